This is an optimization exercise on Yosys and OpenROAD, whose aim is small area and a short achievable clock period, not a production implementation.
Where RTL was checked, it was by simulation tests only, not by an equivalence proof against the original.
Runs are listed by start time; runs that overlapped did not see each other's results, and the first one shown may already differ from the original design.
Not every run is shown, and edits may drop behaviour that the tests do not exercise.
No functional check of the RTL was part of run 5.
Power is estimated from default activity; no workload was simulated.

===== flow/config.mk =====
export PLATFORM = sky130hd
export DESIGN_NAME = sync_fifo
export DESIGN_NICKNAME = sync_fifo
export VERILOG_FILES = /design/flow/design.v
export SDC_FILE = /design/flow/constraint.sdc
export NUM_CORES = 4
export LEC_CHECK = 0
export CAP_MARGIN = 20
export CORE_MARGIN = 2
export CORE_UTILIZATION = 40
export SLEW_MARGIN = 20

===== flow/constraint.sdc =====
create_clock -name core_clock -period 5.0 [get_ports {i_clk}]
set_input_delay 1.0000 -clock core_clock [delete_from_list [all_inputs] [get_ports {i_clk}]]
set_output_delay 1.0000 -clock core_clock [all_outputs]
set_load 0.01 [all_outputs]

===== flow/design.v =====
module sync_fifo #(
  parameter integer ENTRIES      = 20,
  parameter integer ENTRIES_LOG2 = $clog2(ENTRIES), 
  parameter integer DATA_WIDTH   = 64
) (
  input  wire                   i_clk,
  input  wire                   i_rstn,
  input  wire                   i_wren,
  input  wire                   i_rden,
  input  wire [DATA_WIDTH-1:0]  i_data,
  output wire                   o_data_vld,
  output wire [DATA_WIDTH-1:0]  o_data,
  output wire                   o_overflow,
  output wire                   o_underflow
);
reg [DATA_WIDTH-1:0] mem_blk [0:ENTRIES-1];
reg [ENTRIES_LOG2-1:0]                  size;
reg [ENTRIES_LOG2-1:0] wr_ptr;
reg [ENTRIES_LOG2-1:0] rd_ptr;
wire int_overflow;
wire int_underflow;
reg [DATA_WIDTH-1:0] int_o_data;
reg                  int_data_vld;
integer i;
always @(posedge i_clk) begin
  if(!i_rstn) begin
    for (i = 0; i < ENTRIES; i = i + 1)
      mem_blk[i] <= {DATA_WIDTH{1'b0}};
    size                      <= {ENTRIES_LOG2{1'b0}};
    wr_ptr                    <= {ENTRIES_LOG2{1'b0}};
    rd_ptr                    <= {ENTRIES_LOG2{1'b0}};
    int_o_data                <= {DATA_WIDTH{1'b0}};
    int_data_vld              <= 1'b0;
  end else if(~int_overflow & i_wren & ~i_rden) begin
    size <= size + 1'b1;
    mem_blk[wr_ptr] <= i_data;
    wr_ptr <= (wr_ptr + 1'b1) % ENTRIES;
    int_data_vld <= 1'b0;
  end else if(~int_underflow & ~i_wren & i_rden) begin
    size <= size - 1'b1;
    int_o_data <= mem_blk[rd_ptr];
    rd_ptr <= (rd_ptr + 1'b1) % ENTRIES;
    int_data_vld <= 1'b1;
  end else if(i_wren & i_rden & ~|size) begin
    int_o_data <= i_data;
    int_data_vld <= 1'b1;
  end else if(i_wren & i_rden & |size) begin
    mem_blk[wr_ptr] <= i_data;
    int_o_data <= mem_blk[rd_ptr];
    int_data_vld <= 1'b1;
    wr_ptr <= (wr_ptr + 1'b1) % ENTRIES;
    rd_ptr <= (rd_ptr + 1'b1) % ENTRIES;
  end else begin
    int_data_vld <= 1'b0;
  end
end
assign int_overflow  = (rd_ptr == wr_ptr) & |size;
assign int_underflow = (rd_ptr == wr_ptr) & ~|size;
assign o_overflow   = int_overflow;
assign o_underflow  = int_underflow;
assign o_data       = int_o_data;
assign o_data_vld   = int_data_vld;
endmodule

===== flow/run.sh =====
#!/bin/bash
# synth_recipe.tcl (not shown) runs the flow's synth.tcl, then flattens the netlist and writes it again
# the make line also repeats each setting of config.mk as NAME=value (left out here)
make -C /OpenROAD-flow-scripts/flow DESIGN_CONFIG=/design/flow/config.mk WORK_HOME=/design/flow/orfs CLKGATE_MAP_FILE= SYNTH_SCRIPT=/design/flow/synth_recipe.tcl finish

==> key figures, run 1 <==
Floorplanning
  • Die Area: approximately 230000 µm²
  • Cell row count: roughly 180
  • Core box area: 227000 µm²
  • Top Ports: between 100 and 150
  • Initial Util: 0.401
  • Die height: about 480 µm
  • Die X: 481 µm

Clock network
  • Post-CTS Setup Inserts: 0
  • TritonCTS clock tree: yes
  • CTS Buffer Depth: 3
  • CTS Root Cell: clkbuf_16
  • PostCTS Resize Cnt: 0
  • Clk latency of the worst-skew pair: 0.84 ns
  • CTS buffer count: 210
  • Worst-path clk slew: 0.06 ns
  • Clk sinks: 2133
  • CTS Hold Bufs: 0
  • Number of H-tree levels: 4

Layout
  • NumNets Final: 5433
  • Finished Cell Area: ~100000 µm²
  • Area Overhead vs Synth: 13.8%
  • Multi-input logic area: 26400 µm²
  • Share of layout cells above drive strength 1: 0.220
  • Reg area: 63200 µm²
  • Fillers: between 15000 and 20000
  • Fin cells: 8550

STA
  • Setup Skew: 0.0246 ns
  • Final period utilization: 0.776
  • Setup-failing EPs final: 0
  • Final Hold Vio Count: 0
  • Slew headroom: 0.256
  • F_max: 258 MHz
  • Fin crit period: 3.88 ns
  • Worst hold slack: 0.475 ns
  • Final setup margin: ~1.1 ns
  • RSZ-0062 raised after global routing: no
  • Worst-Margin Slew: 1.12 ns
  • Final-report max-slew violation count: 0

Global routing
  • First-pass GRT wire length: around 330000 µm
  • Antenna violations before repair: 3
  • Grt ovf: 0
  • Vias in the first global route: 48800
  • Pin count of the biggest net entering global routing: between 80 and 90
  • Gr usage total: 0.192

Pwr
  • Power per cell area: 461 nW/µm²
  • Power, Total: roughly 48 mW
  • P_leak: 34.6 nW
  • Worst IR drop on VDD: 0.341 mV

Outcome
  • Outcome: timing/DRC/antenna clean

Drt
  • Detail-routed via count per cell: 5.42
  • Initial DRC Count: about 4200
  • Detailed-route DRC error count: 0
  • ANT nets after route: 0
  • Drt pass-1 iters: 5
  • Routed vias: approximately 46000
  • Drt wl/cell: 25.8 µm
  • Detailed Route WL: 221000 µm

Synthesis
  • Largest family of logic cells by synthesized area: multiplexers
  • Netlist Area Pre-Place: a little over 90000 µm²
  • Synth Warn #: 1
  • Avg Inst Size Synth: 17.1 µm²
  • Number of synthesized flops with an enable pin: 2048
  • Post-synth top area share: 0.675
  • Synth async-reset ratio: 0
  • Post-Synth Adder-Cell Area: 0.00201
  • Post-synth top flop: edfxtp_1
  • XOR/XNOR share of the synthesized area: 0.00135
  • Synthesized instance count: 5310
  • Yosys reg bits: between 2000 and 2500
  • Cell taking the most area after synthesis: edfxtp_1
  • Sequential-to-total area share from yosys stat: 0.694
  • Simple-gate share of the synthesized area: 0.107
  • Synth top area cells: edfxtp_1 68%, mux4_2 13%, and2_1 8.8%, dfxtp_1 1.9%, mux2_2 1.6%
  • Mux contribution to synthesized area: 0.151
  • Synth Area in Compound Gates: 0.0241
  • Yosys cell types: 52
  • Syn nets: ~5400

Place
  • Placed insts: 8146
  • # port buffers: about 130
  • Placed cell area: 96800 µm²
  • Hpwl dp: 120000 µm
  • Final Wtd Congestion: 0.729
  • Post-place setup slack: 0.792 ns

Setup path
  • Crit Path Class: register to output pin
  • Worst Path Required: around 4.0 ns
  • Capturing point of the worst reg2reg path: mem_blk[8][52]
  • End of the critical path: o_underflow
  • Reg2reg path depth: 9
  • Crit-path max FO: 16
  • Setup crit start: wr_ptr[4]
  • Crit start category: register
  • Critical Path AT: 2.88 ns
  • Endpoint class of the critical path: output pin
  • Worst R2R Start: size[1]
  • Register-to-register setup slack: 1.49 ns

Run
  • MaxCap Viol Count: 0

Hold path
  • Worst hold path type: register to register
[critical path, stage by stage, from the launching register on]
cell and delay [ns]:
dfxtp_1 0.65, xor2_1 0.15, nor3_2 0.43, nand3_1 0.17, inv_1 0.11, clkdlybuf4s50_1 0.54
[where the power goes]
| group | switching (mW) | internal, mW |
|---|---|---|
| combinational | 5.58 | 5.08 |
| sequential | 0.742 | 20.5 |
| clock | 6.79 | 9.04 |
[per-stage QoR]
step            util  setup TNS [ns]
2_1_floorplan      -         -102.64
4_1_cts        0.457               0
5_1_grt        0.457               0
6_report       0.457               0
3_3_place_gp   0.427               0
3_5_place_dp   0.427               0
[logic make-up (layout without fill, tap and decap cells)]
| kind of cell | after synthesis | in the layout |
|---|---|---|
| fa+ha+maj | 14 | 14 |
| buf+inv | 483 | 709 |
| other cells | 0 | 5 |
| compound gates | 311 | 311 |
| flops | 2133 | 2133 |
| mux | 714 | 714 |
| simple gates | 1641 | 1641 |
| xor+xnor | 14 | 14 |
[Yosys cell counts (all sizes together), types with 68 or more instances]
master  count
edfxtp   2048
and2     1282
mux4      512
clkbuf    363
nand2     140
mux2      129
nor2      116
buf       108
o21ai      90
dfxtp      85
mux2i      73
nor2b      68
[how the worst min path moves through the flow]
stage                         startpoint             end  slack (ns)  cells past startpoint
final                     int_o_data[16]  int_o_data[16]        0.47                      1
after global routing      int_o_data[16]  int_o_data[16]        0.49                      1
after CTS                 int_o_data[16]  int_o_data[16]        0.48                      1
after detailed placement  int_o_data[16]  int_o_data[16]        0.46                      1
after global placement     int_o_data[9]   int_o_data[9]        0.46                      1
after floorplan                  size[4]         size[4]        0.48                      2
[cells in the final DEF (no fill, tap or decap), types with 9 or more instances in the layout]
cell / netlist / layout
nor2_4: 11 / 33
inv_1: 12 / 12
nand2_1: 140 / 140
nor2_1: 105 / 83
a211oi_1: 66 / 66
buf_12: 0 / 68
buf_2: 80 / 25
mux4_2: 512 / 512
nand3_1: 10 / 9
ha_1: 13 / 13
edfxtp_1: 2048 / 2048
clkbuf_16: 0 / 214
and2_1: 1281 / 1280
o22ai_1: 64 / 64
clkdlybuf4s50_1: 0 / 109
o21ai_4: 0 / 20
mux2i_1: 73 / 73
clkinv_1: 0 / 26
buf_4: 1 / 96
bufinv_16: 0 / 15
mux2_2: 129 / 129
clkbuf_1: 363 / 50
dfxtp_1: 85 / 81
clkbuf_8: 0 / 28
a32o_1: 64 / 64
o21ai_0: 90 / 70
nor2b_1: 68 / 68
clkinv_2: 0 / 45
[routing by layer]
metal | wire length (µm) | global-route usage | part of all wire | up-vias
met4 | 4980 | 0.0509 | 0.023 | 0
met3 | 11400 | 0.0248 | 0.052 | 304
met5 | 0 | 0 | 0 | -
met1 | 94800 | 0.262 | 0.43 | 24400
met2 | 110000 | 0.325 | 0.50 | 1261
li1 | - | - | - | 20300
[registers in the layout, indices dropped and copies added (netlist names), named ones only]
| register | count |
|---|---|
| rd_ptr | 5 |
| wr_ptr | 5 |
| size | 5 |
| int_o_data | 64 |
| mem_blk | 2048 |
| int_data_vld | 1 |
[layout make-up]
cell class | count | share of cell area
sequential | 2133 | 0.610
multi-input combinational | 2694 | 0.254
clock buffer | 292 | 0.0572
tap | 3009 | 0.0363
timing repair buffer | 300 | 0.0321
clock inverter | 105 | 0.00935
inverter | 12 | 0.000435
antenna | 5 | 0.000121
==> run 2: changes to the inputs <==
==> flow/design.v (replaced) <==
module sync_fifo #(
  parameter integer ENTRIES      = 20,
  parameter integer ENTRIES_LOG2 = $clog2(ENTRIES),
  parameter integer DATA_WIDTH   = 64
) (
  input  wire                   i_clk,
  input  wire                   i_rstn,
  input  wire                   i_wren,
  input  wire                   i_rden,
  input  wire [DATA_WIDTH-1:0]  i_data,
  output wire                   o_data_vld,
  output wire [DATA_WIDTH-1:0]  o_data,
  output wire                   o_overflow,
  output wire                   o_underflow
);
localparam integer CW = $clog2(ENTRIES + 1);
reg  [DATA_WIDTH-1:0] mem [0:ENTRIES-1];
reg  [ENTRIES-1:0]    wr_oh;
reg  [ENTRIES-1:0]    rd_oh;
reg  [CW-1:0]         cnt;
reg                   full;
reg                   empty;
reg                   hio;
reg                   vld;
reg  [DATA_WIDTH-1:0] dout;
wire pop  = i_rden & (~empty | i_wren);
wire push = i_wren & (~full  | i_rden);
integer k;
always @(posedge i_clk) begin
  for (k = 0; k < ENTRIES; k = k + 1)
    if (wr_oh[k])
      mem[k] <= i_data;
end
reg [DATA_WIDTH-1:0] rdata;
always @(*) begin
  rdata = {DATA_WIDTH{1'b0}};
  for (k = 0; k < ENTRIES; k = k + 1)
    rdata = rdata | (mem[k] & {DATA_WIDTH{rd_oh[k] & ~empty}});
  rdata = rdata | (i_data & {DATA_WIDTH{empty}});
end
always @(posedge i_clk) begin
  if (!hio)
    dout <= rdata;
end
always @(posedge i_clk) begin
  if (!i_rstn) begin
    wr_oh <= {{(ENTRIES-1){1'b0}}, 1'b1};
    rd_oh <= {{(ENTRIES-1){1'b0}}, 1'b1};
    cnt   <= {CW{1'b0}};
    full  <= 1'b0;
    empty <= 1'b1;
    hio   <= 1'b0;
    vld   <= 1'b0;
  end else begin
    if (push) wr_oh <= {wr_oh[ENTRIES-2:0], wr_oh[ENTRIES-1]};
    if (pop)  rd_oh <= {rd_oh[ENTRIES-2:0], rd_oh[ENTRIES-1]};
    if (push & ~pop) begin
      cnt   <= cnt + 1'b1;
      empty <= 1'b0;
      full  <= (cnt == ENTRIES - 1);
    end else if (pop & ~push) begin
      cnt   <= cnt - 1'b1;
      full  <= 1'b0;
      empty <= (cnt == 1);
    end
    hio <= full & ~pop;
    vld <= pop;
  end
end
assign o_data      = dout;
assign o_data_vld  = vld;
assign o_overflow  = full;
assign o_underflow = empty;
endmodule
==> run 2 against run 1 <==
  * Critical path depth fell by 4
  * Combinational power fell by 91%
  * Critical path type unchanged
  * Count of clock-buffer cells in the layout fell by 110
  * Die area fell by 45%
  * Core utilization rose by 0.96 points
  * First-iteration DRC count rose by 7.6%
==> key figures, run 2 <==
Drt
  • Detailed-route DRC error count: 0
  • Top sig layer: met5
  • Detail-routed via count per cell: 6.27
  • Wire length on met1: 58700 µm
  • Initial DRC Count: 4476
  • Met3 wire len: 17700 µm
  • ANT nets after route: 0
  • Drt wl/cell: between 30 and 40 µm
  • Routed vias: 28800
  • Drt pass-1 iters: 5
  • Met2 WL: about 73000 µm
  • Detailed Route WL: 154000 µm

Place
  • Placed insts: between 4000 and 5000
  • Final Wtd Congestion: 0.773
  • Hpwl dp: 75200 µm
  • # port buffers: 134
  • Placed cell area: 53300 µm²

Clock network
  • CTS Buffer Depth: 3
  • Post-CTS Setup Inserts: 0
  • PostCTS Resize Cnt: 0
  • Number of H-tree levels: 4
  • Clk sinks: 1393
  • Worst-path clk slew: 0.06 ns
  • TritonCTS clock tree: yes
  • CTS buffer count: 140
  • Clk latency of the worst-skew pair: between 0.7 and 0.8 ns
  • CTS Root Cell: clkbuf_16
  • CTS Hold Bufs: 0

Pwr
  • Int Pwr: 19.3 mW
  • Worst IR drop on VDD: 0.335 mV
  • Psw: 5.08 mW
  • P_leak: approximately 18 nW
  • Sequential share of power: 0.542
  • Sw Share: 0.208
  • Power per cell area: 422 nW/µm²
  • Clk pwr share: 0.417
  • Logic pwr share: 0.041

Floorplanning
  • Initial Util: 0.404
  • Die X: 357 µm
  • Top Ports: 135
  • Die Area: 128000 µm²
  • Die height: 357 µm
  • Core box area: 124000 µm²
  • Cell row count: around 130

Setup path
  • Capturing point of the worst reg2reg path: cnt[3]
  • Worst R2R Start: empty
  • Crit Path Class: register to output pin
  • Reg2reg path depth: 9
  • CP max stage delay: 0.80 ns
  • Register-to-register setup slack: 2.15 ns
  • Crit path max-delay family: flip-flops
  • Worst Path Required: 4.00 ns
  • Crit-path max FO: 32
  • Critical Path AT: ~2.2 ns
  • Slowest-stage cell, CP: dfxtp_4
  • CP Cell Sequence: clkdlybuf4s50_1
  • Endpoint class of the critical path: output pin
  • WP buf/inv: 1
  • Crit start category: register

Synthesis
  • Avg Inst Size Synth: 18.7 µm²
  • Top-count cell post-synth: edfxtp_1
  • Number of synthesized flops with an enable pin: 1344
  • Post-synth top area share: 0.808
  • Synth async-reset ratio: 0
  • Netlist Area Pre-Place: 50000 µm²
  • Mux contribution to synthesized area: 0.000200
  • Yosys cell types: 39
  • Post-Synth Adder-Cell Area: 0.00100
  • Synth top area cells: edfxtp_1 81%, a22o_1 4.2%, a221oi_1 3.3%, a22oi_1 2.0%, dfxtp_1 2.0%
  • XOR/XNOR share of the synthesized area: 0.000701
  • Commonest cells in the synthesized netlist: 1344 x edfxtp_1, 237 x a22o_1, 188 x a221oi_1
  • Syn nets: 2750
  • Post-synth top flop: edfxtp_1
  • Yosys reg bits: 1393
  • Synthesized instance count: approximately 2700
  • Synth Area in Compound Gates: 0.127
  • Cell taking the most area after synthesis: edfxtp_1
  • Largest family of logic cells by synthesized area: compound AO/OA/AOI/OAI gates
  • Synth Warn #: 2
  • Simple-gate share of the synthesized area: 0.0283
  • Sequential-to-total area share from yosys stat: 0.827

Run
  • MaxCap Viol Count: 0

Global routing
  • Vias in the first global route: between 20000 and 30000
  • Gr usage total: 0.239
  • First-pass GRT wire length: 213000 µm
  • Antenna violations before repair: 12
  • Grt ovf: 0
  • Pin count of the biggest net entering global routing: 65

Layout
  • Commonest non-fill, non-tap cells in the layout: 1344 x edfxtp_1, 237 x a22o_1, 188 x a221oi_1
  • Finished Cell Area: 57700 µm²
  • Commonest non-fill, non-tap cell in the layout: edfxtp_1
  • Share of layout cells above drive strength 1: 0.103
  • Max FFs per register: 1280
  • Fin cells: 4599
  • Fillers: around 10000
  • Core Util, Final: 0.466
  • Area Overhead vs Synth: 15.6%
  • Largest Register: mem
  • Biggest regs: mem (1280), dout (64)
  • NumNets Final: 2918

STA
  • Final Hold Vio Count: 0
  • Fin Setup TNS: 0 ns
  • Slew headroom: 0.178
  • Worst-Margin Slew: 1.23 ns
  • RSZ-0062 raised after global routing: no
  • Worst hold slack: 0.538 ns
  • Final-report max-slew violation count: 0
  • Fin crit period: approximately 3.2 ns
  • Setup Skew: between 0.02 and 0.03 ns
  • Setup-failing EPs final: 0
  • Final period utilization: 0.641
  • F_max: 312 MHz

Hold path
  • Worst hold start: full
  • Hold path cells: 1
  • Worst Hold Path EP: hio
  • Worst hold path type: register to register

Outcome
  • Outcome: timing/DRC/antenna clean
==> run 2: cell types whose count changed in the layout (fill, tap and decap cells not counted), moves of 72 or more <==
cell      delta
mux4_2     -512
and2_1    -1274
dfxtp_1     -73
edfxtp_1   -704
a22o_1     +237
mux2_2     -129
a21oi_1    +112
a221oi_1   +188
a22oi_1    +135
mux2i_1     -72
==> run 2: power groups by stage <==
| stage | registers, mW | clock network [mW] | logic, mW |
|---|---|---|---|
| floorplan | 13.4 | 0 | 0.414 |
| global placement | 13.5 | 0 | 0.964 |
| detailed placement | 13.5 | 0 | 0.996 |
| CTS | 13.2 | 10.3 | 1.00 |
| global route | 13.2 | 10.7 | 1.08 |
| finish | 13.2 | 10.2 | 0.999 |
==> run 2: how the worst max path moves through the flow <==
stage	from	end	cells after the start
2_1_floorplan	i_rden	cnt[4]	9
3_3_place_gp	i_rden	cnt[4]	9
3_5_place_dp	i_rden	cnt[4]	9
4_1_cts	empty	o_underflow	1
5_1_grt	empty	o_underflow	1
6_report	empty	o_underflow	1
==> run 2: routing by layer <==
metal	up-vias	track usage
li1	11600	-
met1	15100	0.324
met2	1851	0.379
met3	305	0.0573
met4	18	0.0785
met5	-	0
==> run 2: logic make-up after synthesis <==
logic type / Yosys count
AO/OA/AOI/OAI: 804
XOR/XNOR: 4
adder cells (fa/ha/maj): 4
buffers and inverters: 180
flip-flops: 1393
multiplexers: 1
AND/OR/NAND/NOR: 292
==> run 2: area by class of cell <==
type	instances	area, µm²	share of cell area
diodes	4	10.0	0.000173
clock buffers	182	3840	0.0665
clock inverters	72	607	0.0105
inverters	7	30.0	0.000520
multi-input cells	1105	7870	0.136
flip-flops and latches	1393	41500	0.718
well taps	1637	2050	0.0355
repair buffers	199	1850	0.0321
==> run 2: through the flow <==
stage / setup WS (ns) / power, mW
3_3_place_gp: 1.38 / 14.4
5_1_grt: 1.75 / 25.0
3_5_place_dp: 1.45 / 14.5
2_1_floorplan: 2.20 / 13.8
6_report: 1.79 / 24.4
4_1_cts: 1.76 / 24.5
==> run 3: changes to the inputs <==
--- a/flow/config.mk
+++ b/flow/config.mk
@@ -8,4 +8,5 @@
 export CAP_MARGIN = 20
 export CORE_MARGIN = 2
-export CORE_UTILIZATION = 40
+export CORE_UTILIZATION = 65
+export SETUP_SLACK_MARGIN = 2.5
 export SLEW_MARGIN = 20
==> run 3 against run 2 <==
  * Still clean
  * Total power fell by 1.9%
  * Register-to-register slack improved by 0.34 ns
  * Global-route usage rose by 13 points
  * Non-clock buffer count did not move
  * Critical endpoint is now dout[18]
==> key figures, run 3 <==
Synthesis
  • Yosys cell types: 39
  • Synth async-reset ratio: 0
  • Post-synth top flop: edfxtp_1
  • Yosys reg bits: 1393
  • Synthesized instance count: about 2700
  • Synth Warn #: 2
  • Commonest cells in the synthesized netlist: 1344 x edfxtp_1, 237 x a22o_1, 188 x a221oi_1
  • Netlist Area Pre-Place: 50000 µm²
  • Syn nets: ~2800
  • Top-count cell post-synth: edfxtp_1
  • Sequential-to-total area share from yosys stat: 0.827
  • Synth top area cells: edfxtp_1 81%, a22o_1 4.2%, a221oi_1 3.3%, a22oi_1 2.0%, dfxtp_1 2.0%
  • Post-synth top area share: 0.808
  • Avg Inst Size Synth: between 15 and 20 µm²
  • Number of synthesized flops with an enable pin: 1344
  • Cell taking the most area after synthesis: edfxtp_1

Clock network
  • CTS buffer count: ~140
  • Number of H-tree levels: 4
  • CTS Root Cell: clkbuf_16
  • TritonCTS clock tree: yes
  • CTS Buffer Depth: 3
  • Clk latency of the worst-skew pair: 0.73 ns
  • Clk sinks: between 1000 and 1500
  • Worst-path clk slew: 0.06 ns

STA
  • Slew headroom: 0.174
  • Final period utilization: 0.502
  • Setup Skew: 0.0277 ns
  • RSZ-0062 raised after global routing: no
  • Final Hold Vio Count: 0
  • Setup-failing EPs final: 0
  • Final-report max-slew violation count: 0
  • Fin crit period: 2.51 ns
  • Fin Setup TNS: 0 ns
  • F_max: roughly 400 MHz
  • Worst-Margin Slew: roughly 1.2 ns

Drt
  • Detailed-route DRC error count: 0
  • Drt wl/cell: 36.5 µm
  • Initial DRC Count: 4464
  • Detailed Route WL: ~150000 µm
  • ANT nets after route: 0
  • Routed vias: just under 30000
  • Detail-routed via count per cell: 7.29
  • Drt pass-1 iters: 5

Floorplanning
  • Cell row count: just over 100
  • Top Ports: 135
  • Die Area: 79100 µm²
  • Core box area: 76100 µm²
  • Die height: 281 µm
  • Die X: roughly 280 µm
  • Initial Util: 0.657

Setup path
  • Crit-path max FO: 37
  • Worst Path Required: 5.53 ns
  • Crit Path Class: register to register
  • Endpoint class of the critical path: register
  • Crit start category: register
  • Critical Path AT: 3.04 ns

Layout
  • Max FFs per register: 1280
  • Fin cells: 3985
  • Commonest non-fill, non-tap cell in the layout: edfxtp_1
  • Finished Cell Area: approximately 57000 µm²
  • Share of layout cells above drive strength 1: 0.104
  • Biggest regs: mem (1280), dout (64)
  • Fillers: around 4500
  • NumNets Final: 2919
  • Multi-input logic area: 7920 µm²
  • Commonest non-fill, non-tap cells in the layout: 1344 x edfxtp_1, 237 x a22o_1, 188 x a221oi_1
  • Reg area: ~41000 µm²
  • Largest Register: mem
  • Area Overhead vs Synth: 13.6%

Global routing
  • Gr usage total: 0.373
  • First-pass GRT wire length: 203000 µm
  • Antenna violations before repair: 5
  • Grt ovf: 0
  • Vias in the first global route: 27800
  • Pin count of the biggest net entering global routing: 54

Pwr
  • Worst IR drop on VDD: 0.384 mV
  • Clk pwr share: 0.408
  • Power per cell area: 421 nW/µm²
  • Psw: 4.97 mW
  • P_leak: 17.9 nW
  • Int Pwr: 18.9 mW
  • Logic pwr share: 0.040
  • Sw Share: 0.208
  • Sequential share of power: 0.551

Place
  • # port buffers: 134
  • Final Wtd Congestion: 0.779
  • Placed cell area: 52500 µm²
  • Placed insts: 3725
  • Hpwl dp: around 66000 µm

Run
  • MaxCap Viol Count: 0

Hold path
  • Worst hold path type: register to register

Outcome
  • Outcome: timing/DRC/antenna clean
[run 3: cell count changes in the layout (fill, tap and decap cells not counted), sizes merged]
cell | previous run | this run
buf | 65 | 66
bufinv | 9 | 5
clkbuf | 182 | 186
clkdlybuf4s15 | 0 | 14
clkdlybuf4s50 | 134 | 64
clkinv | 53 | 52
clkinvlp | 6 | 2
diode | 4 | 1
dlygate4sd2 | 0 | 54
dlymetal6s2s | 0 | 1
inv | 11 | 10
o21a | 5 | 6
o21ai | 4 | 5
[run 3: power by group through the flow]
stage / registers [mW] / logic [mW] / clock network, mW
after global routing: 13.2 / 1.04 / 10.3
final: 13.2 / 0.967 / 9.76
after global placement: 13.4 / 0.925 / 0
after CTS: 13.2 / 0.956 / 9.83
after floorplan: 13.4 / 0.419 / 0
after detailed placement: 13.5 / 0.946 / 0
[run 3: cell type report]
type	count	share of cell area
Sequential cell	1393	0.731
Multi-Input combinational cell	1107	0.139
Clock buffer	186	0.0666
Timing Repair Buffer	199	0.0323
Tap cell	1030	0.0227
Clock inverter	62	0.00789
Inverter	7	0.000507
Antenna cell	1	0.0000441
[run 3: repair_timing]
item	4_1_cts	5_1_grt
cloned	2	0
hold buffers	0	0
setup buffers	6	3
gates resized for setup	88	3
pin swaps	1	0
endpoints found under the hold margin	0	0
setup endpoints to repair	112	8
[run 3: layer usage]
metal,wire [µm],vias to the layer above,share of wire,GRT usage
li1,-,11600,-,-
met1,53200,15000,0.37,0.534
met2,69400,2205,0.48,0.589
met3,18800,300,0.13,0.0809
met4,3980,8,0.027,0.108
met5,57,-,0.00039,0
[run 3: cell families (layout without fill, tap and decap cells)]
logic type,Yosys count,in the layout,synth area share
compound gates,804,806,0.127
xor+xnor,4,4,0.000701
fa+ha+maj,4,4,0.00100
buf+inv,180,454,0.0157
flops,1393,1393,0.827
mux,1,1,0.000200
other cells,0,1,0
simple gates,292,292,0.0283
[run 3: path summary, 6_finish.rpt]
path	startpoint	endpoint	slack, ns	depth (start not counted)
setup / recovery	empty	dout[18]	2.49	6
hold / removal	full	hio	0.57	1
setup reg to reg	empty	dout[18]	2.49	6
hold reg to reg	full	hio	0.57	1
[run 3: critical path, cell delays in order, from the launching register on]
cell,delay [ns]
dfxtp_4,0.36
buf_4,0.18
clkinv_2,0.10
buf_4,0.50
buf_4,0.74
nor2_1,0.11
a21oi_1,0.27
[run 3: metrics by stage]
stage                     utilization  hold WS, ns  setup WS [ns]  total power, mW
after floorplan                     -        0.506           2.42             13.8
after global placement          0.690        0.535           1.16             14.4
after detailed placement        0.690        0.560           1.16             14.4
after CTS                       0.746        0.574           2.28             24.0
after global routing            0.746        0.591           2.50             24.5
final                           0.746        0.575           2.49             23.9
==> run 4: changes to the inputs <==
--- a/flow/config.mk
+++ b/flow/config.mk
@@ -9,4 +9,4 @@
 export CORE_MARGIN = 2
 export CORE_UTILIZATION = 65
-export SETUP_SLACK_MARGIN = 2.5
+export CTS_BUF_LIST = sky130_fd_sc_hd__clkbuf_4 sky130_fd_sc_hd__clkbuf_8
 export SLEW_MARGIN = 20
==> run 4 against run 3 <==
  * Maximum frequency fell by 34%
  * Register-to-register slack got worse by 0.99 ns
  * Sequential cell count did not move
  * Design area fell by 0.59%
  * Routed wire length fell by 0.24%
  * Sequential power barely moved
  * Count of clock-buffer cells in the layout rose by 106
==> key figures, run 4 <==
Layout
  • Commonest non-fill, non-tap cell in the layout: edfxtp_1
  • Finished Cell Area: 56400 µm²
  • Max FFs per register: 1280
  • Fillers: 4588
  • Reg area: 41500 µm²
  • NumNets Final: slightly below 3000
  • Share of layout cells above drive strength 1: 0.140
  • Largest Register: mem
  • Area Overhead vs Synth: 13.0%
  • Commonest non-fill, non-tap cells in the layout: 1344 x edfxtp_1, 237 x a22o_1, 211 x clkbuf_8
  • Biggest regs: mem (1280), dout (64)
  • Multi-input logic area: ~7900 µm²

Clock network
  • CTS Root Cell: clkbuf_8
  • Post-CTS Setup Inserts: 0
  • TritonCTS clock tree: yes
  • PostCTS Resize Cnt: 0
  • Clk latency of the worst-skew pair: 0.87 ns
  • CTS buffer count: 206
  • Number of H-tree levels: 4
  • Worst-path clk slew: 0.06 ns
  • CTS Buffer Depth: 3
  • Clk sinks: 1393
  • CTS Hold Bufs: 0

STA
  • Worst-Margin Slew: 1.21 ns
  • Slew headroom: 0.192
  • Setup-failing EPs final: 0
  • Fin Setup TNS: 0 ns
  • Final Hold Vio Count: 0
  • RSZ-0062 raised after global routing: no
  • Fin crit period: 3.79 ns
  • Final-report max-slew violation count: 0
  • F_max: 264 MHz
  • Final period utilization: 0.757
  • Setup Skew: roughly 0.025 ns

Global routing
  • Antenna violations before repair: 6
  • Vias in the first global route: about 28000
  • Gr usage total: 0.371
  • Pin count of the biggest net entering global routing: 52
  • Grt ovf: 0
  • First-pass GRT wire length: a little over 200000 µm

Synthesis
  • Post-synth top flop: edfxtp_1
  • Cell taking the most area after synthesis: edfxtp_1
  • Number of synthesized flops with an enable pin: around 1300
  • Avg Inst Size Synth: 18.7 µm²
  • Sequential-to-total area share from yosys stat: 0.827
  • Post-synth top area share: 0.808
  • Top-count cell post-synth: edfxtp_1
  • Synth top area cells: edfxtp_1 81%, a22o_1 4.2%, a221oi_1 3.3%, a22oi_1 2.0%, dfxtp_1 2.0%
  • Yosys reg bits: about 1400
  • Syn nets: about 2800
  • Synth Warn #: 2
  • Netlist Area Pre-Place: 50000 µm²
  • Synthesized instance count: 2678
  • Commonest cells in the synthesized netlist: 1344 x edfxtp_1, 237 x a22o_1, 188 x a221oi_1
  • Yosys cell types: 39
  • Synth async-reset ratio: 0

Place
  • Final Wtd Congestion: 0.772
  • Placed cell area: 52400 µm²
  • # port buffers: 134
  • Hpwl dp: 66800 µm

Floorplanning
  • Top Ports: roughly 140
  • Die height: 281 µm
  • Core box area: between 70000 and 80000 µm²
  • Die Area: 79100 µm²
  • Initial Util: 0.657
  • Cell row count: 101
  • Die X: roughly 280 µm

Drt
  • Initial DRC Count: 4383
  • Detail-routed via count per cell: 7.11
  • ANT nets after route: 0
  • Drt wl/cell: 35.4 µm
  • Detailed-route DRC error count: 0
  • Routed vias: 29200
  • Detailed Route WL: 145000 µm
  • Drt pass-1 iters: 7

Setup path
  • Crit Path Class: register to output pin
  • Critical Path AT: 2.79 ns
  • Crit path max-delay family: buffers and inverters
  • CP Cell Sequence: buf_4, clkdlybuf4s50_1
  • Worst Path Required: 4.00 ns
  • Endpoint class of the critical path: output pin
  • Slowest-stage cell, CP: dfxtp_4
  • Crit start category: register
  • Crit-path max FO: 26
  • CP max stage delay: 0.71 ns
  • WP buf/inv: 2

Hold path
  • Worst hold path type: register to register

Pwr
  • Worst IR drop on VDD: 0.316 mV
  • Power per cell area: approximately 410 nW/µm²
  • Power, Total: 23.0 mW
  • P_leak: 17.8 nW

Outcome
  • Outcome: timing/DRC/antenna clean

Run
  • MaxCap Viol Count: 0
-- run 4: cell counts after synthesis --
No cell type changed its count.
-- run 4: logic make-up after synthesis --
group,count (synthesis),synth area share
buffers and inverters,180,0.0157
XOR/XNOR,4,0.000701
multiplexers,1,0.000200
AND/OR/NAND/NOR,292,0.0283
flip-flops,1393,0.827
adder cells (fa/ha/maj),4,0.00100
AO/OA/AOI/OAI,804,0.127
-- run 4: metal layers --
| metal | track usage | wire length [µm] | up-vias |
|---|---|---|---|
| met5 | 0 | 51 | - |
| met4 | 0.121 | 4340 | 8 |
| met3 | 0.0781 | 18800 | 298 |
| met2 | 0.584 | 68500 | 2216 |
| met1 | 0.529 | 53400 | 14900 |
| li1 | - | - | 11700 |
-- run 4: path summary, 6_finish.rpt --
check	depth (start not counted)	slack, ns	to	start
worst max-delay path	2	1.21	o_underflow	empty
worst min-delay path	1	0.55	hio	full
worst max register to register	9	1.50	cnt[4]	empty
worst min register to register	1	0.55	hio	full
-- run 4: area by class of cell --
type	count	share of cell area
Clock inverter	83	0.00807
Tap cell	1030	0.0228
Antenna cell	2	0.0000887
Clock buffer	292	0.0622
Timing Repair Buffer	192	0.0321
Inverter	7	0.000510
Multi-Input combinational cell	1105	0.139
Sequential cell	1393	0.735
-- run 4: metrics by stage --
stage	utilization	hold WS, ns	instances	worst slack (ns)
6_report	0.742	0.552	4104	1.21
5_1_grt	0.742	0.565	4104	1.20
4_1_cts	0.741	0.548	4100	1.18
3_5_place_dp	0.689	0.541	3725	1.32
3_3_place_gp	0.689	0.532	3725	1.37
2_1_floorplan	-	0.506	2678	2.20
-- run 4: power breakdown --
part	switching [mW]	internal (mW)
clock	4.20	4.59
combinational	0.555	0.421
sequential	0.205	13.0
total	4.96	18.0
==> run 5: changes to the inputs <==
==> flow/design.v (replaced) <==
module sync_fifo #(
  parameter integer ENTRIES      = 20,
  parameter integer ENTRIES_LOG2 = $clog2(ENTRIES),
  parameter integer DATA_WIDTH   = 64
) (
  input  wire                   i_clk,
  input  wire                   i_rstn,
  input  wire                   i_wren,
  input  wire                   i_rden,
  input  wire [DATA_WIDTH-1:0]  i_data,
  output wire                   o_data_vld,
  output wire [DATA_WIDTH-1:0]  o_data,
  output wire                   o_overflow,
  output wire                   o_underflow
);
localparam integer CW = $clog2(ENTRIES + 1);
localparam integer JW = ENTRIES / 2;    
reg  [DATA_WIDTH-1:0] mem [0:ENTRIES-1];
reg  [JW-1:0]         wr_j;
reg  [ENTRIES-1:0]    rsel;
reg                   byp;
reg                   full_i;
reg  [CW-1:0]         cnt;
reg                   full_q;
reg                   empty_q;
reg                   vld_q;
reg  [DATA_WIDTH-1:0] dout;
wire [ENTRIES-1:0]    wr_oh;
genvar g;
generate
  for (g = 0; g < ENTRIES; g = g + 1) begin : dec
    if (g == 0) begin : d0
      assign wr_oh[g] = ~wr_j[0] & ~wr_j[JW-1];
    end else if (g < JW) begin : dlo
      assign wr_oh[g] = wr_j[g-1] & ~wr_j[g];
    end else if (g == JW) begin : dmid
      assign wr_oh[g] = wr_j[JW-1] & wr_j[0];
    end else begin : dhi
      assign wr_oh[g] = ~wr_j[g-JW-1] & wr_j[g-JW];
    end
  end
endgenerate
wire pop  = i_rden & (~byp  | i_wren);
wire push = i_wren & (~full_i | i_rden);
integer k;
always @(posedge i_clk) begin
  for (k = 0; k < ENTRIES; k = k + 1)
    if (push & wr_oh[k])
      mem[k] <= i_data;
end
localparam integer NT = ENTRIES + 1;
localparam integer NG = (NT + 2) / 3;
wire [DATA_WIDTH-1:0] tdat [0:3*NG-1];
wire [3*NG-1:0]       tsel;
generate
  for (g = 0; g < 3*NG; g = g + 1) begin : term
    if (g < ENTRIES) begin : m
      assign tdat[g] = mem[g];
      assign tsel[g] = rsel[g];
    end else if (g == ENTRIES) begin : d
      assign tdat[g] = i_data;
      assign tsel[g] = byp;
    end else begin : z
      assign tdat[g] = {DATA_WIDTH{1'b0}};
      assign tsel[g] = 1'b0;
    end
  end
endgenerate
wire [DATA_WIDTH-1:0] grp_n [0:NG-1];
generate
  for (g = 0; g < NG; g = g + 1) begin : grp
    sync_fifo_aoi3 #(.W(DATA_WIDTH)) u_aoi (
      .d0(tdat[3*g]), .d1(tdat[3*g+1]), .d2(tdat[3*g+2]),
      .s(tsel[3*g+2:3*g]),
      .y_n(grp_n[g])
    );
  end
endgenerate
reg [DATA_WIDTH-1:0] rdata_n;
always @(*) begin
  rdata_n = {DATA_WIDTH{1'b1}};
  for (k = 0; k < NG; k = k + 1)
    rdata_n = rdata_n & grp_n[k];
end
always @(posedge i_clk)
  dout <= ~rdata_n;
wire [CW-1:0] cnt_nx = (push & ~pop) ? cnt + 1'b1 :
                       (pop & ~push) ? cnt - 1'b1 : cnt;
wire empty_nx = byp    ? ~(push & ~pop) : ((cnt == 1) & pop & ~push);
wire full_nx  = full_i ? ~(pop & ~push) : ((cnt == ENTRIES - 1) & push & ~pop);
wire [ENTRIES-1:0] rsel_rot = {rsel[ENTRIES-2:0], rsel[ENTRIES-1]};
wire [ENTRIES-1:0] rsel_nx  = empty_nx ? {ENTRIES{1'b0}} :
                              byp      ? wr_oh :
                              pop      ? rsel_rot : rsel;
always @(posedge i_clk) begin
  if (!i_rstn) begin
    wr_j    <= {JW{1'b0}};
    rsel    <= {ENTRIES{1'b0}};
    byp     <= 1'b1;
    full_i  <= 1'b0;
    cnt     <= {CW{1'b0}};
    full_q  <= 1'b0;
    empty_q <= 1'b1;
    vld_q   <= 1'b0;
  end else begin
    if (push) wr_j <= {wr_j[JW-2:0], ~wr_j[JW-1]};
    rsel    <= rsel_nx;
    byp     <= empty_nx;
    full_i  <= full_nx;
    cnt     <= cnt_nx;
    full_q  <= (cnt_nx == ENTRIES);
    empty_q <= (cnt_nx == 0);
    vld_q   <= pop;
  end
end
assign o_data      = dout;
assign o_data_vld  = vld_q;
assign o_overflow  = full_q;
assign o_underflow = empty_q;
endmodule
module sync_fifo_aoi3 #(
  parameter integer W = 64
) (
  input  wire [W-1:0] d0,
  input  wire [W-1:0] d1,
  input  wire [W-1:0] d2,
  input  wire [2:0]   s,
  output wire [W-1:0] y_n
);
assign y_n = ~((d0 & {W{s[0]}}) | (d1 & {W{s[1]}}) | (d2 & {W{s[2]}}));
endmodule
==> flow/flow/run.sh (new file) <==
#!/bin/bash
cp standard.sh standard_sh_copy.log
export BUFFER_PORTS_ARGS="-buffer_cell sky130_fd_sc_hd__buf_2"
bash standard.sh > standard.log 2>&1
==> flow/standard.sh (new file) <==
#!/bin/bash
# synth_recipe.tcl (not shown) runs the flow's synth.tcl, then flattens the netlist and writes it again
# the make line also repeats each setting of config.mk as NAME=value (left out here)
make -C /OpenROAD-flow-scripts/flow DESIGN_CONFIG=/design/flow/config.mk WORK_HOME=/design/flow/orfs CLKGATE_MAP_FILE= SYNTH_SCRIPT=/design/flow/synth_recipe.tcl "${@:-finish}"
--- a/flow/config.mk
+++ b/flow/config.mk
@@ -9,4 +9,6 @@
 export CORE_MARGIN = 2
 export CORE_UTILIZATION = 65
-export CTS_BUF_LIST = sky130_fd_sc_hd__clkbuf_4 sky130_fd_sc_hd__clkbuf_8
+export SETUP_SLACK_MARGIN = 2.5
 export SLEW_MARGIN = 20
+export SYNTH_HIERARCHICAL = 1
+export SYNTH_MINIMUM_KEEP_SIZE = 0
removed: flow/run.sh
==> run 5 against run 4 <==
  * Still clean
  * Die area decreased by 2.9%
  * Final cell count shrank 14%
  * Design area is 4.6% lower
  * Routed wire length shrank 20%
  * Worst hold slack worse by 0.079 ns
  * Combinational power fell by 34%
  * Non-clock buffer count decreased by 20
  * First-iteration DRC count up 11%
  * Global-route usage decreased by 7.0 points
  * Clock skew fell by 0.0016 ns
  * Sequential cell count fell by 9
  * Critical path type is now input port to register
  * Critical endpoint is now mem[4][46]
==> key figures, run 5 <==
STA
  • Final setup margin: 2.57 ns
  • RSZ-0062 raised after global routing: no
  • Fin crit period: 2.43 ns
  • F_max: 411 MHz
  • Final period utilization: 0.487
  • Setup-failing EPs final: 0
  • Final-report max-slew violation count: 0
  • Setup Skew: 0.0233 ns
  • Worst-Margin Slew: between 1 and 1.5 ns
  • Fin Setup TNS: 0 ns
  • Slew headroom: 0.194
  • Final Hold Vio Count: 0

Outcome
  • Outcome: timing/DRC/antenna clean

Setup path
  • Endpoint class of the critical path: register
  • Crit-path max FO: 33
  • Worst Path Required: 5.34 ns
  • Critical Path AT: 2.77 ns
  • Crit start category: input port
  • Crit Path Class: input port to register

Floorplanning
  • Initial Util: 0.654
  • Die height: 277 µm
  • Cell row count: 100
  • Die Area: 76800 µm²
  • Core box area: 74200 µm²
  • Top Ports: about 140
  • Die X: 277 µm

Pwr
  • Power per cell area: 428 nW/µm²
  • P_leak: roughly 17 nW
  • Worst IR drop on VDD: 0.316 mV

Layout
  • Multi-input logic area: 6710 µm²
  • Commonest non-fill, non-tap cell in the layout: edfxtp_1
  • Max FFs per register: 1280
  • Fillers: about 4400
  • Share of layout cells above drive strength 1: 0.161
  • Biggest regs: mem (1280), dout (64), rsel (20)
  • Largest Register: mem
  • NumNets Final: between 2000 and 3000
  • Commonest non-fill, non-tap cells in the layout: 1280 x edfxtp_1, 448 x a222oi_1, 136 x clkbuf_16
  • Reg area: 40600 µm²
  • Area Overhead vs Synth: 11.1%

Place
  • Final Wtd Congestion: 0.782
  • Post-place setup slack: 1.16 ns
  • Hpwl dp: about 54000 µm
  • # port buffers: 134

Clock network
  • CTS Buffer Depth: 3
  • CTS Root Cell: clkbuf_16
  • Worst-path clk slew: around 0.060 ns
  • Number of H-tree levels: 4
  • CTS buffer count: around 140
  • Clk sinks: 1384
  • TritonCTS clock tree: yes
  • Clk latency of the worst-skew pair: 0.72 ns
  • CTS Hold Bufs: 0

Synthesis
  • Post-Synth Adder-Cell Area: 0.000774
  • Cell taking the most area after synthesis: edfxtp_1
  • Post-synth top area share: 0.792
  • Synth Area in Compound Gates: 0.0990
  • Largest family of logic cells by synthesized area: compound AO/OA/AOI/OAI gates
  • Yosys reg bits: 1384
  • Netlist Area Pre-Place: 48500 µm²
  • Sequential-to-total area share from yosys stat: 0.835
  • Syn nets: approximately 2400
  • Post-synth top flop: edfxtp_1
  • Synthesized instance count: 2312
  • Number of synthesized flops with an enable pin: 1280
  • Avg Inst Size Synth: 21.0 µm²
  • Top-count cell post-synth: edfxtp_1
  • Synth top area cells: edfxtp_1 79%, a222oi_1 9.2%, dfxtp_1 4.3%, buf_6 2.3%, and4_1 1.2%
  • Mux contribution to synthesized area: 0.00392
  • Yosys cell types: 39
  • XOR/XNOR share of the synthesized area: 0.000542
  • Synth async-reset ratio: 0
  • Simple-gate share of the synthesized area: 0.0299
  • Commonest cells in the synthesized netlist: 1280 x edfxtp_1, 448 x a222oi_1, 104 x dfxtp_1
  • Synth Warn #: 9

Drt
  • Routed vias: roughly 26000
  • Detail-routed via count per cell: just over 7
  • Drt wl/cell: 32.6 µm
  • Detailed Route WL: 115000 µm
  • Initial DRC Count: 4847
  • Detailed-route DRC error count: 0
  • Drt pass-1 iters: 10
  • ANT nets after route: 0

Run
  • MaxCap Viol Count: 0

Global routing
  • Gr usage total: 0.302
  • Pin count of the biggest net entering global routing: 67
  • Antenna violations before repair: 6
  • First-pass GRT wire length: 168000 µm
  • Grt ovf: 0
  • Vias in the first global route: 25800

Hold path
  • Worst hold path type: register to register
-- run 5: repair_timing --
action,in CTS,in global routing
setup buffers,5,1
gates cloned,1,0
pin swaps,4,1
resized for setup,4,4
endpoints found under the setup margin,1135,695
-- run 5: through the flow --
| step | area, µm² | hold slack (ns) | instances | utilization | total power, mW |
|---|---|---|---|---|---|
| after floorplan | 48700 | 0.443 | 2312 | - | 13.4 |
| after global placement | 49600 | 0.451 | 3286 | 0.669 | 13.8 |
| after detailed placement | 49600 | 0.463 | 3286 | 0.669 | 13.8 |
| after CTS | 53800 | 0.476 | 3536 | 0.726 | 23.2 |
| after global routing | 53900 | 0.495 | 3537 | 0.726 | 23.7 |
| final | 53900 | 0.473 | 3540 | 0.726 | 23.1 |
-- run 5: where the power goes --
part	switching, mW	internal (mW)	total (mW)
Clock	4.07	5.43	9.50
Sequential	0.118	12.8	12.9
Combinational	0.437	0.207	0.644
Total	4.62	18.4	23.1
-- run 5: area by class of cell --
type	instances	area share
diodes	3	0.000139
flip-flops and latches	1384	0.754
well taps	969	0.0225
clock inverters	66	0.00978
repair buffers	172	0.0212
clock buffers	178	0.0672
inverters	16	0.00111
multi-input cells	752	0.124
-- run 5: critical path, cell delays in order --
cell,delay (ns)
buf_4,0.38
inv_1,0.17
a21oi_4,0.30
nand2_1,0.22
nor2_4,0.18
buf_4,0.49
-- run 5: worst paths after layout --
check	startpoint	endpoint	slack, ns	depth (start not counted)
setup reg to reg	byp	rsel[17]	2.71	4
setup / recovery	i_rden	mem[4][46]	2.57	6
hold reg to reg	mem[5][0]	dout[0]	0.47	2
hold / removal	mem[5][0]	dout[0]	0.47	2
-- run 5: kinds of logic (layout without fill, tap and decap cells) --
logic type                 Yosys count  after routing
adders and majority gates            3              3
other                                0              3
buffers and inverters              177            432
DFF                               1384           1384
and+or+nand+nor                    233            234
AOI/OAI and AO/OA                  493            493
xor gates and xnor gates             3              3
muxes                               19             19
-- run 5: routing by layer --
metal  global-route usage  wire length, µm  part of all wire  vias to the layer above
met5                    0               32           0.00028                        -
met4               0.0888             2610             0.023                        6
met3               0.0635            13400              0.12                      163
met2                0.464            54300              0.47                     1587
met1                0.445            45100              0.39                    13200
li1                     -                -                 -                    10700
==> run 6: changes to the inputs <==
--- a/flow/design.v
+++ b/flow/design.v
@@ -43,8 +43,12 @@
 wire pop  = i_rden & (~byp  | i_wren);
 wire push = i_wren & (~full_i | i_rden);
+wire [ENTRIES-1:0] wen;
+sync_fifo_wen #(.N(ENTRIES)) u_wen (
+  .sel(wr_oh), .full(full_i), .rden(i_rden), .wen(wen)
+);
 integer k;
 always @(posedge i_clk) begin
   for (k = 0; k < ENTRIES; k = k + 1)
-    if (push & wr_oh[k])
+    if (wen[k])
       mem[k] <= i_data;
 end
@@ -130,2 +134,12 @@
 assign y_n = ~((d0 & {W{s[0]}}) | (d1 & {W{s[1]}}) | (d2 & {W{s[2]}}));
 endmodule
+module sync_fifo_wen #(
+  parameter integer N = 20
+) (
+  input  wire [N-1:0] sel,
+  input  wire         full,
+  input  wire         rden,
+  output wire [N-1:0] wen
+);
+assign wen = sel & {N{~full | rden}};
+endmodule
--- a/flow/config.mk
+++ b/flow/config.mk
@@ -9,5 +9,7 @@
 export CORE_MARGIN = 2
 export CORE_UTILIZATION = 65
-export SETUP_SLACK_MARGIN = 2.5
+export CTS_CLUSTER_DIAMETER = 100
+export CTS_CLUSTER_SIZE = 30
+export SETUP_SLACK_MARGIN = 3.0
 export SLEW_MARGIN = 20
 export SYNTH_HIERARCHICAL = 1
==> run 6 against run 5 <==
  * Sequential cell count stayed put
  * Non-clock buffer count is 17 higher
  * Worst hold slack better by 0.012 ns
  * Critical endpoint is now o_data[48]
==> key figures, run 6 <==
Setup path
  • Capturing point of the worst reg2reg path: dout[39]
  • Crit start category: register
  • Register-to-register setup slack: 2.95 ns
  • Crit-path max FO: 1
  • CP max stage delay: about 0.38 ns
  • Reg2reg path depth: 3
  • Endpoint class of the critical path: output pin
  • Worst Path Required: 4.00 ns
  • Crit Path Class: register to output pin
  • WP buf/inv: 1
  • Slowest-stage cell, CP: dfxtp_2
  • CP Cell Sequence: buf_6
  • Critical Path AT: 1.17 ns
  • Worst R2R Start: rsel[4]
  • Crit path max-delay family: flip-flops

STA
  • Setup-failing EPs final: 0
  • F_max: 461 MHz
  • Slew headroom: 0.248
  • Worst-Margin Slew: 1.13 ns
  • Final-report max-slew violation count: 0
  • Fin Setup TNS: 0 ns
  • Final period utilization: 0.434
  • Final setup margin: 2.83 ns
  • Final Hold Vio Count: 0
  • Setup Skew: 0.0326 ns
  • RSZ-0062 raised after global routing: yes
  • Fin crit period: 2.17 ns

Layout
  • Max FFs per register: 1280
  • Commonest non-fill, non-tap cell in the layout: edfxtp_1
  • Area Overhead vs Synth: 7.66%
  • Finished Cell Area: approximately 52000 µm²
  • Commonest non-fill, non-tap cells in the layout: 1280 x edfxtp_1, 448 x a222oi_1, 91 x buf_2
  • Biggest regs: mem (1280), dout (64), rsel (20)
  • Core Util, Final: 0.705
  • Share of layout cells above drive strength 1: 0.164
  • Largest Register: mem
  • NumNets Final: 2499

Pwr
  • Worst IR drop on VDD: 0.307 mV
  • P_leak: 16.2 nW
  • Power per cell area: 370 nW/µm²

Synthesis
  • Avg Inst Size Synth: roughly 21 µm²
  • Sequential-to-total area share from yosys stat: 0.833
  • Post-synth top area share: 0.790
  • Number of synthesized flops with an enable pin: 1280
  • Top-count cell post-synth: edfxtp_1
  • Yosys reg bits: 1384
  • Yosys cell types: 38
  • Synth async-reset ratio: 0
  • Commonest cells in the synthesized netlist: 1280 x edfxtp_1, 448 x a222oi_1, 104 x dfxtp_1
  • Post-synth top flop: edfxtp_1
  • Syn nets: 2367
  • Cell taking the most area after synthesis: edfxtp_1
  • Synthesized instance count: 2296
  • Netlist Area Pre-Place: 48600 µm²
  • Synth Warn #: 9
  • Synth top area cells: edfxtp_1 79%, a222oi_1 9.2%, dfxtp_1 4.3%, buf_6 2.3%, and4_1 1.2%

Global routing
  • Gr usage total: 0.333
  • First-pass GRT wire length: between 150000 and 200000 µm
  • Pin count of the biggest net entering global routing: 67
  • Vias in the first global route: between 20000 and 25000
  • Antenna violations before repair: 13
  • Grt ovf: 0

Place
  • Final Wtd Congestion: 0.784
  • # port buffers: around 130
  • Placed cell area: 49400 µm²
  • Post-place setup slack: 1.38 ns
  • Hpwl dp: 60300 µm

Clock network
  • Worst-path clk slew: 0.11 ns
  • CTS Buffer Depth: 3
  • Number of H-tree levels: 2
  • Clk sinks: 1384
  • CTS Hold Bufs: 0
  • TritonCTS clock tree: yes
  • CTS Root Cell: clkbuf_16
  • CTS buffer count: 52
  • Clk latency of the worst-skew pair: 0.66 ns

Outcome
  • Outcome: timing/DRC/antenna clean

Hold path
  • Worst Hold Path EP: dout[38]
  • Hold path cells: 2
  • Worst hold start: mem[5][38]
  • Worst hold path type: register to register

Floorplanning
  • Core box area: 74300 µm²
  • Cell row count: 100
  • Die height: between 200 and 300 µm
  • Top Ports: 135
  • Die X: about 280 µm
  • Die Area: 77000 µm²
  • Initial Util: 0.655

Drt
  • Drt wl/cell: around 38 µm
  • Initial DRC Count: 5907
  • Routed vias: 26400
  • ANT nets after route: 0
  • Detailed-route DRC error count: 0
  • Detail-routed via count per cell: 7.66
  • Detailed Route WL: 132000 µm
  • Drt pass-1 iters: 10

Run
  • MaxCap Viol Count: 0
-- run 6: cell families after synthesis --
family / after synthesis / synth area share
AOI/OAI and AO/OA: 482 / 0.0972
DFF: 1384 / 0.833
and+or+nand+nor: 229 / 0.0330
adders and majority gates: 3 / 0.000772
buffers and inverters: 167 / 0.0298
muxes: 29 / 0.00597
xor gates and xnor gates: 2 / 0.000360
-- run 6: cell type report --
type	instances	area (µm²)
Tap cell	969	1210
Timing Repair Buffer	189	1730
Antenna cell	4	10.0
Inverter	6	22.5
Clock inverter	3	47.5
Fill cell	4594	21900
Clock buffer	95	1490
Sequential cell	1384	40700
Multi-Input combinational cell	795	7200
-- run 6: routing by layer --
layer	share of wire	track usage
met1	0.36	0.489
met2	0.46	0.512
met3	0.15	0.0803
met4	0.030	0.0852
met5	0.00072	0
-- run 6: per-stage QoR --
step	total power, mW	hold slack (ns)	instances
detailed placement	14.2	0.461	3262
global route	19.9	0.507	3442
finish	19.4	0.485	3445
floorplan	13.7	0.443	2296
CTS	19.4	0.489	3429
global placement	14.1	0.457	3259
-- run 6: worst max-delay path by stage --
stage,startpoint,to,depth (start not counted)
finish,dout[48],o_data[48],1
global route,dout[61],o_data[61],1
CTS,dout[61],o_data[61],1
detailed placement,i_rden,mem[4][3],4
global placement,i_rden,mem[4][4],4
floorplan,i_rden,mem[0][0],3
-- run 6: what timing repair did --
| item | CTS | global route |
|---|---|---|
| setup buffers | 19 | 12 |
| pin swaps | 30 | 6 |
| endpoints found under the hold margin | 0 | 0 |
| resized for setup | 118 | 47 |
| cloned | 50 | 0 |
| endpoints found under the setup margin | 1395 | 424 |
-- run 6: power breakdown --
part / internal, mW / total (mW) / switching (mW)
sequential: 12.9 / 13.0 / 0.171
clock: 2.07 / 5.33 / 3.26
combinational: 0.374 / 1.02 / 0.649
==> run 7: changes to the inputs <==
--- a/flow/config.mk
+++ b/flow/config.mk
@@ -8,8 +8,8 @@
 export CAP_MARGIN = 20
 export CORE_MARGIN = 2
-export CORE_UTILIZATION = 65
-export CTS_CLUSTER_DIAMETER = 100
-export CTS_CLUSTER_SIZE = 30
-export SETUP_SLACK_MARGIN = 3.0
+export CORE_UTILIZATION = 70
+export CTS_CLUSTER_DIAMETER = 80
+export CTS_CLUSTER_SIZE = 25
+export SETUP_SLACK_MARGIN = 2.8
 export SLEW_MARGIN = 20
 export SYNTH_HIERARCHICAL = 1
==> run 7 against run 6 <==
  * Still clean on timing, DRC and antenna
  * Synthesized cell count unchanged
  * Final cell count fell by 1.7%
  * Die area fell by 7.0%
  * Design area shrank 1.3%
  * Total power rose by 0.85%
  * Core utilization increased by 4.8 points
  * Register-to-register slack worse by 0.23 ns
  * Routed wire length is 14% lower
  * Combinational power fell by 18%
  * Critical endpoint is now mem[15][57]
  * Highest routed layer unchanged
==> key figures, run 7 <==
Outcome
  • Outcome: timing/DRC/antenna clean

Pwr
  • P_leak: 16.0 nW
  • Power per cell area: 378 nW/µm²
  • Worst IR drop on VDD: around 0.30 mV

Hold path
  • Worst hold path type: register to register

Setup path
  • Crit start category: register
  • CP max stage delay: 0.58 ns
  • WP buf/inv: 1
  • Crit path max-delay family: simple AND/OR/NAND/NOR gates
  • Critical Path AT: about 2.7 ns
  • CP Cell Sequence: nor2b_1, and2_4, buf_4
  • Crit Path Class: register to register
  • Endpoint class of the critical path: register
  • Crit-path max FO: 21
  • Worst Path Required: 5.38 ns
  • Slowest-stage cell, CP: nor2b_1

Global routing
  • GR Util met2: 0.507
  • Grt ovf: 0
  • Pin count of the biggest net entering global routing: 67
  • Vias in the first global route: ~25000
  • First-pass GRT wire length: 162000 µm
  • GR Layer Usage met1: 0.463
  • Met3 Use GR: 0.0488
  • Busiest grt layer: met2
  • Antenna violations before repair: 4
  • Gr usage total: 0.317

Clock network
  • CTS Buffer Depth: 3
  • Clk sinks: 1384
  • CTS buffer count: 61
  • Number of H-tree levels: 2
  • CTS Hold Bufs: 0
  • Worst-path clk slew: 0.10 ns
  • CTS Root Cell: clkbuf_16
  • TritonCTS clock tree: yes
  • Clk latency of the worst-skew pair: 0.69 ns

Synthesis
  • Top-count cell post-synth: edfxtp_1
  • Cell taking the most area after synthesis: edfxtp_1
  • Synth async-reset ratio: 0
  • Post-synth top flop: edfxtp_1
  • Post-synth top area share: 0.790
  • Sequential-to-total area share from yosys stat: 0.833
  • Number of synthesized flops with an enable pin: 1280
  • Synthesized instance count: 2296
  • Yosys reg bits: 1384
  • Commonest cells in the synthesized netlist: 1280 x edfxtp_1, 448 x a222oi_1, 104 x dfxtp_1
  • Syn nets: about 2400
  • Avg Inst Size Synth: 21.2 µm²
  • Netlist Area Pre-Place: 48600 µm²
  • Yosys cell types: 38
  • Synth top area cells: edfxtp_1 79%, a222oi_1 9.2%, dfxtp_1 4.3%, buf_6 2.3%, and4_1 1.2%
  • Synth Warn #: 9

STA
  • RSZ-0062 raised after global routing: yes
  • Worst-Margin Slew: about 1.1 ns
  • Setup-failing EPs final: 0
  • Setup Skew: approximately 0.051 ns
  • F_max: 439 MHz
  • Final Hold Vio Count: 0
  • Final setup margin: 2.72 ns
  • Final period utilization: 0.455
  • Fin crit period: 2.28 ns
  • Fin Setup TNS: 0 ns
  • Final-report max-slew violation count: 0
  • Slew headroom: 0.245

Layout
  • Finished Cell Area: 51700 µm²
  • Fillers: 3970
  • Commonest non-fill, non-tap cells in the layout: 1280 x edfxtp_1, 448 x a222oi_1, 131 x buf_2
  • Largest Register: mem
  • Commonest non-fill, non-tap cell in the layout: edfxtp_1
  • Area Overhead vs Synth: 6.27%
  • Share of layout cells above drive strength 1: 0.131
  • Max FFs per register: 1280
  • NumNets Final: 2474
  • Biggest regs: mem (1280), dout (64), rsel (20)

Run
  • MaxCap Viol Count: 0

Drt
  • ANT nets after route: 0
  • Drt wl/cell: roughly 34 µm
  • Detail-routed via count per cell: 7.48
  • Detailed-route DRC error count: 0
  • Initial DRC Count: 5018
  • Routed vias: 25300
  • Detailed Route WL: 114000 µm
  • Drt pass-1 iters: 10

Place
  • Placed cell area: 49500 µm²
  • Final Wtd Congestion: approximately 0.78
  • Hpwl dp: 56500 µm
  • Post-place setup slack: around 1.4 ns
  • # port buffers: 134

Floorplanning
  • Top Ports: 135
  • Cell row count: 96
  • Die Area: 71600 µm²
  • Initial Util: 0.708
  • Die height: 268 µm
  • Die X: 268 µm
  • Core box area: 68700 µm²
-- run 7: cell types whose count changed in the layout (fill, tap and decap cells not counted), moves of 8 or more --
cell and delta:
and2_2 +9, and2_4 -41, buf_2 +40, buf_4 +10
buf_6 -38, clkbuf_1 +8, clkbuf_16 +9, dfxtp_1 +40
dfxtp_2 -40, nor2b_1 +14, nor2b_2 -10
-- run 7: logic make-up after synthesis --
group	after synthesis	synth area share
multiplexers	29	0.00597
AO/OA/AOI/OAI	482	0.0972
AND/OR/NAND/NOR	229	0.0330
adder cells (fa/ha/maj)	3	0.000772
buffers and inverters	167	0.0298
flip-flops	1384	0.833
XOR/XNOR	2	0.000360
-- run 7: timing repair --
action | 4_1_cts | 5_1_grt
hold endpoints to repair | 0 | 0
pin swaps | 15 | 1
cloned | 16 | 0
gates resized for setup | 16 | 4
setup buffers | 13 | 8
setup endpoints to repair | 1228 | 132
-- run 7: per-layer routing --
layer  up-vias  share of wire  wire length, µm
li1      10500              -                -
met1     12900           0.37            42500
met2      1768           0.48            54300
met3       163           0.12            13900
met4         4          0.028             3170
met5         -        0.00031               35
-- run 7: power breakdown --
part	switching [mW]	internal, mW	total (mW)
clock	3.27	2.40	5.67
sequential	0.195	12.9	13.1
combinational	0.542	0.297	0.838
total	4.00	15.6	19.6
-- run 7: layout make-up --
cell class	instances	area, µm²	share of cell area
inverter	6	22.5	0.000436
clock inverter	2	25.0	0.000484
antenna	2	5.00	0.0000968
timing repair buffer	189	1300	0.0252
multi-input combinational	761	6810	0.132
clock buffer	112	1760	0.0341
sequential	1384	40600	0.785
tap	931	1160	0.0225
-- run 7: worst paths after layout --
check	from	to	slack [ns]	cells after the start
setup reg to reg	wr_j[5]	mem[15][57]	2.72	3
setup / recovery	wr_j[5]	mem[15][57]	2.72	3
hold / removal	mem[5][56]	dout[56]	0.49	2
hold reg to reg	mem[5][56]	dout[56]	0.49	2
-- run 7: stage by stage --
step / hold WS (ns) / cells / power, mW / util
floorplan: 0.443 / 2296 / 13.7 / -
global placement: 0.464 / 3234 / 14.1 / 0.720
detailed placement: 0.461 / 3234 / 14.1 / 0.720
CTS: 0.487 / 3377 / 19.6 / 0.751
global route: 0.509 / 3385 / 20.0 / 0.752
finish: 0.485 / 3387 / 19.6 / 0.752
-- run 7: worst register-to-register path, cell delays in order, from the launching register on --
cell and delay (ns):
dfxtp_1 0.43, nor2b_1 0.58, and2_4 0.56, buf_4 0.39
==> run 8: changes to the inputs <==
--- a/flow/design.v
+++ b/flow/design.v
@@ -15,7 +15,6 @@
 );
 localparam integer CW = $clog2(ENTRIES + 1);
-localparam integer JW = ENTRIES / 2;    
 reg  [DATA_WIDTH-1:0] mem [0:ENTRIES-1];
-reg  [JW-1:0]         wr_j;
+reg  [ENTRIES-1:0]    wr_oh;
 reg  [ENTRIES-1:0]    rsel;
 reg                   byp;
@@ -26,19 +25,5 @@
 reg                   vld_q;
 reg  [DATA_WIDTH-1:0] dout;
-wire [ENTRIES-1:0]    wr_oh;
 genvar g;
-generate
-  for (g = 0; g < ENTRIES; g = g + 1) begin : dec
-    if (g == 0) begin : d0
-      assign wr_oh[g] = ~wr_j[0] & ~wr_j[JW-1];
-    end else if (g < JW) begin : dlo
-      assign wr_oh[g] = wr_j[g-1] & ~wr_j[g];
-    end else if (g == JW) begin : dmid
-      assign wr_oh[g] = wr_j[JW-1] & wr_j[0];
-    end else begin : dhi
-      assign wr_oh[g] = ~wr_j[g-JW-1] & wr_j[g-JW];
-    end
-  end
-endgenerate
 wire pop  = i_rden & (~byp  | i_wren);
 wire push = i_wren & (~full_i | i_rden);
@@ -99,5 +84,5 @@
 always @(posedge i_clk) begin
   if (!i_rstn) begin
-    wr_j    <= {JW{1'b0}};
+    wr_oh   <= {{(ENTRIES-1){1'b0}}, 1'b1};
     rsel    <= {ENTRIES{1'b0}};
     byp     <= 1'b1;
@@ -108,5 +93,5 @@
     vld_q   <= 1'b0;
   end else begin
-    if (push) wr_j <= {wr_j[JW-2:0], ~wr_j[JW-1]};
+    if (push) wr_oh <= {wr_oh[ENTRIES-2:0], wr_oh[ENTRIES-1]};
     rsel    <= rsel_nx;
     byp     <= empty_nx;
--- a/flow/config.mk
+++ b/flow/config.mk
@@ -8,8 +8,8 @@
 export CAP_MARGIN = 20
 export CORE_MARGIN = 2
-export CORE_UTILIZATION = 70
-export CTS_CLUSTER_DIAMETER = 80
-export CTS_CLUSTER_SIZE = 25
-export SETUP_SLACK_MARGIN = 2.8
+export CORE_UTILIZATION = 65
+export CTS_CLUSTER_DIAMETER = 100
+export CTS_CLUSTER_SIZE = 30
+export SETUP_SLACK_MARGIN = 3.0
 export SLEW_MARGIN = 20
 export SYNTH_HIERARCHICAL = 1
==> run 8 against run 7 <==
  * Total power shrank 3.6%
  * Largest power group unchanged
  * Clock skew shrank 0.024 ns
  * Routed wire length grew 11%
  * Design area grew 1.5%
  * Still clean on timing, DRC and antenna
==> key figures, run 8 <==
Setup path
  • Crit path max-delay family: flip-flops
  • Crit Path Class: register to output pin
  • WP buf/inv: 1
  • Crit-path max FO: 1
  • CP max stage delay: 0.38 ns
  • Crit start category: register
  • CP Cell Sequence: buf_6
  • Worst Path Required: 4.00 ns
  • Critical Path AT: 1.16 ns
  • Endpoint class of the critical path: output pin
  • Slowest-stage cell, CP: dfxtp_4

STA
  • Worst-Margin Slew: approximately 1.2 ns
  • Final Hold Vio Count: 0
  • Setup Skew: 0.0276 ns
  • Slew headroom: 0.203
  • Final period utilization: 0.432
  • Final-report max-slew violation count: 0
  • Setup-failing EPs final: 0
  • Fin Setup TNS: 0 ns
  • RSZ-0062 raised after global routing: yes
  • Fin crit period: 2.16 ns
  • F_max: approximately 460 MHz

Synthesis
  • Post-synth top area share: 0.787
  • Commonest cells in the synthesized netlist: 1280 x edfxtp_1, 448 x a222oi_1, 114 x dfxtp_1
  • Synthesized instance count: 2345
  • Yosys cell types: 36
  • Yosys reg bits: 1394
  • Number of synthesized flops with an enable pin: 1280
  • Synth Warn #: 9
  • Netlist Area Pre-Place: approximately 49000 µm²
  • Cell taking the most area after synthesis: edfxtp_1
  • Synth top area cells: edfxtp_1 79%, a222oi_1 9.2%, dfxtp_1 4.7%, buf_6 2.3%, and4_1 1.1%
  • Top-count cell post-synth: edfxtp_1
  • Sequential-to-total area share from yosys stat: 0.833
  • Post-synth top flop: edfxtp_1
  • Avg Inst Size Synth: 20.8 µm²
  • Synth async-reset ratio: 0
  • Syn nets: ~2400

Global routing
  • Antenna violations before repair: 4
  • GR Util met2: 0.506
  • Pin count of the biggest net entering global routing: 67
  • First-pass GRT wire length: between 150000 and 200000 µm
  • Gr usage total: 0.322
  • Busiest grt layer: met2
  • Vias in the first global route: 24900
  • GR Layer Usage met1: 0.477
  • Met3 Use GR: 0.0536
  • Grt ovf: 0

Floorplanning
  • Initial Util: 0.656
  • Die X: 278 µm
  • Die Area: 77400 µm²
  • Core box area: 74400 µm²
  • Top Ports: 135
  • Cell row count: 100
  • Die height: 278 µm

Pwr
  • Power, Total: 18.9 mW
  • Worst IR drop on VDD: 0.313 mV
  • Power per cell area: 360 nW/µm²
  • P_leak: 16.2 nW

Drt
  • ANT nets after route: 0
  • Drt wl/cell: ~36 µm
  • Detail-routed via count per cell: 7.47
  • Drt pass-1 iters: 11
  • Routed vias: 26100
  • Detailed-route DRC error count: 0
  • Detailed Route WL: 126000 µm
  • Initial DRC Count: 5226

Layout
  • Core Util, Final: 0.705
  • Max FFs per register: 1280
  • Commonest non-fill, non-tap cell in the layout: edfxtp_1
  • Fin cells: ~3500
  • Largest Register: mem
  • NumNets Final: 2550
  • Share of layout cells above drive strength 1: 0.151
  • Area Overhead vs Synth: 7.38%
  • Biggest regs: mem (1280), dout (64)
  • Commonest non-fill, non-tap cells in the layout: 1280 x edfxtp_1, 448 x a222oi_1, 102 x buf_2

Clock network
  • TritonCTS clock tree: yes
  • CTS Hold Bufs: 0
  • CTS buffer count: 52
  • Number of H-tree levels: 2
  • CTS Root Cell: clkbuf_16
  • CTS Buffer Depth: 3
  • Clk sinks: 1394
  • Worst-path clk slew: 0.11 ns
  • Clk latency of the worst-skew pair: 0.67 ns

Place
  • Final Wtd Congestion: a little under 0.8
  • # port buffers: between 100 and 150
  • Hpwl dp: around 58000 µm
  • Placed insts: around 3300

Run
  • MaxCap Viol Count: 0

Outcome
  • Outcome: timing/DRC/antenna clean

Hold path
  • Worst hold path type: register to register
run 8: changes by cell type in the layout (fill, tap and decap cells not counted), sizes merged, moves of 16 or more:
cell,before,now
buf,189,214
a211oi,18,1
clkbuf,112,95
nor2b,30,2
a21oi,3,41
nor2,28,44
nand2,1,42
run 8: cell type report:
type                    count  area, µm²
flip-flops and latches   1394      40800
fillers                  4569      22000
clock buffers              95       1480
well taps                 969       1210
multi-input cells         811       6950
diodes                      4       10.0
inverters                   6       22.5
clock inverters             1       16.3
repair buffers            214       1920
run 8: cells by family (layout without fill, tap and decap cells):
| logic type | count (synthesis) | after routing | synth area share |
|---|---|---|---|
| flip-flops | 1394 | 1394 | 0.833 |
| buffers and inverters | 171 | 316 | 0.0299 |
| multiplexers | 20 | 20 | 0.00410 |
| other | 0 | 4 | 0 |
| AND/OR/NAND/NOR | 256 | 287 | 0.0335 |
| XOR/XNOR | 4 | 4 | 0.000871 |
| adder cells (fa/ha/maj) | 3 | 3 | 0.000768 |
| AO/OA/AOI/OAI | 497 | 497 | 0.0974 |
run 8: through the flow:
step	hold WS, ns	setup slack, ns	instance area (µm²)
finish	0.481	2.84	52500
global route	0.502	2.81	52500
detailed placement	0.460	1.35	49800
CTS	0.489	2.82	52200
global placement	0.459	1.43	49600
floorplan	0.443	2.84	48900
run 8: metal layers:
layer  share of wire  up-vias
li1                -    10700
met1            0.38    13400
met2            0.47     1842
met3            0.12      194
met4           0.027        2
met5        0.000095        -
run 8: power by group:
part / internal, mW / switching [mW] / leakage [nW]
clock network: 2.05 / 3.25 / 0.710
logic: 0.207 / 0.417 / 2.90
registers: 12.9 / 0.0858 / 12.6
total: 15.1 / 3.75 / 16.2
run 8: timing repair:
item                        CTS  global route
cloned                       30             1
pin swaps                    21             1
setup endpoints to repair  1423           186
setup buffers                42             4
gates resized for setup      60            33
run 8: path summary, 6_finish.rpt:
| path | startpoint | end | slack (ns) | cells past startpoint |
|---|---|---|---|---|
| setup / recovery | dout[15] | o_data[15] | 2.84 | 1 |
| hold / removal | mem[5][36] | dout[36] | 0.48 | 2 |
| setup reg to reg | rsel[19] | dout[36] | 3.02 | 3 |
| hold reg to reg | mem[5][36] | dout[36] | 0.48 | 2 |
==> run 9: changes to the inputs <==
--- a/flow/config.mk
+++ b/flow/config.mk
@@ -8,8 +8,8 @@
 export CAP_MARGIN = 20
 export CORE_MARGIN = 2
-export CORE_UTILIZATION = 65
+export CORE_UTILIZATION = 75
 export CTS_CLUSTER_DIAMETER = 100
 export CTS_CLUSTER_SIZE = 30
-export SETUP_SLACK_MARGIN = 3.0
+export SETUP_SLACK_MARGIN = 2.9
 export SLEW_MARGIN = 20
 export SYNTH_HIERARCHICAL = 1
==> run 9 against run 8 <==
  * Synthesized cell count stayed put
  * Worst hold slack better by 0.0041 ns
  * Highest routed layer unchanged
  * First-iteration DRC count grew 2.6%
  * Core utilization rose by 9.7 points
==> key figures, run 9 <==
Outcome
  • Outcome: timing/DRC/antenna clean

Layout
  • Area Overhead vs Synth: 5.74%
  • Biggest regs: mem (1280), dout (64)
  • Max FFs per register: 1280
  • Finished Cell Area: 51700 µm²
  • Commonest non-fill, non-tap cell in the layout: edfxtp_1
  • NumNets Final: between 2000 and 2500
  • Fin cells: between 3000 and 4000
  • Share of layout cells above drive strength 1: 0.133
  • Commonest non-fill, non-tap cells in the layout: 1280 x edfxtp_1, 448 x a222oi_1, 98 x buf_2
  • Largest Register: mem
  • Core Util, Final: 0.801

Floorplanning
  • Core box area: between 60000 and 70000 µm²
  • Initial Util: 0.758
  • Die X: 259 µm
  • Die height: 259 µm
  • Top Ports: 135
  • Die Area: 67200 µm²
  • Cell row count: 93

STA
  • Setup Skew: 0.0286 ns
  • Final setup margin: around 2.7 ns
  • Setup-failing EPs final: 0
  • F_max: about 430 MHz
  • Final-report max-slew violation count: 0
  • Fin crit period: 2.31 ns
  • Worst hold slack: 0.485 ns
  • Final Hold Vio Count: 0
  • Slew headroom: 0.213
  • Fin Setup TNS: 0 ns
  • RSZ-0062 raised after global routing: yes
  • Final period utilization: 0.462
  • Worst-Margin Slew: 1.18 ns

Setup path
  • WP buf/inv: 1
  • CP max stage delay: 0.90 ns
  • Crit-path max FO: 64
  • Crit start category: input port
  • CP Cell Sequence: buf_6, nand2b_4, and2_4
  • Setup crit start: i_rden
  • Crit Path Class: input port to register
  • Endpoint class of the critical path: register
  • Worst Path Required: 5.26 ns
  • Worst R2R Start: full_i
  • Crit path max-delay family: simple AND/OR/NAND/NOR gates
  • Slowest-stage cell, CP: and2_4
  • Critical Path AT: 2.57 ns

Pwr
  • Worst IR drop on VDD: 0.391 mV
  • Power per cell area: about 360 nW/µm²
  • Power, Total: around 19 mW
  • P_leak: 15.8 nW

Drt
  • Drt wl/cell: around 34 µm
  • ANT nets after route: 0
  • Detailed-route DRC error count: 0
  • Detail-routed via count per cell: 7.71
  • Routed vias: roughly 26000
  • Drt pass-1 iters: 13
  • Detailed Route WL: 112000 µm
  • Initial DRC Count: 5362

Place
  • Placed insts: 3175
  • Placed cell area: roughly 50000 µm²
  • Final Wtd Congestion: 0.748
  • Post-place setup slack: roughly 1.5 ns
  • Hpwl dp: between 50000 and 60000 µm
  • # port buffers: about 130

Synthesis
  • Post-synth top flop: edfxtp_1
  • Synth async-reset ratio: 0
  • Cell taking the most area after synthesis: edfxtp_1
  • Yosys reg bits: 1394
  • Sequential-to-total area share from yosys stat: 0.833
  • Avg Inst Size Synth: 20.8 µm²
  • Number of synthesized flops with an enable pin: ~1300
  • Yosys cell types: 36
  • Commonest cells in the synthesized netlist: 1280 x edfxtp_1, 448 x a222oi_1, 114 x dfxtp_1
  • Netlist Area Pre-Place: 48900 µm²
  • Synth Warn #: 9
  • Syn nets: 2416
  • Synthesized instance count: 2345
  • Post-synth top area share: 0.787
  • Top-count cell post-synth: edfxtp_1
  • Synth top area cells: edfxtp_1 79%, a222oi_1 9.2%, dfxtp_1 4.7%, buf_6 2.3%, and4_1 1.1%

Clock network
  • CTS buffer count: 52
  • CTS Root Cell: clkbuf_16
  • Clk sinks: 1394
  • CTS Buffer Depth: 3
  • Worst-path clk slew: approximately 0.11 ns
  • Number of H-tree levels: 2
  • Clk latency of the worst-skew pair: about 0.66 ns
  • TritonCTS clock tree: yes

Hold path
  • Worst hold start: mem[5][51]
  • Worst hold path type: register to register

Global routing
  • Pin count of the biggest net entering global routing: between 60 and 70
  • First-pass GRT wire length: between 150000 and 200000 µm
  • Vias in the first global route: 24900
  • Antenna violations before repair: 7
  • Gr usage total: 0.317
  • Grt ovf: 0

Run
  • MaxCap Viol Count: 0
-- run 9: area by class of cell --
type | instances | area, µm²
antenna | 2 | 5.00
clock buffer | 95 | 1480
clock inverter | 1 | 16.3
fill | 3222 | 12800
inverter | 6 | 22.5
multi-input combinational | 803 | 6870
sequential | 1394 | 40800
tap | 855 | 1070
timing repair buffer | 166 | 1350
-- run 9: cell families after synthesis --
| kind of cell | after synthesis | share of synthesized area |
|---|---|---|
| adders and majority gates | 3 | 0.000768 |
| muxes | 20 | 0.00410 |
| buffers and inverters | 171 | 0.0299 |
| and+or+nand+nor | 256 | 0.0335 |
| DFF | 1394 | 0.833 |
| xor gates and xnor gates | 4 | 0.000871 |
| AOI/OAI and AO/OA | 497 | 0.0974 |
-- run 9: final timing paths --
kind	slack, ns	endpoint	cells past startpoint
worst max-delay path	2.69	mem[14][60]	3
worst min-delay path	0.49	dout[51]	2
worst max register to register	2.85	mem[14][60]	2
worst min register to register	0.49	dout[51]	2
-- run 9: timing repair --
| item | in CTS | in global routing |
|---|---|---|
| setup buffers | 2 | 14 |
| pin swaps | 1 | 12 |
| resized for setup | 30 | 57 |
| endpoints found under the setup margin | 1394 | 899 |
| hold buffers | 0 | 0 |
| endpoints found under the hold margin | 0 | 0 |
| cloned | 7 | 16 |
-- run 9: layer usage --
metal,share of wire,track usage
met1,0.35,0.464
met2,0.48,0.512
met3,0.14,0.0543
met4,0.031,0.0843
met5,0.00045,0
-- run 9: worst min-delay path, delay by kind of cell, from the launching register on --
family | cells | cell delay, ns
and+or+nand+nor | 1 | 0.07
AOI/OAI and AO/OA | 1 | 0.06
DFF | 1 | 0.33
-- run 9: where the power goes --
part | total, mW | switching [mW] | internal [mW]
clock network | 5.21 | 3.16 | 2.05
logic | 0.598 | 0.394 | 0.204
registers | 12.9 | 0.0897 | 12.9
total | 18.7 | 3.64 | 15.1
==> run 10: changes to the inputs <==
--- a/flow/config.mk
+++ b/flow/config.mk
@@ -8,8 +8,8 @@
 export CAP_MARGIN = 20
 export CORE_MARGIN = 2
-export CORE_UTILIZATION = 75
+export CORE_UTILIZATION = 65
 export CTS_CLUSTER_DIAMETER = 100
 export CTS_CLUSTER_SIZE = 30
-export SETUP_SLACK_MARGIN = 2.9
+export SETUP_SLACK_MARGIN = 2.85
 export SLEW_MARGIN = 20
 export SYNTH_HIERARCHICAL = 1
==> run 10 against run 9 <==
  * Still clean
  * Sequential share of layout area shrank 0.40 points
  * Clock power grew 2%
  * Sequential power is essentially flat
  * Via count grew 0.78%
  * Register-to-register slack lost 0.03 ns
  * Setup slack gained 0.10 ns
  * Non-clock buffer count grew 25
  * Critical endpoint is now mem[12][61]
==> key figures, run 10 <==
Outcome
  • Outcome: timing/DRC/antenna clean

STA
  • Fin crit period: 2.21 ns
  • Final-report max-slew violation count: 0
  • RSZ-0062 raised after global routing: yes
  • Worst hold slack: 0.493 ns
  • Worst-Margin Slew: 1.22 ns
  • Final period utilization: 0.442
  • Final Hold Vio Count: 0
  • F_max: 453 MHz
  • Setup-failing EPs final: 0
  • Slew headroom: 0.188
  • Fin Setup TNS: 0 ns
  • Setup Skew: 0.0397 ns

Global routing
  • Vias in the first global route: 24600
  • Gr usage total: 0.320
  • First-pass GRT wire length: 177000 µm
  • Pin count of the biggest net entering global routing: 67
  • Grt ovf: 0
  • Antenna violations before repair: 8

Place
  • Hpwl dp: 63100 µm
  • Final Wtd Congestion: slightly below 0.8
  • # port buffers: between 100 and 150

Pwr
  • P_leak: 15.9 nW
  • Power, Total: ~19 mW
  • Worst IR drop on VDD: 0.291 mV
  • Power per cell area: 363 nW/µm²

Layout
  • Reg area: 40800 µm²
  • Max FFs per register: 1280
  • Commonest non-fill, non-tap cell in the layout: edfxtp_1
  • Area Overhead vs Synth: 6.23%
  • Fillers: roughly 4600
  • Biggest regs: mem (1280), dout (64)
  • Largest Register: mem
  • NumNets Final: about 2500
  • Multi-input logic area: 6890 µm²
  • Share of layout cells above drive strength 1: 0.136
  • Core Util, Final: 0.697
  • Commonest non-fill, non-tap cells in the layout: 1280 x edfxtp_1, 448 x a222oi_1, 114 x buf_2

Synthesis
  • Number of synthesized flops with an enable pin: 1280
  • Cell taking the most area after synthesis: edfxtp_1
  • Commonest cells in the synthesized netlist: 1280 x edfxtp_1, 448 x a222oi_1, 114 x dfxtp_1
  • Synth async-reset ratio: 0
  • Avg Inst Size Synth: 20.8 µm²
  • Yosys reg bits: 1394
  • Synthesized instance count: 2345
  • Syn nets: 2416
  • Netlist Area Pre-Place: ~49000 µm²
  • Post-synth top area share: 0.787
  • Synth top area cells: edfxtp_1 79%, a222oi_1 9.2%, dfxtp_1 4.7%, buf_6 2.3%, and4_1 1.1%
  • Synth Warn #: 9
  • Post-synth top flop: edfxtp_1
  • Yosys cell types: 36
  • Top-count cell post-synth: edfxtp_1
  • Sequential-to-total area share from yosys stat: 0.833

Setup path
  • Crit Path Class: input port to register
  • Crit-path max FO: 31
  • Setup crit start: i_rden
  • Crit start category: input port
  • Critical Path AT: 2.57 ns
  • Worst R2R Start: rsel[14]
  • Worst Path Required: about 5.4 ns
  • Endpoint class of the critical path: register

Drt
  • Detail-routed via count per cell: ~7.5
  • ANT nets after route: 0
  • Drt pass-1 iters: 13
  • Routed vias: 25800
  • Initial DRC Count: between 4000 and 5000
  • Detailed Route WL: 125000 µm
  • Detailed-route DRC error count: 0
  • Drt wl/cell: 36.0 µm

Clock network
  • Clk latency of the worst-skew pair: 0.68 ns
  • Clk sinks: roughly 1400
  • CTS Buffer Depth: 3
  • Worst-path clk slew: 0.10 ns
  • TritonCTS clock tree: yes
  • Number of H-tree levels: 2
  • CTS Root Cell: clkbuf_16
  • CTS buffer count: 52

Floorplanning
  • Core box area: 74400 µm²
  • Die Area: 77400 µm²
  • Top Ports: approximately 140
  • Die height: 278 µm
  • Initial Util: 0.656
  • Die X: 278 µm
  • Cell row count: 100

Run
  • MaxCap Viol Count: 0

Hold path
  • Worst hold start: mem[5][13]
  • Worst hold path type: register to register
==> run 10: cell count changes in the layout (fill, tap and decap cells not counted), sizes merged <==
cell and delta:
diode +2, nand2b +2, buf +25, clkbuf -1
==> run 10: worst paths after layout <==
kind	endpoint	slack, ns	cells past startpoint
worst min-delay path	dout[13]	0.49	2
worst max-delay path	mem[12][61]	2.79	4
worst min register to register	dout[13]	0.49	2
worst max register to register	dout[13]	2.82	4
==> run 10: layout make-up <==
cell class,count,area share
repair buffers,191,0.0277
flip-flops and latches,1394,0.787
clock buffers,94,0.0285
diodes,4,0.000193
clock inverters,1,0.000313
multi-input cells,805,0.133
inverters,6,0.000434
well taps,969,0.0234
==> run 10: layer usage <==
| layer | part of all wire | vias to the layer above | global-route usage |
|---|---|---|---|
| met1 | 0.38 | 13200 | 0.477 |
| met4 | 0.025 | 4 | 0.0796 |
| met5 | 0.00020 | - | 0 |
| li1 | - | 10600 | - |
| met3 | 0.12 | 181 | 0.0629 |
| met2 | 0.47 | 1759 | 0.499 |
==> run 10: repair_timing <==
action	in CTS	in global routing
cloned	25	0
hold buffers	0	0
endpoints found under the setup margin	1348	148
setup buffers	11	1
gates resized for setup	32	28
pin swaps	21	2
==> run 10: critical path, stage by stage <==
cell and delay (ns):
buf_6 0.29, nand2b_4 0.33, and2_4 0.57, buf_4 0.32
==> run 10: power breakdown <==
group          internal (mW)  switching [mW]  leakage [nW]
sequential              12.9          0.0725          12.6
clock                   2.04            3.26         0.709
combinational          0.187           0.440          2.67
==> run 10: cell families after synthesis <==
| kind of cell | share of synthesized area |
|---|---|
| AO/OA/AOI/OAI | 0.0974 |
| XOR/XNOR | 0.000871 |
| adder cells (fa/ha/maj) | 0.000768 |
| buffers and inverters | 0.0299 |
| flip-flops | 0.833 |
| multiplexers | 0.00410 |
| AND/OR/NAND/NOR | 0.0335 |
==> run 10: stage by stage <==
| stage | worst slack, ns | cell area [µm²] | cells |
|---|---|---|---|
| after floorplan | 2.84 | 48900 | 2345 |
| after global placement | 1.56 | 49700 | 3325 |
| after detailed placement | 1.54 | 49800 | 3328 |
| after CTS | 2.85 | 51800 | 3459 |
| after global routing | 2.79 | 51900 | 3464 |
| final | 2.79 | 51900 | 3464 |
==> run 11: changes to the inputs <==
--- a/flow/config.mk
+++ b/flow/config.mk
@@ -9,7 +9,7 @@
 export CORE_MARGIN = 2
 export CORE_UTILIZATION = 65
-export CTS_CLUSTER_DIAMETER = 100
-export CTS_CLUSTER_SIZE = 30
-export SETUP_SLACK_MARGIN = 2.85
+export CTS_CLUSTER_DIAMETER = 80
+export CTS_CLUSTER_SIZE = 25
+export SETUP_SLACK_MARGIN = 3.0
 export SLEW_MARGIN = 20
 export SYNTH_HIERARCHICAL = 1
==> run 11 against run 10 <==
  * Final cell count up 1.0%
  * Routed wire length rose by 2.0%
  * Register-to-register slack better by 0.17 ns
  * Total power increased by 2.2%
  * Sequential power barely moved
  * Critical path depth down 3
  * Combinational power fell by 0.6%
  * Global-route usage grew 0.31 points
  * Setup slack improved by 0.048 ns
  * Via count rose by 1.4%
  * Sequential share of layout area fell by 1.0 points
  * Largest cell class unchanged
==> key figures, run 11 <==
Outcome
  • Outcome: timing/DRC/antenna clean

Synthesis
  • Synthesized instance count: approximately 2300
  • Top-count cell post-synth: edfxtp_1
  • Commonest cells in the synthesized netlist: 1280 x edfxtp_1, 448 x a222oi_1, 114 x dfxtp_1
  • Netlist Area Pre-Place: 48900 µm²
  • Synth Area in Compound Gates: 0.0974
  • Sequential-to-total area share from yosys stat: 0.833
  • XOR/XNOR share of the synthesized area: 0.000871
  • Mux contribution to synthesized area: 0.00410
  • Yosys reg bits: 1394
  • Post-synth top flop: edfxtp_1
  • Number of synthesized flops with an enable pin: about 1300
  • Synth async-reset ratio: 0
  • Avg Inst Size Synth: between 20 and 25 µm²
  • Yosys cell types: 36
  • Post-synth top area share: 0.787
  • Cell taking the most area after synthesis: edfxtp_1
  • Simple-gate share of the synthesized area: 0.0335
  • Synth top area cells: edfxtp_1 79%, a222oi_1 9.2%, dfxtp_1 4.7%, buf_6 2.3%, and4_1 1.1%
  • Synth Warn #: 9
  • Post-Synth Adder-Cell Area: 0.000768
  • Syn nets: 2416
  • Largest family of logic cells by synthesized area: compound AO/OA/AOI/OAI gates

Pwr
  • P_leak: 16.2 nW
  • Worst IR drop on VDD: 0.433 mV
  • Psw: 3.82 mW
  • Logic pwr share: 0.032
  • Power per cell area: 366 nW/µm²
  • Int Pwr: 15.4 mW
  • Sw Share: 0.198
  • Clk pwr share: 0.296
  • Sequential share of power: 0.671

Global routing
  • GR Util met2: 0.516
  • Met3 Use GR: 0.0653
  • GR Layer Usage met1: 0.467
  • Grt ovf: 0
  • Pin count of the biggest net entering global routing: 67
  • First-pass GRT wire length: 178000 µm
  • Gr usage total: 0.324
  • Antenna violations before repair: 6
  • Vias in the first global route: 25100
  • Busiest grt layer: met2

Setup path
  • Critical Path AT: 1.16 ns
  • Slowest-stage cell, CP: dfxtp_4
  • Crit Path Class: register to output pin
  • Crit start category: register
  • Worst Path Required: around 4.0 ns
  • CP Cell Sequence: buf_6
  • CP max stage delay: ~0.38 ns
  • Endpoint class of the critical path: output pin
  • Crit-path max FO: 1
  • Crit path max-delay family: flip-flops
  • WP buf/inv: 1

Floorplanning
  • Die height: about 280 µm
  • Core box area: 74400 µm²
  • Top Ports: 135
  • Initial Util: 0.656
  • Cell row count: 100
  • Die X: 278 µm
  • Die Area: 77400 µm²

Clock network
  • CTS buffer count: 61
  • CTS Root Cell: clkbuf_16
  • Clk sinks: 1394
  • Number of H-tree levels: 2
  • Worst-path clk slew: about 0.1 ns
  • CTS Hold Bufs: 0
  • TritonCTS clock tree: yes
  • CTS Buffer Depth: 3
  • Clk latency of the worst-skew pair: between 0.6 and 0.7 ns

Layout
  • Max FFs per register: 1280
  • Share of layout cells above drive strength 1: 0.152
  • Commonest non-fill, non-tap cells in the layout: 1280 x edfxtp_1, 448 x a222oi_1, 102 x buf_2
  • Area Overhead vs Synth: 7.69%
  • Fillers: 4559
  • Commonest non-fill, non-tap cell in the layout: edfxtp_1
  • Largest Register: mem
  • NumNets Final: 2552
  • Biggest regs: mem (1280), dout (64)

Run
  • MaxCap Viol Count: 0

STA
  • Fin crit period: 2.16 ns
  • Fin Setup TNS: 0 ns
  • Worst hold slack: 0.477 ns
  • Final-report max-slew violation count: 0
  • Worst-Margin Slew: 1.21 ns
  • Slew headroom: 0.193
  • Setup-failing EPs final: 0
  • F_max: 463 MHz
  • Final Hold Vio Count: 0
  • Setup Skew: 0.0238 ns
  • RSZ-0062 raised after global routing: yes
  • Final period utilization: 0.432

Place
  • # port buffers: 134
  • Final Wtd Congestion: 0.787
  • Hpwl dp: 57900 µm

Drt
  • Detailed Route WL: 127000 µm
  • Detail-routed via count per cell: 7.48
  • Detailed-route DRC error count: 0
  • Drt wl/cell: 36.3 µm
  • Drt pass-1 iters: 12
  • ANT nets after route: 0
  • Initial DRC Count: 5483
  • Routed vias: 26200

Hold path
  • Worst hold path type: register to register
## run 11: cell counts after synthesis
No cell type changed its count.
## run 11: layer usage
metal	share of wire	vias up	wire length, µm
li1	-	10700	-
met3	0.13	210	16800
met4	0.029	4	3690
met5	0.00021	-	27
met2	0.48	1983	60500
met1	0.36	13300	46100
## run 11: repair_timing
action	in CTS	in global routing
pin swaps	21	2
gates cloned	30	1
setup endpoints to repair	1423	245
gates resized for setup	46	41
buffers inserted	36	3
## run 11: worst paths after layout
check / depth (start not counted) / slack (ns) / startpoint / endpoint
setup / recovery: 1 / 2.84 / dout[15] / o_data[15]
hold / removal: 2 / 0.48 / mem[5][36] / dout[36]
setup reg to reg: 3 / 2.99 / rsel[19] / dout[36]
hold reg to reg: 2 / 0.48 / mem[5][36] / dout[36]
## run 11: through the flow
step / cell area (µm²) / utilization / setup slack (ns) / cells / power, mW
floorplan: 48900 / - / 2.84 / 2345 / 13.4
global placement: 49600 / 0.667 / 1.43 / 3311 / 13.7
CTS: 52400 / 0.704 / 2.82 / 3495 / 19.3
detailed placement: 49800 / 0.668 / 1.35 / 3317 / 13.8
finish: 52600 / 0.707 / 2.84 / 3500 / 19.3
global route: 52600 / 0.707 / 2.81 / 3500 / 19.8
## run 11: power by group through the flow
stage               clock, mW  combinational [mW]  sequential [mW]
floorplan                   0               0.218             13.2
global placement            0               0.548             13.2
detailed placement          0               0.566             13.2
CTS                      5.76               0.607             12.9
global route             6.15               0.665             13.0
finish                   5.71               0.623             12.9
## run 11: logic make-up (layout without fill, tap and decap cells)
logic type / count (synthesis) / count (layout)
flip-flops: 1394 / 1394
multiplexers: 20 / 20
buffers and inverters: 171 / 325
XOR/XNOR: 4 / 4
AND/OR/NAND/NOR: 256 / 287
adder cells (fa/ha/maj): 3 / 3
other: 0 / 1
AO/OA/AOI/OAI: 497 / 497
## run 11: worst register-to-register path, stage by stage (launching register included)
cell	delay, ns
dfxtp_4	1.13
a222oi_1	0.38
and4_1	0.34
nand4_1	0.10
## run 11: layout make-up
cell class,instances,area [µm²],share of cell area
Clock buffer,110,1750,0.0333
Timing Repair Buffer,207,1820,0.0346
Inverter,6,22.5,0.000428
Multi-Input combinational cell,811,6940,0.132
Sequential cell,1394,40800,0.776
Antenna cell,1,2.50,0.0000476
Tap cell,969,1210,0.0230
Clock inverter,2,15.0,0.000285
==> run 12: changes to the inputs <==
--- a/flow/config.mk
+++ b/flow/config.mk
@@ -9,8 +9,9 @@
 export CORE_MARGIN = 2
 export CORE_UTILIZATION = 65
-export CTS_CLUSTER_DIAMETER = 80
-export CTS_CLUSTER_SIZE = 25
-export SETUP_SLACK_MARGIN = 3.0
+export CTS_CLUSTER_DIAMETER = 100
+export CTS_CLUSTER_SIZE = 30
+export SETUP_SLACK_MARGIN = 3.1
 export SLEW_MARGIN = 20
 export SYNTH_HIERARCHICAL = 1
 export SYNTH_MINIMUM_KEEP_SIZE = 0
+export TNS_END_PERCENT = 30
==> run 12 against run 11 <==
  * Critical path depth unchanged
  * Largest cell class unchanged
  * Largest power group unchanged
  * Design area up 0.49%
  * Total power down 1.9%
  * Setup slack better by 0.031 ns
  * Clock skew up 0.011 ns
  * Die area unchanged
  * Register-to-register slack better by 0.02 ns
  * Synthesized cell count unchanged
  * Critical path type unchanged
  * Final cell count up 0.77%
  * Clock power down 7.0%
  * Core utilization up 0.35 points
==> key figures, run 12 <==
Layout
  • NumNets Final: 2581
  • Area Overhead vs Synth: 8.21%
  • Biggest regs: mem (1280), dout (64)
  • Finished Cell Area: 52900 µm²
  • Largest Register: mem
  • Reg area: 40800 µm²
  • Commonest non-fill, non-tap cell in the layout: edfxtp_1
  • Fin cells: about 3500
  • Fillers: 4534
  • Commonest non-fill, non-tap cells in the layout: 1280 x edfxtp_1, 448 x a222oi_1, 99 x buf_2
  • Multi-input logic area: roughly 7000 µm²
  • Share of layout cells above drive strength 1: 0.163
  • Max FFs per register: 1280

Floorplanning
  • Top Ports: 135
  • Die Area: 77400 µm²
  • Initial Util: 0.656
  • Die height: 278 µm
  • Core box area: ~74000 µm²
  • Cell row count: 100
  • Die X: 278 µm

Drt
  • Initial DRC Count: 5296
  • Routed vias: 26900
  • Detailed-route DRC error count: 0
  • Detailed Route WL: 134000 µm
  • Detail-routed via count per cell: 7.62
  • Drt wl/cell: ~38 µm
  • Drt pass-1 iters: 13
  • ANT nets after route: 0

STA
  • RSZ-0062 raised after global routing: yes
  • Final period utilization: 0.426
  • Worst-Margin Slew: 1.23 ns
  • Slew headroom: 0.180
  • F_max: between 400 and 500 MHz
  • Setup-failing EPs final: 0
  • Fin crit period: 2.13 ns
  • Final-report max-slew violation count: 0
  • Setup Skew: 0.0345 ns
  • Fin Setup TNS: 0 ns
  • Final Hold Vio Count: 0

Synthesis
  • Synthesized instance count: 2345
  • Synth top area cells: edfxtp_1 79%, a222oi_1 9.2%, dfxtp_1 4.7%, buf_6 2.3%, and4_1 1.1%
  • Cell taking the most area after synthesis: edfxtp_1
  • Post-synth top flop: edfxtp_1
  • Yosys reg bits: 1394
  • Synth Warn #: 9
  • Number of synthesized flops with an enable pin: 1280
  • Synth async-reset ratio: 0
  • Top-count cell post-synth: edfxtp_1
  • Sequential-to-total area share from yosys stat: 0.833
  • Yosys cell types: 36
  • Post-synth top area share: 0.787
  • Netlist Area Pre-Place: 48900 µm²
  • Commonest cells in the synthesized netlist: 1280 x edfxtp_1, 448 x a222oi_1, 114 x dfxtp_1
  • Avg Inst Size Synth: 20.8 µm²
  • Syn nets: 2416

Global routing
  • Vias in the first global route: 24700
  • First-pass GRT wire length: 180000 µm
  • Gr usage total: 0.328
  • Grt ovf: 0
  • Antenna violations before repair: 8
  • Pin count of the biggest net entering global routing: 67

Pwr
  • P_leak: 16.4 nW
  • Power per cell area: 358 nW/µm²
  • Worst IR drop on VDD: about 0.32 mV

Place
  • Placed cell area: around 50000 µm²
  • Placed insts: around 3300
  • Final Wtd Congestion: between 0.7 and 0.8
  • # port buffers: between 100 and 150
  • Hpwl dp: 63100 µm

Setup path
  • Crit start category: register
  • Crit path max-delay family: flip-flops
  • Crit Path Class: register to output pin
  • Slowest-stage cell, CP: dfxtp_2
  • Reg2reg path depth: 1
  • CP max stage delay: 0.35 ns
  • Worst Path Required: 4.00 ns
  • Critical Path AT: approximately 1.1 ns
  • Critical Path Stages: 1
  • CP Cell Sequence: buf_6
  • WP buf/inv: 1
  • Endpoint class of the critical path: output pin
  • Crit-path max FO: 1

Clock network
  • Number of H-tree levels: 2
  • Clk latency of the worst-skew pair: 0.68 ns
  • Clk sinks: 1394
  • CTS buffer count: 52
  • CTS Buffer Depth: 3
  • Worst-path clk slew: 0.11 ns
  • CTS Hold Bufs: 0
  • CTS Root Cell: clkbuf_16
  • TritonCTS clock tree: yes

Hold path
  • Hold path cells: 2
  • Worst hold path type: register to register

Outcome
  • Outcome: timing/DRC/antenna clean

Run
  • MaxCap Viol Count: 0
==> run 12: cell types whose count changed in the layout (fill, tap and decap cells not counted), moves of 2 or more <==
cell | before | now
clkbuf_1 | 47 | 41
buf_6 | 32 | 43
buf_16 | 8 | 12
buf_4 | 45 | 63
buf_8 | 2 | 0
diode_2 | 1 | 7
clkbuf_16 | 63 | 58
and2_2 | 14 | 18
dfxtp_1 | 60 | 56
dfxtp_2 | 32 | 35
buf_2 | 102 | 99
==> run 12: logic make-up (layout without fill, tap and decap cells) <==
| group | Yosys count | count (layout) | share of synthesized area |
|---|---|---|---|
| DFF | 1394 | 1394 | 0.833 |
| AOI/OAI and AO/OA | 497 | 497 | 0.0974 |
| and+or+nand+nor | 256 | 291 | 0.0335 |
| buffers and inverters | 171 | 342 | 0.0299 |
| muxes | 20 | 20 | 0.00410 |
| xor gates and xnor gates | 4 | 4 | 0.000871 |
| adders and majority gates | 3 | 3 | 0.000768 |
| other | 0 | 7 | 0 |
==> run 12: metal layers <==
metal / part of all wire / track usage
met3: 0.13 / 0.0703
met5: 0.000097 / 0
met2: 0.47 / 0.510
met1: 0.37 / 0.476
met4: 0.032 / 0.102
==> run 12: stage by stage <==
stage | setup WS [ns] | utilization | hold WS, ns | total power [mW]
2_1_floorplan | 2.84 | - | 0.443 | 13.4
3_3_place_gp | 1.56 | 0.668 | 0.471 | 13.7
3_5_place_dp | 1.54 | 0.669 | 0.472 | 13.8
4_1_cts | 2.85 | 0.698 | 0.491 | 18.9
5_1_grt | 2.84 | 0.710 | 0.516 | 19.4
6_report | 2.87 | 0.710 | 0.496 | 18.9
==> run 12: power breakdown <==
group | switching (mW) | leakage (nW) | internal [mW]
clock network | 3.27 | 0.709 | 2.04
logic | 0.462 | 3.11 | 0.212
registers | 0.0722 | 12.6 | 12.9
total | 3.80 | 16.4 | 15.1
==> run 12: timing repair <==
item                       4_1_cts  5_1_grt
setup endpoints to repair     1428      630
resized for setup               41      108
pin swaps                       22       19
setup buffers                   22       35
gates cloned                    35        5
hold endpoints to repair         0        0
==> run 12: worst paths after layout <==
| check | startpoint | to | slack, ns |
|---|---|---|---|
| setup / recovery | dout[8] | o_data[8] | 2.87 |
| hold / removal | mem[5][13] | dout[13] | 0.50 |
| setup reg to reg | wr_oh[4] | mem[4][26] | 3.01 |
| hold reg to reg | mem[5][13] | dout[13] | 0.50 |
==> run 12: area by class of cell <==
class	count	area share
flip-flops and latches	1394	0.773
multi-input cells	815	0.132
repair buffers	241	0.0433
clock buffers	94	0.0280
well taps	969	0.0229
inverters	6	0.000426
diodes	7	0.000331
clock inverters	1	0.000308
==> run 13: changes to the inputs <==
--- a/flow/config.mk
+++ b/flow/config.mk
@@ -9,6 +9,6 @@
 export CORE_MARGIN = 2
 export CORE_UTILIZATION = 65
-export CTS_CLUSTER_DIAMETER = 100
-export CTS_CLUSTER_SIZE = 30
+export CTS_CLUSTER_DIAMETER = 80
+export CTS_CLUSTER_SIZE = 25
 export SETUP_SLACK_MARGIN = 3.1
 export SLEW_MARGIN = 20
==> run 13 against run 12 <==
  * Count of clock-buffer cells in the layout increased by 19
  * Maximum frequency decreased by 0.76%
  * Largest power group unchanged
  * Sequential share of layout area decreased by 0.27 points
  * Clock skew decreased by 0.0044 ns
  * Die area unchanged
  * Global-route usage decreased by 0.052 points
  * Core utilization increased by 0.25 points
  * Synthesized cell count unchanged
  * Clock power increased by 9.4%
  * Setup slack got worse by 0.016 ns
  * Largest cell class unchanged
  * Sequential power about the same
==> key figures, run 13 <==
Synthesis
  • Synth async-reset ratio: 0
  • Yosys cell types: 36
  • Post-Synth Adder-Cell Area: 0.000768
  • Synthesized instance count: between 2000 and 2500
  • Sequential-to-total area share from yosys stat: 0.833
  • Syn nets: between 2000 and 2500
  • Synth Warn #: 9
  • Avg Inst Size Synth: between 20 and 25 µm²
  • Top-count cell post-synth: edfxtp_1
  • Number of synthesized flops with an enable pin: 1280
  • Netlist Area Pre-Place: 48900 µm²
  • Commonest cells in the synthesized netlist: 1280 x edfxtp_1, 448 x a222oi_1, 114 x dfxtp_1
  • Post-synth top area share: 0.787
  • Largest family of logic cells by synthesized area: compound AO/OA/AOI/OAI gates
  • Post-synth top flop: edfxtp_1
  • Mux contribution to synthesized area: 0.00410
  • XOR/XNOR share of the synthesized area: 0.000871
  • Cell taking the most area after synthesis: edfxtp_1
  • Synth top area cells: edfxtp_1 79%, a222oi_1 9.2%, dfxtp_1 4.7%, buf_6 2.3%, and4_1 1.1%
  • Yosys reg bits: 1394
  • Synth Area in Compound Gates: 0.0974
  • Simple-gate share of the synthesized area: 0.0335

Hold path
  • Worst hold start: mem[5][52]
  • Worst hold path type: register to register

Drt
  • Drt wl/cell: 37.5 µm
  • Detailed-route DRC error count: 0
  • Detailed Route WL: 133000 µm
  • ANT nets after route: 0
  • Drt pass-1 iters: 9
  • Detail-routed via count per cell: 7.56
  • Routed vias: 26800
  • Initial DRC Count: between 5000 and 6000

Layout
  • Commonest non-fill, non-tap cells in the layout: 1280 x edfxtp_1, 448 x a222oi_1, 100 x buf_2
  • Commonest non-fill, non-tap cell in the layout: edfxtp_1
  • Largest Register: mem
  • Fillers: 4513
  • Share of layout cells above drive strength 1: 0.163
  • NumNets Final: 2579
  • Area Overhead vs Synth: 8.59%
  • Max FFs per register: 1280
  • Biggest regs: mem (1280), dout (64)

Floorplanning
  • Initial Util: 0.656
  • Die X: 278 µm
  • Core box area: 74400 µm²
  • Top Ports: roughly 140
  • Die height: around 280 µm
  • Die Area: 77400 µm²
  • Cell row count: 100

Global routing
  • First-pass GRT wire length: 180000 µm
  • Vias in the first global route: 24700
  • Pin count of the biggest net entering global routing: 67
  • Antenna violations before repair: 7
  • Grt ovf: 0
  • Gr usage total: 0.328

Setup path
  • Worst R2R Start: rsel[14]
  • Setup crit start: dout[52]
  • Crit path max-delay family: flip-flops
  • Crit-path max FO: 1
  • CP Cell Sequence: buf_6
  • Slowest-stage cell, CP: dfxtp_2
  • WP buf/inv: 1
  • Endpoint class of the critical path: output pin
  • Crit Path Class: register to output pin
  • Critical Path AT: 1.15 ns
  • Worst Path Required: 4.00 ns
  • Crit start category: register
  • CP max stage delay: 0.36 ns

Clock network
  • Clk latency of the worst-skew pair: 0.69 ns
  • CTS Root Cell: clkbuf_16
  • Number of H-tree levels: 2
  • Clk sinks: 1394
  • TritonCTS clock tree: yes
  • Worst-path clk slew: 0.10 ns
  • CTS buffer count: 61
  • CTS Buffer Depth: 3
  • CTS Hold Bufs: 0

STA
  • Fin Setup TNS: 0 ns
  • Fin crit period: roughly 2.1 ns
  • RSZ-0062 raised after global routing: yes
  • Final setup margin: 2.85 ns
  • Worst-Margin Slew: about 1.2 ns
  • Final period utilization: 0.429
  • F_max: 466 MHz
  • Final Hold Vio Count: 0
  • Final-report max-slew violation count: 0
  • Setup Skew: 0.0302 ns
  • Worst hold slack: 0.490 ns
  • Setup-failing EPs final: 0
  • Slew headroom: 0.179

Run
  • MaxCap Viol Count: 0

Pwr
  • P_leak: 16.5 nW
  • Power, Total: 19.4 mW
  • Power per cell area: 366 nW/µm²
  • Worst IR drop on VDD: 0.322 mV

Place
  • Final Wtd Congestion: 0.785
  • Hpwl dp: approximately 63000 µm
  • Post-place setup slack: around 1.5 ns
  • # port buffers: 134

Outcome
  • Outcome: timing/DRC/antenna clean
## run 13: cell count changes in the layout (fill, tap and decap cells not counted), sizes merged
cell    change
clkbuf     +18
buf         -7
diode       +6
and2        -3
bufinv      +1
## run 13: path summary, 6_finish.rpt
| kind | to | depth (start not counted) | slack (ns) |
|---|---|---|---|
| worst max-delay path | o_data[52] | 1 | 2.85 |
| worst min-delay path | dout[52] | 2 | 0.49 |
| worst max register to register | dout[13] | 4 | 3.02 |
| worst min register to register | dout[52] | 2 | 0.49 |
## run 13: layer usage
layer	up-vias	wire length, µm	part of all wire	track usage
met5	-	26	0.00020	0
met4	4	3980	0.030	0.0826
met3	208	16900	0.13	0.0571
met2	1940	62900	0.47	0.521
met1	13900	49100	0.37	0.482
li1	10800	-	-	-
## run 13: power breakdown
part | internal, mW | switching [mW]
Sequential | 12.9 | 0.0799
Clock | 2.45 | 3.36
Combinational | 0.207 | 0.446
## run 13: cell type report
cell class	count	area, µm²	share of cell area
diodes	13	32.5	0.000613
well taps	969	1210	0.0229
multi-input cells	812	6960	0.131
clock buffers	113	1760	0.0333
flip-flops and latches	1394	40800	0.770
inverters	6	22.5	0.000425
repair buffers	233	2170	0.0409
clock inverters	2	38.8	0.000731
## run 13: metrics by stage
stage / cell area (µm²) / util / instances
after floorplan: 48900 / - / 2345
after global routing: 53000 / 0.712 / 3532
after global placement: 49700 / 0.668 / 3325
final: 53000 / 0.713 / 3542
after CTS: 52200 / 0.701 / 3499
after detailed placement: 49800 / 0.669 / 3328
## run 13: what timing repair did
action                      CTS  global route
gates cloned                 32             4
buffers inserted             24            26
gates resized for setup      33           110
setup endpoints to repair  1428           505
pin swaps                    21            15
## run 13: cells by family (layout without fill, tap and decap cells)
family / Yosys count / count (layout)
AOI/OAI and AO/OA: 497 / 497
xor gates and xnor gates: 4 / 4
adders and majority gates: 3 / 3
buffers and inverters: 171 / 354
DFF: 1394 / 1394
muxes: 20 / 20
other: 0 / 13
and+or+nand+nor: 256 / 288
==> run 14: changes to the inputs <==
--- a/flow/config.mk
+++ b/flow/config.mk
@@ -9,6 +9,8 @@
 export CORE_MARGIN = 2
 export CORE_UTILIZATION = 65
-export CTS_CLUSTER_DIAMETER = 80
-export CTS_CLUSTER_SIZE = 25
+export CTS_CLUSTER_DIAMETER = 100
+export CTS_CLUSTER_SIZE = 30
+export GPL_ROUTABILITY_DRIVEN = 0
+export GPL_TIMING_DRIVEN = 0
 export SETUP_SLACK_MARGIN = 3.1
 export SLEW_MARGIN = 20
==> run 14 against run 13 <==
  * Worst hold slack lost 0.013 ns
  * Core utilization grew 0.37 points
  * Synthesized area is the same
  * Still clean
  * Sequential power is essentially flat
  * Non-clock buffer count grew 104
  * Critical endpoint is now o_data[63]
  * Largest cell class unchanged
  * Setup slack lost 0.027 ns
==> key figures, run 14 <==
Outcome
  • Outcome: timing/DRC/antenna clean

Clock network
  • CTS buffer count: 52
  • Clk sinks: roughly 1400
  • Worst-path clk slew: between 0.1 and 0.15 ns
  • Clk latency of the worst-skew pair: around 0.67 ns
  • CTS Root Cell: clkbuf_16
  • TritonCTS clock tree: yes
  • Number of H-tree levels: 2
  • CTS Buffer Depth: 3

STA
  • Setup-failing EPs final: 0
  • Worst hold slack: about 0.48 ns
  • Worst-Margin Slew: between 0.8 and 0.9 ns
  • RSZ-0062 raised after global routing: yes
  • Setup Skew: 0.0276 ns
  • Fin Setup TNS: 0 ns
  • Final-report max-slew violation count: 0
  • Final setup margin: 2.83 ns
  • F_max: 460 MHz
  • Slew headroom: 0.433
  • Final period utilization: 0.435
  • Fin crit period: 2.17 ns
  • Final Hold Vio Count: 0

Place
  • Post-place setup slack: 2.26 ns
  • Hpwl dp: 69900 µm
  • # port buffers: 134
  • Placed insts: 3475
  • Placed cell area: 51300 µm²

Global routing
  • Antenna violations before repair: 8
  • Vias in the first global route: 25300
  • Pin count of the biggest net entering global routing: 41
  • Grt ovf: 0
  • First-pass GRT wire length: approximately 170000 µm
  • Gr usage total: 0.316

Drt
  • Detail-routed via count per cell: 7.32
  • Detailed Route WL: around 120000 µm
  • Drt wl/cell: 34.7 µm
  • Initial DRC Count: 5190
  • Routed vias: 26300
  • Drt pass-1 iters: 9
  • Detailed-route DRC error count: 0
  • ANT nets after route: 0

Layout
  • Finished Cell Area: 53300 µm²
  • Max FFs per register: roughly 1300
  • Area Overhead vs Synth: 9.15%
  • Largest Register: mem
  • Commonest non-fill, non-tap cell in the layout: edfxtp_1
  • Share of layout cells above drive strength 1: 0.173
  • NumNets Final: between 2000 and 3000
  • Biggest regs: mem (1280), dout (64)
  • Commonest non-fill, non-tap cells in the layout: 1280 x edfxtp_1, 448 x a222oi_1, 156 x buf_2
  • Fin cells: 3597
  • Fillers: ~4500

Run
  • MaxCap Viol Count: 0

Hold path
  • Hold path cells: 2
  • Worst hold path type: register to register

Pwr
  • Logic pwr share: 0.035
  • Psw: 3.75 mW
  • Power per cell area: 354 nW/µm²
  • Int Pwr: 15.1 mW
  • P_leak: roughly 17 nW
  • Clk pwr share: 0.281
  • Worst IR drop on VDD: between 0.3 and 0.4 mV
  • Sw Share: 0.199
  • Sequential share of power: 0.685

Floorplanning
  • Die height: 278 µm
  • Top Ports: ~140
  • Die X: ~280 µm
  • Initial Util: 0.656
  • Cell row count: 100
  • Core box area: 74400 µm²
  • Die Area: 77400 µm²

Synthesis
  • Sequential-to-total area share from yosys stat: 0.833
  • Synth async-reset ratio: 0
  • Avg Inst Size Synth: approximately 21 µm²
  • Commonest cells in the synthesized netlist: 1280 x edfxtp_1, 448 x a222oi_1, 114 x dfxtp_1
  • Synthesized instance count: 2345
  • Number of synthesized flops with an enable pin: 1280
  • Synth Warn #: 9
  • Yosys cell types: 36
  • Cell taking the most area after synthesis: edfxtp_1
  • Yosys reg bits: ~1400
  • Post-synth top flop: edfxtp_1
  • Syn nets: 2416
  • Post-synth top area share: 0.787
  • Top-count cell post-synth: edfxtp_1
  • Netlist Area Pre-Place: 48900 µm²
  • Synth top area cells: edfxtp_1 79%, a222oi_1 9.2%, dfxtp_1 4.7%, buf_6 2.3%, and4_1 1.1%

Setup path
  • Crit Path Class: register to output pin
  • Critical Path AT: ~1.2 ns
  • CP max stage delay: 0.40 ns
  • Crit-path max FO: 1
  • Critical Path Stages: 1
  • Crit path max-delay family: flip-flops
  • Crit start category: register
  • Reg2reg path depth: 4
  • Endpoint class of the critical path: output pin
  • Worst Path Required: 4.00 ns
  • CP Cell Sequence: buf_6
  • WP buf/inv: 1
  • Slowest-stage cell, CP: dfxtp_4
[run 14: cell counts after synthesis]
Identical to the previous run, type by type.
[run 14: final timing paths]
check	from	endpoint	slack (ns)
setup reg to reg	full_i	mem[17][35]	2.93
hold / removal	mem[5][19]	dout[19]	0.48
hold reg to reg	mem[5][19]	dout[19]	0.48
setup / recovery	dout[63]	o_data[63]	2.83
[run 14: what timing repair did]
action                                  in CTS  in global routing
pin swaps                                    2                  4
hold buffers                                 0                  0
gates cloned                                 7                  5
buffers inserted                             5                  6
gates resized for setup                     35                 36
endpoints found under the setup margin     626                485
[run 14: cell families after synthesis]
group,after synthesis,share of synthesized area
AO/OA/AOI/OAI,497,0.0974
XOR/XNOR,4,0.000871
adder cells (fa/ha/maj),3,0.000768
buffers and inverters,171,0.0299
flip-flops,1394,0.833
multiplexers,20,0.00410
AND/OR/NAND/NOR,256,0.0335
[run 14: power groups by stage]
stage | Sequential (mW) | Clock [mW] | Combinational, mW
4_1_cts | 12.9 | 5.34 | 0.633
2_1_floorplan | 13.2 | 0 | 0.218
6_report | 12.9 | 5.30 | 0.656
3_3_place_gp | 13.2 | 0 | 0.567
3_5_place_dp | 13.2 | 0 | 0.611
5_1_grt | 12.9 | 5.71 | 0.699
[run 14: layout make-up]
class | instances | area [µm²] | area share
antenna | 3 | 7.51 | 0.000141
buffer | 165 | 1440 | 0.0270
clock buffer | 94 | 1480 | 0.0278
clock inverter | 2 | 20.0 | 0.000375
inverter | 6 | 22.5 | 0.000422
multi-input combinational | 792 | 6760 | 0.127
sequential | 1394 | 40800 | 0.765
tap | 969 | 1210 | 0.0227
timing repair buffer | 172 | 1610 | 0.0301
[run 14: routing by layer]
layer | track usage | routed length, µm
met5 | 0 | 68
met4 | 0.0793 | 3130
met3 | 0.0832 | 16900
met2 | 0.489 | 58200
met1 | 0.458 | 46700
[run 14: through the flow]
step	utilization	power [mW]
floorplan	-	13.4
global placement	0.682	13.7
detailed placement	0.690	13.8
CTS	0.713	18.9
global route	0.716	19.3
finish	0.716	18.9
==> run 15: changes to the inputs <==
--- a/flow/config.mk
+++ b/flow/config.mk
@@ -9,8 +9,7 @@
 export CORE_MARGIN = 2
 export CORE_UTILIZATION = 65
-export CTS_CLUSTER_DIAMETER = 100
-export CTS_CLUSTER_SIZE = 30
-export GPL_ROUTABILITY_DRIVEN = 0
-export GPL_TIMING_DRIVEN = 0
+export CTS_CLUSTER_DIAMETER = 80
+export CTS_CLUSTER_SIZE = 24
+export PLACE_DENSITY = 0.8
 export SETUP_SLACK_MARGIN = 3.1
 export SLEW_MARGIN = 20
==> run 15 against run 14 <==
  * Setup slack got worse by 0.022 ns
  * Core utilization is 0.59 points lower
  * First-iteration DRC count rose by 24%
  * Critical path depth is 3 higher
  * Worst hold slack improved by 0.013 ns
  * Global-route usage down 3.7 points
  * Clock power rose by 18%
  * Sequential share of layout area increased by 0.69 points
  * Register-to-register slack better by 0.08 ns
  * Still clean on timing, DRC and antenna
  * Largest power group unchanged
==> key figures, run 15 <==
Outcome
  • Outcome: timing/DRC/antenna clean

Synthesis
  • Synth Area in Compound Gates: 0.0974
  • Yosys cell types: 36
  • Top-count cell post-synth: edfxtp_1
  • Post-Synth Adder-Cell Area: 0.000768
  • Yosys reg bits: 1394
  • Synth Warn #: 9
  • Post-synth top flop: edfxtp_1
  • Post-synth top area share: 0.787
  • Avg Inst Size Synth: 20.8 µm²
  • Syn nets: 2416
  • Largest family of logic cells by synthesized area: compound AO/OA/AOI/OAI gates
  • Sequential-to-total area share from yosys stat: 0.833
  • Commonest cells in the synthesized netlist: 1280 x edfxtp_1, 448 x a222oi_1, 114 x dfxtp_1
  • Number of synthesized flops with an enable pin: between 1000 and 1500
  • XOR/XNOR share of the synthesized area: 0.000871
  • Simple-gate share of the synthesized area: 0.0335
  • Mux contribution to synthesized area: 0.00410
  • Synth async-reset ratio: 0
  • Synthesized instance count: 2345
  • Netlist Area Pre-Place: 48900 µm²
  • Cell taking the most area after synthesis: edfxtp_1
  • Synth top area cells: edfxtp_1 79%, a222oi_1 9.2%, dfxtp_1 4.7%, buf_6 2.3%, and4_1 1.1%

Layout
  • Area Overhead vs Synth: 8.25%
  • Max FFs per register: about 1300
  • Commonest non-fill, non-tap cells in the layout: 1280 x edfxtp_1, 448 x a222oi_1, 130 x buf_2
  • Largest Register: mem
  • NumNets Final: between 2000 and 3000
  • Biggest regs: mem (1280), dout (64)
  • Fin cells: 3518
  • Share of layout cells above drive strength 1: 0.146
  • Commonest non-fill, non-tap cell in the layout: edfxtp_1

Floorplanning
  • Initial Util: 0.656
  • Die height: 278 µm
  • Top Ports: ~140
  • Core box area: around 74000 µm²
  • Die Area: approximately 77000 µm²
  • Cell row count: 100
  • Die X: around 280 µm

Hold path
  • Hold path cells: 2
  • Worst hold start: mem[5][59]
  • Worst hold path type: register to register
  • Worst Hold Path EP: dout[59]

Clock network
  • CTS Root Cell: clkbuf_16
  • CTS Buffer Depth: 3
  • Number of H-tree levels: 3
  • Worst-path clk slew: ~0.09 ns
  • CTS buffer count: 69
  • CTS Hold Bufs: 0
  • Clk sinks: 1394
  • TritonCTS clock tree: yes
  • Clk latency of the worst-skew pair: 0.68 ns

Pwr
  • Worst IR drop on VDD: 0.238 mV
  • Power, Total: 19.8 mW
  • P_leak: around 16 nW
  • Power per cell area: 374 nW/µm²

Drt
  • Detailed-route DRC error count: 0
  • ANT nets after route: 0
  • Detailed Route WL: between 100000 and 150000 µm
  • Routed vias: approximately 27000
  • Drt pass-1 iters: 14
  • Initial DRC Count: 6422
  • Detail-routed via count per cell: 7.80
  • Drt wl/cell: about 37 µm

STA
  • F_max: 456 MHz
  • Final-report max-slew violation count: 0
  • Fin Setup TNS: 0 ns
  • Setup-failing EPs final: 0
  • Worst hold slack: 0.490 ns
  • RSZ-0062 raised after global routing: yes
  • Slew headroom: 0.280
  • Worst-Margin Slew: about 1.1 ns
  • Final Hold Vio Count: 0
  • Final setup margin: 2.80 ns
  • Fin crit period: 2.20 ns
  • Final period utilization: 0.439
  • Setup Skew: 0.0463 ns

Global routing
  • Grt ovf: 0
  • Antenna violations before repair: 8
  • Gr usage total: 0.279
  • Pin count of the biggest net entering global routing: 70
  • Vias in the first global route: 25900
  • First-pass GRT wire length: between 150000 and 200000 µm

Setup path
  • Register-to-register setup slack: 3.01 ns
  • Crit Path Class: input port to register
  • Reg2reg path depth: 4
  • WP buf/inv: 2
  • Critical Path AT: approximately 2.5 ns
  • Worst Path Required: about 5.3 ns
  • Crit-path max FO: 31
  • Crit start category: input port
  • Crit path max-delay family: simple AND/OR/NAND/NOR gates
  • Endpoint class of the critical path: register
  • Capturing point of the worst reg2reg path: dout[0]
  • Slowest-stage cell, CP: and2_4
  • Worst R2R Start: rsel[13]
  • CP Cell Sequence: buf_6, nand2b_4, and2_4, buf_12
  • CP max stage delay: between 0.4 and 0.5 ns

Place
  • Placed insts: 3292
  • # port buffers: around 130
  • Final Wtd Congestion: 0.779
  • Hpwl dp: 51500 µm
  • Post-place setup slack: 1.60 ns

Run
  • MaxCap Viol Count: 0
[run 15: cell counts after synthesis]
No cell type changed its count.
[run 15: per-stage QoR]
| stage | util | area (µm²) |
|---|---|---|
| after floorplan | - | 48900 |
| after global placement | 0.664 | 49400 |
| after detailed placement | 0.664 | 49400 |
| after CTS | 0.693 | 51600 |
| after global routing | 0.710 | 52900 |
| final | 0.710 | 52900 |
[run 15: final cells by class]
cell class	count	area, µm²
clock inverter	10	105
antenna	6	15.0
multi-input combinational	820	7040
timing repair buffer	197	1750
tap	969	1210
inverter	6	22.5
sequential	1394	40800
fill	4091	21600
clock buffer	116	1950
[run 15: cell families after synthesis]
family                     after synthesis
and+or+nand+nor                        256
AOI/OAI and AO/OA                      497
xor gates and xnor gates                 4
muxes                                   20
buffers and inverters                  171
adders and majority gates                3
DFF                                   1394
[run 15: worst register-to-register path: stages, from the launching register on]
cell	delay (ns)
dfxtp_4	0.49
buf_8	0.25
a222oi_1	0.40
and4_1	0.27
nand4_1	0.30
[run 15: worst max path at each step]
| stage | startpoint | endpoint | slack, ns | depth (start not counted) |
|---|---|---|---|---|
| finish | i_rden | mem[5][36] | 2.80 | 4 |
| global route | dout[10] | o_data[10] | 2.83 | 1 |
| CTS | i_rden | mem[11][22] | 2.56 | 3 |
| detailed placement | i_rden | mem[18][38] | 1.60 | 3 |
| global placement | i_rden | mem[18][33] | 1.70 | 3 |
| floorplan | i_rden | mem[0][0] | 2.84 | 3 |
[run 15: repair_timing]
item	CTS	global route
pin swaps	0	16
resized for setup	5	74
endpoints found under the setup margin	1436	1419
cloned	7	35
setup buffers	2	39
[run 15: per-layer routing]
metal,part of all wire,global-route usage,up-vias
met4,0.056,0.109,10
met5,0.00064,0.00375,-
met3,0.17,0.0598,458
li1,-,-,10700
met1,0.31,0.380,13400
met2,0.46,0.450,2803
[run 15: where the power goes]
part	leakage (nW)	internal [mW]	switching, mW	total [mW]
sequential	12.6	12.8	0.0805	12.9
clock	0.982	2.73	3.54	6.27
combinational	2.83	0.186	0.414	0.600

separate check: timing with driven ports:
How much do the figures lean on ideal ports? The routed layouts below were timed once more, with nothing changed but the port constraints.
Step 1 sets driving cells, clkbuf_16 on the clock port and buf_2 on the other inputs (assumed; they add their load-dependent delay and slew).
Step 2 also shifts input and output timing later by t, the mid clock arrival at the registers, as if the neighbouring blocks saw the same clock.
Three values: ideal ports, drivers, drivers and shift; two values: the first two.
| run | shift t [ns] | setup slack, ns | worst register clock-pin slew, ns | pins driven straight from the clock port |
|---|---|---|---|---|
| run 1 | 0.928 | 1.118 / 1.022 / 0.738 | 0.07 / 0.07 | 1 |
| run 2 | 0.796 | 1.793 / 1.724 / 1.399 | 0.06 / 0.06 | 1 |
| run 3 | 0.790 | 2.488 / 2.444 / 1.809 | 0.06 / 0.06 | 1 |
| run 4 | 0.925 | 1.214 / 1.144 / 1.289 | 0.07 / 0.07 | 1 |
| run 5 | 0.778 | 2.565 / 2.578 / 1.833 | 0.06 / 0.06 | 1 |
| run 6 | 0.724 | 2.831 / 2.757 / 2.287 | 0.12 / 0.12 | 1 |
| run 7 | 0.728 | 2.723 / 2.723 / 2.111 | 0.10 / 0.10 | 1 |
| run 8 | 0.725 | 2.838 / 2.766 / 2.273 | 0.12 / 0.12 | 1 |
| run 9 | 0.712 | 2.689 / 2.715 / 2.003 | 0.12 / 0.12 | 1 |
| run 10 | 0.727 | 2.791 / 2.797 / 2.084 | 0.12 / 0.12 | 1 |
| run 11 | 0.732 | 2.839 / 2.770 / 2.254 | 0.10 / 0.10 | 1 |
| run 12 | 0.728 | 2.870 / 2.801 / 2.274 | 0.12 / 0.12 | 1 |
| run 13 | 0.740 | 2.854 / 2.786 / 2.337 | 0.10 / 0.10 | 1 |
| run 14 | 0.718 | 2.827 / 2.759 / 2.251 | 0.11 / 0.11 | 1 |
| run 15 | 0.716 | 2.805 / 2.810 / 2.113 | 0.11 / 0.11 | 1 |
After both steps every run listed still meets setup and hold. For run 5, which loses most, drivers alone change the setup slack by +0.013 ns; drivers and shift together by -0.732 ns.
